This is an optimization exercise on Yosys and OpenROAD, whose aim is small area, not a production implementation.
Only simulation tests tie the RTL to the original design; equivalence was not proved.
Runs are listed by start time; runs that overlapped did not see each other's results, and the first one shown may already differ from the original design.
The series may have gaps, and a smaller design here may also do less where the tests do not look.
Power and IR drop assume default switching activity.

## design/flow/config.mk

```make
export PLATFORM = sky130hd
export DESIGN_NAME = adas_top
export DESIGN_NICKNAME = adas_top
export VERILOG_FILES = /design/flow/design.v
export SDC_FILE = /design/flow/constraint.sdc
export NUM_CORES = 4
export LEC_CHECK = 0
export CAP_MARGIN = 20
export CORE_MARGIN = 2
export CORE_UTILIZATION = 40
export SLEW_MARGIN = 20
```

## design/flow/constraint.sdc

```tcl
create_clock -name core_clock -period 15.0 [get_ports {clk}]
set_input_delay 3.0000 -clock core_clock [delete_from_list [all_inputs] [get_ports {clk}]]
set_output_delay 3.0000 -clock core_clock [all_outputs]
set_load 0.01 [all_outputs]
```

## design/flow/design.v

```verilog
module adas_top
(
    input clk,
    input rst_n,
    input timer_trick_i,
    input mode_i,                    
    input [1:0] redlight_i,          
    input [1:0] crosswall_i,
    input [7:0] distance_lidar_i,
    input [7:0] distance_cam_i,
    input [7:0] speed_measured_i,
    input [7:0] following_distance_i,
    input [7:0] speed_i,
    output gas_o,
    output brake_o,
    output redlight_o,
    output crosswall_o,
    output [7:0] following_distance_o
);
localparam assistance = 1'b0;
localparam autonomous = 1'b1;
reg gas_r;
reg brake_r;
reg [7:0] speed_buff;
reg [7:0] following_distance_buff;
reg [7:0] sensor_data_flow [3:0];
reg [1:0] state_fmd;
reg [7:0] sensor_measured_data_r;
wire [7:0] sensor_data_diff;
wire [7:0] sensor_data_avg_w;
wire [7:0] sensor_data_avg;
assign gas_o = gas_r;
assign brake_o = brake_r;
assign sensor_data_diff = distance_cam_i - distance_lidar_i;
assign sensor_data_avg_w = (distance_cam_i + distance_lidar_i) / 2;
assign sensor_data_avg = (sensor_data_diff>20) ? 
                        distance_lidar_i : sensor_data_avg_w;
assign following_distance_o = sensor_measured_data_r;
assign redlight_o = redlight_i[0] & redlight_i[1];
assign crosswall_o = crosswall_i[0] & crosswall_i[1];
always @(posedge clk) begin
    if(~rst_n) begin
        gas_r <= 1'b0;
        brake_r <= 1'b0;
    end
    else if(timer_trick_i) begin
        case(mode_i)
            autonomous: begin
                if(speed_measured_i > speed_buff) begin
                        gas_r <= 1'b0;
                        brake_r <= 1'b1;
                end
                else if(speed_measured_i < speed_buff) begin
                    if(following_distance_i > sensor_measured_data_r) begin
                        gas_r <= 1'b0;
                        brake_r <= 1'b1;
                    end
                    else if(following_distance_i == sensor_measured_data_r) begin
                        gas_r <= 1'b1;
                        brake_r <= 1'b1;
                    end
                    else begin
                        gas_r <= 1'b1;
                        brake_r <= 1'b0; 
                    end                     
                end
                else if(speed_measured_i == speed_buff) begin
                    if(following_distance_i > sensor_measured_data_r) begin
                        gas_r <= 1'b0;
                        brake_r <= 1'b1;
                    end
                    else begin
                        gas_r <= 1'b1;
                        brake_r <= 1'b1; 
                    end                    
                end
            end
            assistance: begin 
                gas_r <= 1'b0;
                brake_r <= 1'b0;
            end
        endcase
    end
end
always @(posedge clk) begin
    if(~rst_n) begin
        speed_buff <= 'd100; 
        following_distance_buff <= 'd50;
    end
    else if(timer_trick_i && mode_i) begin
        case({redlight_i, crosswall_i})
            4'b1100: begin
                speed_buff <= 8'b0;
            end
            4'b1111: begin
                speed_buff <= 8'b0;
            end
            4'b0011: begin
                speed_buff <= 'd20;
            end
            default: begin 
                if(speed_i == 8'b0) begin
                    speed_buff <= 'd100; 
                end
                else begin
                    speed_buff <= speed_i; 
                end
            end
        endcase
        if(following_distance_i == 8'b0) begin
            following_distance_buff <= 'd50; 
        end
        else begin
            following_distance_buff <= following_distance_i; 
        end
    end
    else begin
        speed_buff <= speed_buff; 
        following_distance_buff <= following_distance_buff;
    end
end
always @(posedge clk) begin
    if(~rst_n) begin
        sensor_data_flow[0] <= 8'b0;
        sensor_data_flow[1] <= 8'b0;
        sensor_data_flow[2] <= 8'b0;
        sensor_data_flow[3] <= 8'b0;
        state_fmd <= 2'b00;
        sensor_measured_data_r <= 8'b0;
    end
    else if(timer_trick_i) begin
        case(state_fmd)
            2'b00: begin
                sensor_data_flow[0] <= sensor_data_avg;
                sensor_measured_data_r <=  (sensor_data_flow[1] + sensor_data_flow[2] + 
                    sensor_data_flow[3] + sensor_data_avg) / 3;
                state_fmd <= 2'b01;
            end
            2'b01: begin
                sensor_data_flow[1] <= sensor_data_avg;
                sensor_measured_data_r <=  (sensor_data_flow[0] + sensor_data_flow[2] + 
                    sensor_data_flow[3] + sensor_data_avg) / 3;
                state_fmd <= 2'b10;
            end
            2'b10: begin
                sensor_data_flow[2] <= sensor_data_avg;
                sensor_measured_data_r <=  (sensor_data_flow[0] + sensor_data_flow[1] + 
                    sensor_data_flow[3] + sensor_data_avg) / 3;
                state_fmd <= 2'b11;
            end
            2'b11: begin
                sensor_data_flow[2] <= sensor_data_avg;
                sensor_measured_data_r <=  (sensor_data_flow[0] + sensor_data_flow[1] + 
                    sensor_data_flow[2] + sensor_data_avg) / 3;
                state_fmd <= 2'b00;
            end
            default: begin
                sensor_data_flow[0] <= 8'b0;
                sensor_data_flow[1] <= 8'b0;
                sensor_data_flow[2] <= 8'b0;
                sensor_data_flow[3] <= 8'b0;
                state_fmd <= 2'b00;
                sensor_measured_data_r <= 8'b0;
            end
        endcase
    end
    else begin
            sensor_data_flow[0] <= sensor_data_flow[0];
            sensor_data_flow[1] <= sensor_data_flow[1];
            sensor_data_flow[2] <= sensor_data_flow[2];
            sensor_data_flow[3] <= sensor_data_flow[3];
            state_fmd <= state_fmd;
            sensor_measured_data_r <= sensor_measured_data_r;
    end
end
endmodule
```

## design/flow/run.sh

```bash
#!/bin/bash
# synth_recipe.tcl (not shown) runs the flow's synth.tcl, then flattens the netlist and writes it again
# the make line also repeats each setting of config.mk as NAME=value (left out here)
make -C /OpenROAD-flow-scripts/flow DESIGN_CONFIG=/design/flow/config.mk WORK_HOME=/design/flow/orfs CLKGATE_MAP_FILE= SYNTH_SCRIPT=/design/flow/synth_recipe.tcl finish
```

==> reports/qor.csv, run 1 <==
metric;value;unit
io_pins;60;
run_status;complete, no violations;
viasPerCell;5.751;
rows;47;
drv_cap;0;
setup_tns;0;ns
cts.sink_count;44;
synth.area.top_cells;ha_1 (15%), dfxtp_1 (13%), fa_1 (7.3%);
reg2reg_from;sensor_data_flow[0][1]$_SDFFE_PN0P_;
holdWs;0.4588;ns
r2r-end;sensor_measured_data_r[0]$_SDFFE_PN0P_;
netlist.area_leader.share;14.55;%
layout_setup_ws;2.098;ns
synth.distinct_cells;89;
port_buffers;59;
dieArea;18270;sq um
cp_slowest_cell;clkdlybuf4s50_1;
synth_edf_count;0;
synth_area_leader_cell;ha_1;
drc;0;
grt_pass1_vias;6157;
htreeDepth;2;
synth_warnings;2;
diodes;0;
ctsResizeCount;0;
antenna_left;0;
seq_area_frac_synth;12.80;%
maxSlewViolCount;0;
die_x;135.2;um
vias;6746;
synthCells;917;
dr.pass1.iters;5;
crit_start;distance_lidar_i[3];
rsz0062_at_grt;no;
timing.reg2reg.setup_slack;5.85;ns
crit_path_end;sensor_measured_data_r[0]$_SDFFE_PN0P_;
slew_headroom;36.78;%
core-area;16700;sq um
wl;18780;um
syn_avg_cell_area;7.504;sq um
layout_common_cells;inv_1 (115), ha_1 (80), a21oi_1 (75);
postSynth.asyncResetShare;0;%
fin_crit;12.90;ns
netlist_area;6882;sq um
fin_crit_sh;86.02;%
setup.worst_path.start_class;primary input;
setup_viol;0;
setup.worst_path.end_class;flop;
max_freq;77.50;MHz
yosys_register_bits;44;
gp_congestion;0.9100;
area_delta_synth_final;12.53;%
root_buffer;clkbuf_16;
dp.cells;1166;
die_h;135.2;um
numCtsBuffers;5;
multi_input_area;5401;sq um
critPathMaxStageDelay;0.57;ns
mostFrequentLayoutCell;inv_1;
syn_nets;1070;
leakage;3.423;nW
register_area;880.8;sq um
clock_skew;0.007582;ns
track_usage;20.91;%
grt_max_degree;38;
finalHoldViolations;0;
nets;1106;
reg2reg_depth;36;
dpl.hpwl;15080;um
drt-wirelength-per-cell;16.01;um
cts_tree;built;
synth_flop_cell;dfxtp_1;
fin_cells;1173;
pre_cts_slack;1.942;ns
cts_setup_buffers;0;
ir_worst_vdd;0.00006056;V
worst_slew_pin_slew;0.9384;ns
cp.required;15.16;ns
clock_latency;0.30;ns
gr-total-overflow;0;
clk_pin_slew;0.06;ns
layout-drive-gt1-share;4.197;%
cp_max_fo;12;
grt_pass1_wl;31060;um
initialDrtViolationCount;449;
fin_util;46.37;%
cts_buffer_depth;2;
p_per_area;121.4;nW/um^2
postCtsHoldBufs;0;
criticalPathCategory;in -> reg;
antenna_found_initial;0;
start_util;41.20;%
hold_class;reg -> reg;
fillers;1695;
arrival;13.07;ns
## power by group
group / switching, W / total [W] / internal, W
sequential: 0.0000109 / 0.000141 / 0.000130
combinational: 0.000413 / 0.000691 / 0.000278
clock: 0.0000479 / 0.000108 / 0.0000605
## per-stage QoR
step | instance area [sq um] | total power, W
after floorplan | 6882 | 0.0006630
after global placement | 7606 | 0.0008262
after detailed placement | 7606 | 0.0008219
after CTS | 7744 | 0.0009364
after global routing | 7744 | 0.001027
final | 7744 | 0.0009397
## synthesized netlist by cell type (4+ instances only)
| master | count |
|---|---|
| xnor2_1 | 38 |
| mux2i_1 | 8 |
| fa_1 | 25 |
| nor4_1 | 6 |
| or3_1 | 6 |
| ha_1 | 80 |
| and3_1 | 5 |
| o22ai_1 | 10 |
| nor2b_1 | 8 |
| nand3_1 | 18 |
| mux2_2 | 5 |
| a21oi_1 | 75 |
| a31oi_1 | 14 |
| o21bai_1 | 7 |
| a221oi_1 | 9 |
| xor2_1 | 4 |
| o31a_1 | 5 |
| inv_1 | 115 |
| nor2_1 | 73 |
| nand2b_1 | 11 |
| or4_1 | 4 |
| nor3_1 | 12 |
| a2111o_1 | 5 |
| a22oi_1 | 5 |
| buf_2 | 5 |
| a211oi_1 | 16 |
| o21ai_0 | 50 |
| a21o_1 | 24 |
| o21a_1 | 11 |
| nand2_1 | 73 |
| o211ai_1 | 7 |
| nand4_1 | 11 |
| o21ai_1 | 6 |
| a211o_1 | 6 |
| buf_6 | 4 |
| and2_1 | 11 |
| clkbuf_1 | 21 |
| dfxtp_1 | 44 |
## cells by family after synthesis
kind of cell,share of synthesized area (%)
buffers and inverters,8.709
muxes,2.836
adders and majority gates,21.96
AOI/OAI and AO/OA,30.33
DFF,12.80
and+or+nand+nor,18.02
xor gates and xnor gates,5.345
## worst min-delay path by stage
stage | from | endpoint | slack (ns) | depth (start not counted)
2_1_floorplan | sensor_data_flow[2][4]$_SDFFE_PN0P_ | sensor_data_flow[2][4]$_SDFFE_PN0P_ | 0.44 | 2
3_3_place_gp | sensor_data_flow[2][4]$_SDFFE_PN0P_ | sensor_data_flow[2][4]$_SDFFE_PN0P_ | 0.44 | 2
3_5_place_dp | sensor_data_flow[2][5]$_SDFFE_PN0P_ | sensor_data_flow[2][5]$_SDFFE_PN0P_ | 0.45 | 2
4_1_cts | sensor_data_flow[2][5]$_SDFFE_PN0P_ | sensor_data_flow[2][5]$_SDFFE_PN0P_ | 0.46 | 2
5_1_grt | sensor_data_flow[2][4]$_SDFFE_PN0P_ | sensor_data_flow[2][4]$_SDFFE_PN0P_ | 0.48 | 2
6_report | sensor_data_flow[2][5]$_SDFFE_PN0P_ | sensor_data_flow[2][5]$_SDFFE_PN0P_ | 0.46 | 2
## sequential cells by signal, summed over array words and instances (netlist names)
register / flops
brake_r: 1
sensor_measured_data_r: 8
sensor_data_flow: 24
gas_r: 1
state_fmd: 2
speed_buff: 8
## worst max-delay path, delay by kind of cell
family	cells	cell delay (ns)
simple gates	10	2.67
fa+ha+maj	5	1.94
buf+inv	6	1.18
compound gates	15	4.00
xor+xnor	2	0.24
## cell type report
cell class | instances | area share, %
clock inverter | 2 | 0.1616
multi-input combinational | 723 | 69.75
sequential | 44 | 11.38
clock buffer | 5 | 1.616
tap | 220 | 3.555
inverter | 118 | 5.720
timing repair buffer | 61 | 7.820
## metal layers
| metal | vias to the layer above | global-route usage (%) | share of wire, % |
|---|---|---|---|
| li1 | 3363 | - | - |
| met5 | - | 0 | 0 |
| met4 | 0 | 4.919 | 1.8 |
| met3 | 24 | 2.843 | 6.3 |
| met2 | 227 | 33.93 | 44 |
| met1 | 3132 | 29.53 | 48 |
==> run 2, diff against run 1 <==
==> design/flow/design.v (replaced) <==
module adas_top
(
    input clk,
    input rst_n,
    input timer_trick_i,
    input mode_i,
    input [1:0] redlight_i,
    input [1:0] crosswall_i,
    input [7:0] distance_lidar_i,
    input [7:0] distance_cam_i,
    input [7:0] speed_measured_i,
    input [7:0] following_distance_i,
    input [7:0] speed_i,
    output gas_o,
    output brake_o,
    output redlight_o,
    output crosswall_o,
    output [7:0] following_distance_o
);
reg        gas_r, brake_r;
reg [7:0]  t_r;
reg [8:0]  x_r;
reg [7:0]  y_r;
reg [1:0]  p_r;
reg [7:0]  f_r;
assign gas_o = gas_r;
assign brake_o = brake_r;
assign following_distance_o = f_r;
assign redlight_o = redlight_i[0] & redlight_i[1];
assign crosswall_o = crosswall_i[0] & crosswall_i[1];
wire [8:0] bc;
wire [7:0] d;
assign bc[0] = 1'b1;
genvar k;
generate for (k = 0; k < 8; k = k + 1) begin : g_sub
    assign d[k] = distance_cam_i[k] ^ ~distance_lidar_i[k] ^ bc[k];
    assign bc[k+1] = (distance_cam_i[k] & ~distance_lidar_i[k]) |
                     (distance_cam_i[k] & bc[k]) | (~distance_lidar_i[k] & bc[k]);
end endgenerate
wire       bo = ~bc[8];
wire       far = (d[7:5] != 3'b000) | (d[4] & (d[3] | (d[2] & (d[1] | d[0]))));
wire [3:0] e = far ? 4'd0 : d[4:1];
wire [8:0] ac;
wire [7:0] as;
assign ac[0] = 1'b0;
generate for (k = 0; k < 8; k = k + 1) begin : g_fus
    if (k < 4) begin : g_fa
        assign as[k] = distance_lidar_i[k] ^ e[k] ^ ac[k];
        assign ac[k+1] = (distance_lidar_i[k] & e[k]) | (distance_lidar_i[k] & ac[k]) | (e[k] & ac[k]);
    end else begin : g_ha
        assign as[k] = distance_lidar_i[k] ^ ac[k];
        assign ac[k+1] = distance_lidar_i[k] & ac[k];
    end
end endgenerate
wire [7:0] a = {as[7] ^ (bo & ~far), as[6:0]};
wire [9:0] ps, s;
wire [9:0] pc, sc;
assign pc[0] = 1'b0;
assign sc[0] = 1'b0;
generate for (k = 0; k < 9; k = k + 1) begin : g_sum
    wire ak = (k < 8) ? a[k] : 1'b0;
    wire yk = (k < 8) ? y_r[k] : 1'b0;
    assign ps[k] = x_r[k] ^ ak ^ pc[k];
    assign pc[k+1] = (x_r[k] & ak) | (x_r[k] & pc[k]) | (ak & pc[k]);
    assign s[k] = ps[k] ^ yk ^ sc[k];
    assign sc[k+1] = (ps[k] & yk) | (ps[k] & sc[k]) | (yk & sc[k]);
end endgenerate
assign ps[9] = pc[9];
assign s[9] = ps[9] ^ sc[9];
wire [10:0] r1, r0;
wire [9:0]  qb;
assign r1[10] = 1'b0;
assign r0[10] = 1'b0;
generate for (k = 9; k >= 0; k = k - 1) begin : g_div
    assign qb[k] = r1[k+1] | (r0[k+1] & s[k]);
    assign r1[k] = (r0[k+1] & ~s[k]) | (r1[k+1] & s[k]);
    assign r0[k] = (~r1[k+1] & ~r0[k+1] & s[k]) | (r1[k+1] & ~s[k]);
end endgenerate
wire [7:0] q = qb[7:0];
function automatic lt8(input [7:0] x, input [7:0] y);
    integer j;
    reg l;
    begin
        l = 1'b0;
        for (j = 0; j < 8; j = j + 1)
            l = (~x[j] & y[j]) | (~x[j] & l) | (y[j] & l);
        lt8 = l;
    end
endfunction
wire v_gt_t = lt8(t_r, speed_measured_i);
wire v_lt_t = lt8(speed_measured_i, t_r);
wire u_gt_f = lt8(f_r, following_distance_i);
wire u_lt_f = lt8(following_distance_i, f_r);
always @(posedge clk) begin
    if (~rst_n) begin
        gas_r <= 1'b0;
        brake_r <= 1'b0;
    end else if (timer_trick_i) begin
        gas_r <= mode_i & ~v_gt_t & ~u_gt_f;
        brake_r <= mode_i & ~(v_lt_t & u_lt_f);
    end
end
always @(posedge clk) begin
    if (~rst_n)
        t_r <= 8'd100;
    else if (timer_trick_i && mode_i) begin
        case ({redlight_i, crosswall_i})
            4'b1100, 4'b1111: t_r <= 8'd0;
            4'b0011: t_r <= 8'd20;
            default: t_r <= (speed_i == 8'd0) ? 8'd100 : speed_i;
        endcase
    end
end
always @(posedge clk) begin
    if (~rst_n) begin
        x_r <= 9'd0;
        y_r <= 8'd0;
        p_r <= 2'd0;
        f_r <= 8'd0;
    end else if (timer_trick_i) begin
        p_r <= p_r + 2'd1;
        f_r <= q;
        case (p_r)
            2'd0: x_r <= {1'b0, a};
            2'd1: y_r <= a;
            2'd2: x_r <= ps[8:0];
            2'd3: begin x_r <= {1'b0, y_r}; y_r <= a; end
        endcase
    end
end
endmodule
==> reports/qor.csv, run 2 <==
metric;value;unit;change
run_status;complete, no violations;;unchanged
core-area;7687;sq um;was 16,700 sq um
synth_flop_cell;dfxtp_1;;unchanged
leakage;1.628;nW;was 3.423 nW
drt-wirelength-per-cell;13.49;um;was 16.01 um
fin_crit_sh;84.56;%;was 86.02%
synthCells;380;;was 917
syn_nets;466;;was 1,070
port_buffers;59;;unchanged
viasPerCell;5.259;;was 5.751
drc;0;;unchanged
dr.pass1.iters;4;;was 5
p_per_area;127.6;nW/um^2;was 121.4 nW/um^2
grt_pass1_vias;2670;;was 6,157
syn_avg_cell_area;8.334;sq um;was 7.504 sq um
clock_skew;0.008465;ns;was 0.007582 ns
arrival;12.88;ns;was 13.07 ns
area_delta_synth_final;22.88;%;was 12.53%
yosys_register_bits;37;;was 44
grt_pass1_wl;11850;um;was 31,060 um
gr-total-overflow;0;;unchanged
setup_viol;0;;unchanged
maxSlewViolCount;0;;unchanged
rows;32;;was 47
dieArea;8644;sq um;was 18,270 sq um
diodes;0;;unchanged
ir_worst_vdd;0.00009364;V;was 0.00006056 V
die_h;92.98;um;was 135.2 um
layout_common_cells;clkdlybuf4s50_1 (59), inv_1 (55), dfxtp_1 (37);;was inv_1 (115), ha_1 (80), a21oi_1 (75)
dpl.hpwl;5698;um;was 15,080 um
nets;516;;was 1,106
postCtsHoldBufs;0;;unchanged
reg2reg_depth;20;;was 36
mostFrequentLayoutCell;clkdlybuf4s50_1;;was inv_1
antenna_found_initial;0;;unchanged
criticalPathCategory;in -> reg;;unchanged
regMostFlops;x_r;;was sensor_data_flow
numCtsBuffers;5;;unchanged
rsz0062_at_grt;no;;unchanged
synth_warnings;1;;was 2
seq_area_frac_synth;23.39;%;was 12.80%
synth.distinct_cells;61;;was 89
largest_register_ffs;9;;was 24
grt_max_degree;24;;was 38
initialDrtViolationCount;99;;was 449
wl;7191;um;was 18,780 um
cts_setup_buffers;0;;unchanged
ctsResizeCount;0;;unchanged
cp_slowest_cell;fa_1;;was clkdlybuf4s50_1
worst_slew_pin_slew;0.9539;ns;was 0.9384 ns
fin_crit;12.68;ns;was 12.90 ns
setup.worst_path.start_class;primary input;;unchanged
worstHoldPathCells;2;;unchanged
place_area;3805;sq um;was 7606 sq um
slew_headroom;36.17;%;was 36.78%
finalHoldViolations;0;;unchanged
netlist_area;3167;sq um;was 6882 sq um
root_buffer;clkbuf_8;;was clkbuf_16
finish.instance_area;3891;sq um;was 7744 sq um
cts_buffer_depth;2;;unchanged
track_usage;16.90;%;was 20.91%
start_util;41.19;%;was 41.20%
io_pins;60;;unchanged
setup.worst_path.end_class;flop;;unchanged
synth.area.top_cells;dfxtp_1 (23%), fa_1 (16%), inv_1 (6.5%);;was ha_1 (15%), dfxtp_1 (13%), fa_1 (7.3%)
clock_latency;0.29;ns;was 0.30 ns
critPathMaxStageDelay;0.52;ns;was 0.57 ns
setup_tns;0;ns;unchanged
antenna_left;0;;unchanged
synth_area_leader_cell;dfxtp_1;;was ha_1
max_freq;78.84;MHz;was 77.50 MHz
postSynth.asyncResetShare;0;%;unchanged
clk_pin_slew;0.08;ns;was 0.06 ns
htreeDepth;2;;unchanged
yosysMostFrequentCell;inv_1;;unchanged
synth_edf_count;0;;unchanged
die_x;92.98;um;was 135.2 um
layout-drive-gt1-share;3.712;%;was 4.197%
cp.required;15.20;ns;was 15.16 ns
drv_cap;0;;unchanged
synth_common_cells;inv_1 (55), dfxtp_1 (37), nor2_1 (33);;was inv_1 (115), ha_1 (80), a21oi_1 (75)
hold_class;reg -> reg;;unchanged
crit_top_cell;fa_1;;
netlist.area_leader.share;23.39;%;was 14.55%
cts_tree;built;;unchanged
gp_congestion;0.8637;;was 0.9100
cts.sink_count;37;;was 44
timing.reg2reg.setup_slack;8.59;ns;was 5.85 ns
vias;2803;;was 6,746
cp_max_fo;7;;was 12
[run 2: cell types whose count changed in the layout (fill, tap and decap cells not counted), moves of 13 or more]
| cell | previous run | this run |
|---|---|---|
| inv_1 | 115 | 55 |
| o21ai_0 | 50 | 27 |
| a21oi_1 | 75 | 20 |
| xnor2_1 | 38 | 5 |
| a211oi_1 | 16 | 3 |
| nor2_1 | 73 | 33 |
| nand2_1 | 73 | 26 |
| a21o_1 | 24 | 1 |
| nand3_1 | 18 | 3 |
| ha_1 | 80 | 13 |
[run 2: stage by stage]
step                      setup WS [ns]  std cells  util, %  hold WS, ns  power (W)
after global routing              1.765        533    50.62       0.4859  0.0005374
after detailed placement          2.002        525    49.50       0.4672  0.0004304
after floorplan                   3.070        380        -       0.4621  0.0003627
after CTS                         2.297        533    50.57       0.4781  0.0005007
after global placement            2.234        525    49.50       0.4685  0.0004277
final                             2.317        533    50.62       0.4870  0.0004964
[run 2: report_power, final]
group          switching (W)  internal [W]
sequential         0.0000129      0.000111
combinational       0.000163      0.000141
clock              0.0000363     0.0000322
total               0.000212      0.000284
[run 2: cell type report]
class | count | area, sq um
clock inverter | 2 | 10.01
inverter | 55 | 206.4
sequential | 37 | 740.7
timing repair buffer | 59 | 590.6
fill | 743 | 3796
multi-input combinational | 272 | 2143
clock buffer | 6 | 72.57
tap | 102 | 127.6
[run 2: critical path: cells and delay by family]
kind	cells	cell delay, ns
simple gates	3	0.71
xor+xnor	1	0.20
buf+inv	10	0.98
fa+ha+maj	20	6.86
compound gates	5	1.11
[run 2: logic make-up after synthesis]
logic type,share of synthesized area [%]
compound gates,26.55
xor+xnor,2.213
simple gates,14.93
flops,23.39
buf+inv,9.048
mux,2.924
fa+ha+maj,20.94
[run 2: metal layers]
layer	routed length, um	track usage (%)	vias up
met5	0	0	-
met4	72	3.799	0
met3	337	3.546	9
met2	3309	29.05	55
met1	3472	21.90	1327
li1	-	-	1412
[run 2: worst paths after layout]
check                        endpoint           startpoint
hold reg to reg    gas_r$_SDFFE_PN0P_   gas_r$_SDFFE_PN0P_
hold / removal     gas_r$_SDFFE_PN0P_   gas_r$_SDFFE_PN0P_
setup / recovery  f_r[0]$_SDFFE_PN0P_    distance_cam_i[0]
setup reg to reg  f_r[0]$_SDFFE_PN0P_  x_r[0]$_SDFFE_PN0P_
==> run 3, diff against run 2 <==
==> design/flow/flow/run.sh (new file) <==
#!/bin/bash
# Standard synthesis, then an area re-mapping of its combinational logic
# (flip-flops untouched), then the standard layout with buf_1 port buffers.
set -euo pipefail
R=orfs/results/sky130hd/adas_top/base
bash standard.sh synth > 1_standard_synth.log 2>&1
cp $R/1_2_yosys.v 1_2_yosys.standard.v
bash flow/resynth.sh 1_2_yosys.standard.v 1_2_yosys.resynth.v resynth > 2_resynth.log 2>&1
python3 flow/checkregs.py 1_2_yosys.standard.v 1_2_yosys.resynth.v > 3_checkregs.log 2>&1
cp 1_2_yosys.resynth.v $R/1_2_yosys.v
rm -f $R/1_synth.odb $R/1_synth.sdc
export BUFFER_PORTS_ARGS="-buffer_cell sky130_fd_sc_hd__buf_1"
bash standard.sh > 4_standard_layout.log 2>&1
==> design/flow/flow/area.abc (new file) <==
&get -n
&deepsyn -T 60
&put
dch
amap
==> design/flow/flow/checkregs.py (new file) <==
# Check that both netlists hold the same flip-flop instances (name and cell type).
import re, sys
def regs(path):
    t = open(path).read()
    return sorted(re.findall(r'^\s*(sky130_fd_sc_hd__(?:df|sdf|edf|dl)\w*)\s+(\S+)\s*\(', t, re.M))
a, b = regs(sys.argv[1]), regs(sys.argv[2])
print(len(a), 'registers in standard,', len(b), 'after re-mapping')
if a != b:
    print('MISMATCH', set(a) ^ set(b))
    sys.exit(1)
print('registers match')
==> design/flow/flow/mkcomb.py (new file) <==
# Write a copy of the liberty file holding only its combinational cells.
import re, sys
t = open(sys.argv[1]).read()
i = t.index('cell (')
head = t[:i]
out = [head]
pat = re.compile(r'\n\s*cell\s*\(')
while True:
    m = pat.search(t, i - 1)
    if not m:
        break
    s = m.start()
    b = t.index('{', s)
    d = 1
    j = b + 1
    while d:
        c = t[j]
        if c == '{':
            d += 1
        elif c == '}':
            d -= 1
        j += 1
    cell = t[s:j]
    if not re.search(r'\b(ff|latch|statetable)\s*\(', cell):
        out.append(cell)
    i = j
out.append('\n}\n')
open(sys.argv[2], 'w').write(''.join(out))
==> design/flow/flow/resynth.sh (new file) <==
#!/bin/bash
# Re-map the combinational logic of the standard synthesis netlist for area.
# The flip-flops stay the same instances (names, cell types, connections).
# usage: resynth.sh in.v out.v workdir
set -euo pipefail
IN=$1; OUT=$2; W=$3
LIB=$FLOW_HOME/platforms/sky130hd/lib/sky130_fd_sc_hd__tt_025C_1v80.lib
HERE=$(cd "$(dirname "$0")" && pwd)
mkdir -p $W
python3 $HERE/mkcomb.py $LIB $W/comb.lib
cp $HERE/area.abc $W/area.abc
cat > $W/resynth.ys <<Y
read_liberty -lib $LIB
read_liberty -overwrite $W/comb.lib
read_verilog $IN
hierarchy -top $FLOW_TOP
flatten
opt_clean -purge
opt -fast
abc -liberty $LIB -dont_use *lpflow* -dont_use *probe* -dont_use *clkdly* -dont_use *dlygate* -script $W/area.abc
read_liberty -lib -overwrite $LIB
opt_clean -purge
hilomap -singleton -hicell sky130_fd_sc_hd__conb_1 HI -locell sky130_fd_sc_hd__conb_1 LO
insbuf -buf sky130_fd_sc_hd__buf_4 A X
splitnets
opt_clean -purge
check -assert -mapped
tee -o $W/resynth_stat.txt stat -liberty $LIB
write_verilog -noattr -nohex -nodec $OUT
Y
yosys -s $W/resynth.ys
==> design/flow/standard.sh (new file) <==
#!/bin/bash
# synth_recipe.tcl (not shown) runs the flow's synth.tcl, then flattens the netlist and writes it again
# the make line also repeats each setting of config.mk as NAME=value (left out here)
make -C /OpenROAD-flow-scripts/flow DESIGN_CONFIG=/design/flow/config.mk WORK_HOME=/design/flow/orfs CLKGATE_MAP_FILE= SYNTH_SCRIPT=/design/flow/synth_recipe.tcl "${@:-finish}"
--- a/design/flow/config.mk
+++ b/design/flow/config.mk
@@ -7,5 +7,5 @@
 export LEC_CHECK = 0
 export CAP_MARGIN = 20
 export CORE_MARGIN = 2
-export CORE_UTILIZATION = 40
+export CORE_UTILIZATION = 60
 export SLEW_MARGIN = 20
removed: design/flow/run.sh
==> reports/qor.csv, run 3 <==
metric;value;unit;change
drt-wirelength-per-cell;12.37;um;was 13.49 um
numCtsBuffers;5;;unchanged
initialDrtViolationCount;176;;was 99
gr-total-overflow;0;;unchanged
regMostFlops;x_r;;unchanged
io_pins;60;;unchanged
slew_headroom;55.36;%;was 36.17%
mostFrequentLayoutCell;nor2_1;;was clkdlybuf4s50_1
cp_max_fo;5;;was 7
setup_tns;0;ns;unchanged
arrival;11.45;ns;was 12.88 ns
cp.required;15.17;ns;was 15.20 ns
finalHoldViolations;0;;unchanged
cp_slowest_cell;o31ai_1;;was fa_1
p_per_area;127.1;nW/um^2;was 127.6 nW/um^2
clock_latency;0.29;ns;about the same
ir_worst_vdd;0.00006279;V;was 0.00009364 V
drv_cap;0;;unchanged
drc;0;;unchanged
wl;6568;um;was 7191 um
critPathMaxStageDelay;0.59;ns;was 0.52 ns
dr.pass1.iters;5;;was 4
die_x;70.79;um;was 92.98 um
hold_class;reg -> reg;;unchanged
syn_avg_cell_area;6.387;sq um;was 8.334 sq um
grt_pass1_vias;2627;;was 2,670
layout-drive-gt1-share;1.670;%;was 3.712%
gp_congestion;0.8821;;was 0.8637
rows;24;;was 32
htreeDepth;2;;unchanged
cts_tree;built;;unchanged
die_h;70.79;um;was 92.98 um
max_freq;88.63;MHz;was 78.84 MHz
area_delta_synth_final;11.83;%;was 22.88%
clk_pin_slew;0.07;ns;was 0.08 ns
layout_common_cells;nor2_1 (81), buf_1 (59), clkinv_1 (55), o21ai_0 (55), nand2_1 (47);;was clkdlybuf4s50_1 (59), inv_1 (55), dfxtp_1 (37)
antenna_found_initial;0;;unchanged
dp.cells;523;;was 525
netlist_area;2676;sq um;was 3167 sq um
fin_crit_sh;75.22;%;was 84.56%
syn_nets;467;;was 466
leakage;1.069;nW;was 1.628 nW
criticalPathCategory;in -> reg;;unchanged
fillers;413;;was 743
setup_viol;0;;unchanged
antenna_left;0;;unchanged
diodes;0;;unchanged
start_util;61.89;%;was 41.19%
largest_register_ffs;9;;unchanged
clock_skew;0.007955;ns;was 0.008465 ns
rsz0062_at_grt;no;;unchanged
synth_warnings;1;;unchanged
nets;526;;was 516
track_usage;27.08;%;was 16.90%
synthCells;419;;was 380
fin_cells;531;;was 533
root_buffer;clkbuf_8;;unchanged
maxSlewViolCount;0;;unchanged
dpl.hpwl;5248;um;was 5698 um
postCtsHoldBufs;0;;unchanged
dieArea;5011;sq um;was 8644 sq um
viasPerCell;5.810;;was 5.259
cts_setup_buffers;0;;unchanged
register_area;740.7;sq um;unchanged
worst_slew_pin_slew;0.6672;ns;was 0.9539 ns
grt_pass1_wl;11010;um;was 11,850 um
pre_cts_slack;3.582;ns;was 2.002 ns
multi_input_area;1669;sq um;was 2143 sq um
vias;3085;;was 2,803
layout_setup_ws;3.718;ns;was 2.317 ns
cts.sink_count;37;;unchanged
grt_max_degree;23;;was 24
crit_top_cell;nor2_1;;was fa_1
port_buffers;59;;unchanged
fin_crit;11.28;ns;was 12.68 ns
cts_buffer_depth;2;;unchanged
setup.worst_path.end_class;flop;;unchanged
ctsResizeCount;0;;unchanged
core-area;4324;sq um;was 7687 sq um
run_status;complete, no violations;;unchanged
setup.worst_path.start_class;primary input;;unchanged
## run 3: final timing paths
check / slack (ns) / endpoint / startpoint / depth (start not counted)
max: 3.72 / f_r[1]$_SDFFE_PN0P_ / distance_lidar_i[2] / 58
max reg2reg: 8.36 / f_r[1]$_SDFFE_PN0P_ / x_r[1]$_SDFFE_PN0P_ / 41
min reg2reg: 0.47 / brake_r$_SDFFE_PN0P_ / brake_r$_SDFFE_PN0P_ / 2
min: 0.47 / brake_r$_SDFFE_PN0P_ / brake_r$_SDFFE_PN0P_ / 2
## run 3: area by class of cell
cell class	count	area share (%)
clock buffers	6	2.425
clock inverters	2	0.3344
inverters	55	6.898
multi-input cells	319	55.77
flip-flops and latches	37	24.75
well taps	52	2.174
repair buffers	60	7.651
## run 3: where the power goes
group / switching (W) / internal, W
logic: 0.000125 / 0.0000678
clock network: 0.0000345 / 0.0000322
registers: 0.00000962 / 0.000112
## run 3: stage by stage
stage / util [%] / cell area [sq um] / hold WS, ns / total power [W]
5_1_grt: 69.21 / 2993 / 0.5030 / 0.0004112
4_1_cts: 69.21 / 2993 / 0.4717 / 0.0003773
2_1_floorplan: - / 2676 / 0.4473 / 0.0002770
3_3_place_gp: 67.30 / 2910 / 0.4603 / 0.0003041
6_report: 69.21 / 2993 / 0.4720 / 0.0003803
3_5_place_dp: 67.30 / 2910 / 0.4613 / 0.0003112
## run 3: per-layer routing
| metal | track usage [%] | vias up | wire [um] |
|---|---|---|---|
| li1 | - | 1616 | - |
| met1 | 35.14 | 1346 | 3014 |
| met2 | 44.65 | 105 | 3034 |
| met3 | 5.128 | 18 | 389 |
| met4 | 10.48 | 0 | 129 |
| met5 | 0 | - | 0 |
## run 3: worst max-delay path, delay by kind of cell
kind	cells	cell delay, ns
buf+inv	6	0.81
compound gates	29	5.33
simple gates	23	2.30
==> run 4, diff against run 3 <==
==> design/flow/flow/area.abc (replaced) <==
strash
&get -n
&deepsyn -T 60
&put
dch
amap -F 4 -A 10 -x
--- a/design/flow/flow/mkcomb.py
+++ b/design/flow/flow/mkcomb.py
@@ -21,7 +21,11 @@
             d -= 1
         j += 1
     cell = t[s:j]
-    if not re.search(r'\b(ff|latch|statetable)\s*\(', cell):
+    name = re.search(r'cell\s*\(\s*"?(\w+)', cell).group(1)
+    # full adders stay cells of their own (the mapper cannot use two-output cells)
+    if re.match(r'sky130_fd_sc_hd__fah?_', name):
+        pass
+    elif not re.search(r'\b(ff|latch|statetable)\s*\(', cell):
         out.append(cell)
     i = j
 out.append('\n}\n')
--- a/design/flow/config.mk
+++ b/design/flow/config.mk
@@ -8,4 +8,5 @@
 export CAP_MARGIN = 20
 export CORE_MARGIN = 2
 export CORE_UTILIZATION = 60
+export CTS_BUF_LIST = sky130_fd_sc_hd__clkbuf_4
 export SLEW_MARGIN = 20
==> reports/qor.csv, run 4 <==
metric;value;unit;change
layout_common_cells;clkinv_1 (81), buf_1 (59), nor2_1 (40);;was nor2_1 (81), buf_1 (59), clkinv_1 (55), o21ai_0 (55), nand2_1 (47)
finish.instance_area;2924;sq um;was 2993 sq um
fin_crit_sh;87.13;%;was 75.22%
dr.pass1.iters;7;;was 5
place_area;2874;sq um;was 2910 sq um
postCtsHoldBufs;0;;unchanged
setup_tns;0;ns;unchanged
initialDrtViolationCount;173;;was 176
drt-wirelength-per-cell;13.38;um;was 12.37 um
setup_viol;0;;unchanged
largest_register_ffs;9;;unchanged
gp_congestion;0.8960;;was 0.8821
gr-total-overflow;0;;unchanged
setup.worst_path.end_class;flop;;unchanged
antenna_found_initial;0;;unchanged
synth_warnings;1;;unchanged
wl;5952;um;was 6568 um
leakage;1.036;nW;was 1.069 nW
worst_slew_pin_slew;0.7337;ns;was 0.6672 ns
hold_class;reg -> reg;;unchanged
ir_worst_vdd;0.0001173;V;was 0.00006279 V
power;0.0003567;W;was 0.0003803 W
syn_avg_cell_area;7.928;sq um;was 6.387 sq um
vias;2476;;was 3,085
antenna_left;0;;unchanged
area_delta_synth_final;10.76;%;was 11.83%
grt_pass1_wl;10380;um;was 11,010 um
cts_buffer_depth;2;;unchanged
start_util;61.48;%;was 61.89%
port_buffers;59;;unchanged
critPathMaxStageDelay;0.52;ns;was 0.59 ns
ctsResizeCount;0;;unchanged
root_buffer;clkbuf_4;;was clkbuf_8
p_per_area;122.0;nW/um^2;was 127.1 nW/um^2
numCtsBuffers;5;;unchanged
die_x;70.33;um;was 70.79 um
fin_crit;13.07;ns;was 11.28 ns
maxSlewViolCount;0;;unchanged
run_status;complete, no violations;;unchanged
nets;465;;was 526
clock_skew;0.009603;ns;was 0.007955 ns
cp.required;15.25;ns;was 15.17 ns
arrival;13.32;ns;was 11.45 ns
netlist_area;2640;sq um;was 2676 sq um
viasPerCell;5.564;;was 5.810
finalHoldViolations;0;;unchanged
criticalPathCategory;in -> reg;;unchanged
rsz0062_at_grt;no;;unchanged
core-area;4294;sq um;was 4324 sq um
cts.sink_count;37;;unchanged
crit_top_cell;fa_1;;was nor2_1
grt_util_met3;6.205;%;was 5.128%
cp_max_fo;3;;was 5
dieArea;4946;sq um;was 5011 sq um
slew_headroom;50.57;%;was 55.36%
drv_cap;0;;unchanged
use_met1;36.25;%;was 35.14%
track_usage;26.12;%;was 27.08%
timing.reg2reg.setup_slack;7.97;ns;was 8.36 ns
regMostFlops;x_r;;unchanged
clk_pin_slew;0.11;ns;was 0.07 ns
setup.worst_path.start_class;primary input;;unchanged
io_pins;60;;unchanged
met2_usage;41.19;%;was 44.65%
grt_max_degree;21;;was 23
cp_slowest_cell;fa_1;;was o31ai_1
layout-drive-gt1-share;1.781;%;was 1.670%
die_h;70.33;um;was 70.79 um
syn_nets;406;;was 467
mostFrequentLayoutCell;clkinv_1;;was nor2_1
drc;0;;unchanged
rows;24;;unchanged
clock_latency;0.35;ns;was 0.29 ns
max_freq;76.51;MHz;was 88.63 MHz
grt_busiest_layer;met2;;unchanged
dpl.hpwl;4829;um;was 5248 um
synthCells;333;;was 419
fin_util;68.09;%;was 69.21%
cts_tree;built;;unchanged
htreeDepth;2;;unchanged
diodes;0;;unchanged
cts_setup_buffers;0;;unchanged
grt_pass1_vias;2393;;was 2,627
-- run 4: area by class of cell --
type                            count  area, sq um
Multi-Input combinational cell    209         1543
Fill cell                         406         1370
Sequential cell                    37        740.7
Inverter                           79        296.5
Timing Repair Buffer               60        229.0
Tap cell                           52        65.06
Clock buffer                        5        37.54
Clock inverter                      3        12.51
-- run 4: critical path, delay by kind of cell --
family,cells,cell delay (ns)
buffers and inverters,9,0.68
adder cells (fa/ha/maj),17,6.29
AND/OR/NAND/NOR,9,1.27
AO/OA/AOI/OAI,12,2.04
-- run 4: metal layers --
metal / share of wire, % / vias to the layer above
met3: 6.2 / 6
met5: 0 / -
li1: - / 1261
met1: 47 / 1138
met4: 0.71 / 0
met2: 46 / 71
-- run 4: path summary, 6_finish.rpt --
check	startpoint	end	cells past startpoint
worst min-delay path	t_r[1]$_SDFFE_PN0P_	t_r[1]$_SDFFE_PN0P_	2
worst min register to register	t_r[1]$_SDFFE_PN0P_	t_r[1]$_SDFFE_PN0P_	2
worst max-delay path	distance_cam_i[0]	f_r[0]$_SDFFE_PN0P_	47
worst max register to register	x_r[1]$_SDFFE_PN0P_	f_r[0]$_SDFFE_PN0P_	26
-- run 4: stage by stage --
step | hold slack, ns | instances | setup WS [ns]
after global placement | 0.4547 | 437 | 1.876
after global routing | 0.5079 | 445 | 1.095
final | 0.4810 | 445 | 1.931
after floorplan | 0.4350 | 333 | 2.440
after CTS | 0.4852 | 445 | 1.937
after detailed placement | 0.4660 | 437 | 1.525
-- run 4: power by group --
part,internal [W],switching (W),total (W)
sequential,0.000111,0.0000102,0.000121
clock,0.0000170,0.0000340,0.0000510
combinational,0.0000724,0.000112,0.000184
==> run 5, diff against run 4 <==
--- a/design/flow/design.v
+++ b/design/flow/design.v
@@ -18,7 +18,7 @@
     output [7:0] following_distance_o
 );
 reg        gas_r, brake_r;
-reg [7:0]  t_r;
+reg [7:0]  tn_r;    
 reg [8:0]  x_r;
 reg [7:0]  y_r;
 reg [1:0]  p_r;
@@ -77,37 +77,38 @@
     assign r0[k] = (~r1[k+1] & ~r0[k+1] & s[k]) | (r1[k+1] & ~s[k]);
 end endgenerate
 wire [7:0] q = qb[7:0];
-function automatic lt8(input [7:0] x, input [7:0] y);
+function automatic cy8(input [7:0] x, input [7:0] y, input c0);
     integer j;
-    reg l;
+    reg c;
     begin
-        l = 1'b0;
+        c = c0;
         for (j = 0; j < 8; j = j + 1)
-            l = (~x[j] & y[j]) | (~x[j] & l) | (y[j] & l);
-        lt8 = l;
+            c = (x[j] & y[j]) | (x[j] & c) | (y[j] & c);
+        cy8 = c;
     end
 endfunction
-wire v_gt_t = lt8(t_r, speed_measured_i);
-wire v_lt_t = lt8(speed_measured_i, t_r);
-wire u_gt_f = lt8(f_r, following_distance_i);
-wire u_lt_f = lt8(following_distance_i, f_r);
+wire [7:0] fn = ~f_r;
+wire v_gt_t = cy8(speed_measured_i, tn_r, 1'b0);
+wire v_ge_t = cy8(speed_measured_i, tn_r, 1'b1);
+wire u_gt_f = cy8(following_distance_i, fn, 1'b0);
+wire u_ge_f = cy8(following_distance_i, fn, 1'b1);
 always @(posedge clk) begin
     if (~rst_n) begin
         gas_r <= 1'b0;
         brake_r <= 1'b0;
     end else if (timer_trick_i) begin
         gas_r <= mode_i & ~v_gt_t & ~u_gt_f;
-        brake_r <= mode_i & ~(v_lt_t & u_lt_f);
+        brake_r <= mode_i & (v_ge_t | u_ge_f);
     end
 end
 always @(posedge clk) begin
     if (~rst_n)
-        t_r <= 8'd100;
+        tn_r <= ~8'd100;
     else if (timer_trick_i && mode_i) begin
         case ({redlight_i, crosswall_i})
-            4'b1100, 4'b1111: t_r <= 8'd0;
-            4'b0011: t_r <= 8'd20;
-            default: t_r <= (speed_i == 8'd0) ? 8'd100 : speed_i;
+            4'b1100, 4'b1111: tn_r <= ~8'd0;
+            4'b0011: tn_r <= ~8'd20;
+            default: tn_r <= (speed_i == 8'd0) ? ~8'd100 : ~speed_i;
         endcase
     end
 end
==> design/flow/flow/area0.abc (new file) <==
strash
&get -n
&deepsyn -T 15
&put
dch
amap -F 4 -A 10 -x
==> design/flow/flow/area1.abc (new file) <==
strash
&get -n
&deepsyn -T 30
&put
dc2
dch
amap -F 4 -A 10 -x
==> design/flow/flow/area2.abc (new file) <==
strash
&get -n
&deepsyn -T 20 -S 3
&put
dch
amap -F 4 -A 10 -x
==> design/flow/flow/area3.abc (new file) <==
strash
&get -n
&deepsyn -T 45 -S 1
&put
dc2
dch
amap -F 4 -A 10 -x
==> design/flow/flow/resynth.sh (replaced) <==
#!/bin/bash
# Re-map the combinational logic of the standard synthesis netlist for area.
# The flip-flops and full adders stay the same instances (names, cell types,
# connections). Several ABC runs (different scripts) go in parallel and
# the smallest result is kept.
# usage: resynth.sh in.v out.v workdir
set -euo pipefail
IN=$(readlink -f $1); OUT=$(readlink -f $2); W=$3
LIB=$FLOW_HOME/platforms/sky130hd/lib/sky130_fd_sc_hd__tt_025C_1v80.lib
HERE=$(cd "$(dirname "$0")" && pwd)
mkdir -p $W
W=$(readlink -f $W)
python3 $HERE/mkcomb.py $LIB $W/comb.lib
for i in 0 1 2 3; do
  mkdir -p $W/r$i
  cp $HERE/area$i.abc $W/r$i/area.abc
  cat > $W/r$i/resynth.ys <<Y
read_liberty -lib $LIB
read_liberty -overwrite $W/comb.lib
read_verilog $IN
hierarchy -top $FLOW_TOP
flatten
opt_clean -purge
opt -fast
abc -liberty $LIB -dont_use *lpflow* -dont_use *probe* -dont_use *clkdly* -dont_use *dlygate* -script $W/r$i/area.abc
read_liberty -lib -overwrite $LIB
opt_clean -purge
hilomap -singleton -hicell sky130_fd_sc_hd__conb_1 HI -locell sky130_fd_sc_hd__conb_1 LO
insbuf -buf sky130_fd_sc_hd__buf_4 A X
splitnets
opt_clean -purge
check -assert -mapped
tee -o $W/r$i/stat.txt stat -liberty $LIB
write_verilog -noattr -nohex -nodec $W/r$i/out.v
Y
  (cd $W/r$i && yosys -s resynth.ys > yosys.log 2>&1) &
done
wait
best=""
bestarea=""
for i in 0 1 2 3; do
  a=$(grep "Chip area" $W/r$i/stat.txt | awk '{print $NF}')
  echo "run $i: area $a"
  if [[ -z "$best" ]] || python3 -c "import sys; sys.exit(0 if $a < $bestarea else 1)"; then
    best=$i; bestarea=$a
  fi
done
echo "kept run $best: area $bestarea"
cp $W/r$best/out.v $OUT
removed: design/flow/flow/area.abc
==> reports/qor.csv, run 5 <==
metric;value;unit;change
reg2reg_depth;30;;was 26
setup_viol;0;;unchanged
antenna_found_initial;0;;unchanged
start_util;63.61;%;was 61.48%
viasPerCell;5.515;;was 5.564
synth_warnings;1;;unchanged
use_met1;32.83;%;was 36.25%
setup.worst_path.start_class;primary input;;unchanged
worstHoldPathCells;2;;unchanged
reg2reg_from;x_r[1]$_SDFFE_PN0P_;;unchanged
dpl.hpwl;4475;um;was 4829 um
pre_cts_slack;0.7653;ns;was 1.525 ns
die_h;69.59;um;was 70.33 um
cp_slowest_cell;fa_1;;unchanged
regMostFlops;x_r;;unchanged
leakage;0.9961;nW;was 1.036 nW
clk_pin_slew;0.11;ns;about the same
gp_congestion;0.8631;;was 0.8960
met2_usage;40.92;%;was 41.19%
port_buffers;59;;unchanged
rows;23;;was 24
track_usage;24.49;%;was 26.12%
wl;5516;um;was 5952 um
dieArea;4843;sq um;was 4946 sq um
die_x;69.59;um;was 70.33 um
grt_pass1_wl;9666;um;was 10,380 um
cts_setup_buffers;0;;unchanged
cts_tree;built;;unchanged
slew_headroom;56.11;%;was 50.57%
clock_skew;0.01192;ns;was 0.009603 ns
cts_buffer_depth;2;;unchanged
grt_max_degree;13;;was 21
layout_setup_ws;1.129;ns;was 1.931 ns
root_buffer;clkbuf_4;;unchanged
grt_pass1_vias;2313;;was 2,393
setup_tns;0;ns;unchanged
critPathMaxStageDelay;0.56;ns;was 0.52 ns
fin_crit;13.87;ns;was 13.07 ns
criticalPathCategory;in -> reg;;unchanged
cp_max_fo;4;;was 3
finalHoldViolations;0;;unchanged
cts.sink_count;37;;unchanged
ctsResizeCount;0;;unchanged
drv_cap;0;;unchanged
dr.pass1.iters;5;;was 7
multi_input_area;1510;sq um;was 1543 sq um
crit_top_cell;fa_1;;unchanged
gr-total-overflow;0;;unchanged
drc;0;;unchanged
diodes;0;;unchanged
syn_nets;398;;was 406
postCtsHoldBufs;0;;unchanged
syn_avg_cell_area;7.942;sq um;was 7.928 sq um
synthCells;325;;was 333
maxSlewViolCount;0;;unchanged
area_delta_synth_final;10.57;%;was 10.76%
vias;2388;;was 2,476
arrival;14.10;ns;was 13.32 ns
grt_busiest_layer;met2;;unchanged
ir_worst_vdd;0.00007843;V;was 0.0001173 V
worst_slew_pin_slew;0.6417;ns;was 0.7337 ns
setup.worst_path.end_class;flop;;unchanged
grt_util_met3;3.924;%;was 6.205%
numCtsBuffers;5;;unchanged
initialDrtViolationCount;176;;was 173
nets;456;;was 465
timing.reg2reg.setup_slack;7.60;ns;was 7.97 ns
hold_class;reg -> reg;;unchanged
clock_latency;0.35;ns;about the same
largest_register_ffs;9;;unchanged
antenna_left;0;;unchanged
min_to;gas_r$_SDFFE_PN0P_;;was t_r[1]$_SDFFE_PN0P_
fin_crit_sh;92.47;%;was 87.13%
register_area;740.7;sq um;unchanged
rsz0062_at_grt;no;;unchanged
layout-drive-gt1-share;1.567;%;was 1.781%
fillers;385;;was 406
min_from;gas_r$_SDFFE_PN0P_;;was t_r[1]$_SDFFE_PN0P_
layout_common_cells;clkinv_1 (73), buf_1 (59), nor2_1 (40);;was clkinv_1 (81), buf_1 (59), nor2_1 (40)
htreeDepth;2;;unchanged
run_status;complete, no violations;;unchanged
p_per_area;122.3;nW/um^2;was 122.0 nW/um^2
io_pins;60;;unchanged
core-area;4058;sq um;was 4294 sq um
max_freq;72.09;MHz;was 76.51 MHz
r2r-end;f_r[0]$_SDFFE_PN0P_;;unchanged
netlist_area;2581;sq um;was 2640 sq um
mostFrequentLayoutCell;clkinv_1;;unchanged
drt-wirelength-per-cell;12.74;um;was 13.38 um
fin_util;70.34;%;was 68.09%
cp.required;15.23;ns;was 15.25 ns
==> run 5: area by class of cell <==
cell class	instances	area share (%)
Timing Repair Buffer	59	7.760
Clock inverter	1	0.1315
Inverter	72	9.470
Sequential cell	37	25.95
Multi-Input combinational cell	208	52.92
Clock buffer	6	1.578
Tap cell	50	2.192
==> run 5: critical path, delay by kind of cell <==
kind,cells,cell delay (ns)
compound gates,11,2.04
fa+ha+maj,17,6.28
buf+inv,12,1.08
simple gates,12,1.67
==> run 5: layer usage <==
metal  routed length, um  up-vias  part of all wire (%)
li1                    -     1227                     -
met5                   0        -                     0
met1                2489     1091                    45
met2                2649       63                    48
met4                  72        0                   1.3
met3                 306        7                   5.5
==> run 5: power by group <==
part	switching, W	internal, W	leakage, nW
clock	0.0000325	0.0000188	0.0292
sequential	0.00000880	0.000110	0.304
combinational	0.000109	0.0000700	0.663
total	0.000150	0.000199	0.996
==> run 5: worst max-delay path by stage <==
stage	startpoint	end	slack, ns
3_3_place_gp	distance_lidar_i[0]	f_r[0]$_SDFFE_PN0P_	1.10
6_report	distance_lidar_i[0]	f_r[0]$_SDFFE_PN0P_	1.13
5_1_grt	distance_lidar_i[0]	f_r[0]$_SDFFE_PN0P_	0.05
2_1_floorplan	distance_lidar_i[0]	f_r[0]$_SDFFE_PN0P_	1.85
4_1_cts	distance_lidar_i[0]	f_r[0]$_SDFFE_PN0P_	1.10
3_5_place_dp	distance_lidar_i[0]	f_r[0]$_SDFFE_PN0P_	0.77
==> run 5: metrics by stage <==
step	hold slack (ns)	total power [W]	cell area, sq um	std cells
6_report	0.4770	0.0003490	2854	433
5_1_grt	0.5063	0.0003833	2854	433
3_3_place_gp	0.4558	0.0002951	2805	426
4_1_cts	0.4807	0.0003505	2854	433
3_5_place_dp	0.4636	0.0003000	2805	426
2_1_floorplan	0.4577	0.0002680	2581	325
==> run 6, diff against run 5 <==
--- a/design/flow/design.v
+++ b/design/flow/design.v
@@ -21,24 +21,28 @@
 reg [7:0]  tn_r;    
 reg [8:0]  x_r;
 reg [7:0]  y_r;
-reg [1:0]  p_r;
+reg [1:0]  p_r;     
 reg [7:0]  f_r;
 assign gas_o = gas_r;
 assign brake_o = brake_r;
 assign following_distance_o = f_r;
 assign redlight_o = redlight_i[0] & redlight_i[1];
 assign crosswall_o = crosswall_i[0] & crosswall_i[1];
-wire [8:0] bc;
-wire [7:0] d;
+wire [5:0] bc;
+wire [4:0] d;
 assign bc[0] = 1'b1;
 genvar k;
-generate for (k = 0; k < 8; k = k + 1) begin : g_sub
+generate for (k = 0; k < 5; k = k + 1) begin : g_sub
     assign d[k] = distance_cam_i[k] ^ ~distance_lidar_i[k] ^ bc[k];
     assign bc[k+1] = (distance_cam_i[k] & ~distance_lidar_i[k]) |
                      (distance_cam_i[k] & bc[k]) | (~distance_lidar_i[k] & bc[k]);
 end endgenerate
-wire       bo = ~bc[8];
-wire       far = (d[7:5] != 3'b000) | (d[4] & (d[3] | (d[2] & (d[1] | d[0]))));
+wire [2:0] ch = distance_cam_i[7:5];
+wire [2:0] lh = distance_lidar_i[7:5];
+wire [2:0] lh1 = {lh[2] ^ (lh[1] & lh[0]), lh[1] ^ lh[0], ~lh[0]};
+wire       hi_zero = bc[5] ? (ch == lh) : (ch == lh1);
+wire       far = ~hi_zero | (d[4] & (d[3] | (d[2] & (d[1] | d[0]))));
+wire       bo = ~bc[5] & (lh == 3'b111);
 wire [3:0] e = far ? 4'd0 : d[4:1];
 wire [8:0] ac;
 wire [7:0] as;
@@ -119,13 +123,13 @@
         p_r <= 2'd0;
         f_r <= 8'd0;
     end else if (timer_trick_i) begin
-        p_r <= p_r + 2'd1;
+        p_r <= {p_r[0], ~p_r[1]};
         f_r <= q;
         case (p_r)
-            2'd0: x_r <= {1'b0, a};
-            2'd1: y_r <= a;
-            2'd2: x_r <= ps[8:0];
-            2'd3: begin x_r <= {1'b0, y_r}; y_r <= a; end
+            2'b00: x_r <= {1'b0, a};
+            2'b01: y_r <= a;
+            2'b11: x_r <= ps[8:0];
+            2'b10: begin x_r <= {1'b0, y_r}; y_r <= a; end
         endcase
     end
 end
--- a/design/flow/config.mk
+++ b/design/flow/config.mk
@@ -8,5 +8,7 @@
 export CAP_MARGIN = 20
 export CORE_MARGIN = 2
 export CORE_UTILIZATION = 60
-export CTS_BUF_LIST = sky130_fd_sc_hd__clkbuf_4
+export CTS_BUF_LIST = sky130_fd_sc_hd__clkbuf_8
+export CTS_CLUSTER_DIAMETER = 200
+export CTS_CLUSTER_SIZE = 40
 export SLEW_MARGIN = 20
==> reports/qor.csv, run 6 <==
metric;value;unit;change
run_status;complete, no violations;;unchanged
gr-total-overflow;0;;unchanged
rsz0062_at_grt;no;;unchanged
die_x;69.23;um;was 69.59 um
fin_crit_sh;88.78;%;was 92.47%
grt_pass1_wl;9763;um;was 9666 um
cp.required;15.22;ns;was 15.23 ns
crit_top_cell;fa_1;;unchanged
diodes;0;;unchanged
wl_met3;229;um;was 306 um
wl_met2;2633;um;was 2649 um
cts_setup_buffers;0;;unchanged
regMostFlops;x_r;;unchanged
timing.reg2reg.setup_slack;7.76;ns;was 7.60 ns
synthCells;323;;was 325
syn_nets;393;;was 398
criticalPathCategory;in -> reg;;unchanged
numCtsBuffers;5;;unchanged
antenna_found_initial;0;;unchanged
maxSlewViolCount;0;;unchanged
setup.worst_path.start_class;primary input;;unchanged
syn_avg_cell_area;7.902;sq um;was 7.942 sq um
clock_latency;0.28;ns;was 0.35 ns
r2r-end;f_r[0]$_SDFFE_PN0P_;;unchanged
setup_viol;0;;unchanged
gp_congestion;0.8370;;was 0.8631
cp_slowest_cell;fa_1;;unchanged
htreeDepth;2;;unchanged
netlist_area;2552;sq um;was 2581 sq um
start_util;62.90;%;was 63.61%
port_buffers;59;;unchanged
drc;0;;unchanged
crit_start;distance_lidar_i[1];;was distance_lidar_i[0]
fin_cells;432;;was 433
largest_register_ffs;9;;unchanged
clock_skew;0.006227;ns;was 0.01192 ns
leakage;1.001;nW;was 0.9961 nW
dpl.hpwl;4624;um;was 4475 um
io_pins;60;;unchanged
track_usage;24.71;%;was 24.49%
setup_tns;0;ns;unchanged
vias;2455;;was 2,388
ir_worst_vdd;0.00009692;V;was 0.00007843 V
dieArea;4792;sq um;was 4843 sq um
reg2reg_from;x_r[1]$_SDFFE_PN0P_;;unchanged
arrival;13.54;ns;was 14.10 ns
setup.worst_path.end_class;flop;;unchanged
finalHoldViolations;0;;unchanged
p_per_area;151.6;nW/um^2;was 122.3 nW/um^2
antenna_left;0;;unchanged
cts_tree;built;;unchanged
cts.sink_count;37;;unchanged
core-area;4058;sq um;unchanged
dp.cells;424;;was 426
area_delta_synth_final;11.91;%;was 10.57%
postCtsHoldBufs;0;;unchanged
nets;451;;was 456
wl;5607;um;was 5516 um
critPathMaxStageDelay;0.56;ns;about the same
hold_class;reg -> reg;;unchanged
dr.pass1.iters;5;;unchanged
slew_headroom;32.27;%;was 56.11%
dr.max_layer_used;met4;;unchanged
layout-drive-gt1-share;1.309;%;was 1.567%
power;0.0004329;W;was 0.0003490 W
reg2reg_depth;27;;was 30
wl_met1;2696;um;was 2489 um
initialDrtViolationCount;121;;was 176
mostFrequentLayoutCell;clkinv_1;;unchanged
drv_cap;0;;unchanged
crit_path_end;f_r[0]$_SDFFE_PN0P_;;unchanged
fin_crit;13.32;ns;was 13.87 ns
worst_slew_pin_slew;1.005;ns;was 0.6417 ns
drt-wirelength-per-cell;12.98;um;was 12.74 um
holdWs;0.4754;ns;was 0.4770 ns
die_h;69.23;um;was 69.59 um
ctsResizeCount;0;;unchanged
layout_common_cells;clkinv_1 (68), buf_1 (59), nor2_1 (41);;was clkinv_1 (73), buf_1 (59), nor2_1 (40)
grt_max_degree;18;;was 13
cts_buffer_depth;2;;unchanged
viasPerCell;5.683;;was 5.515
max_freq;75.09;MHz;was 72.09 MHz
clk_pin_slew;0.07;ns;was 0.11 ns
grt_pass1_vias;2317;;was 2,313
cp_max_fo;4;;unchanged
root_buffer;clkbuf_8;;was clkbuf_4
rows;23;;unchanged
synth_warnings;1;;unchanged
[run 6: power breakdown]
group          switching (W)  total [W]  internal, W
registers          0.0000100   0.000123     0.000113
clock network      0.0000340  0.0000650    0.0000310
logic               0.000152   0.000245    0.0000928
[run 6: area by class of cell]
| class | count | area, sq um |
|---|---|---|
| clock buffer | 5 | 68.82 |
| clock inverter | 3 | 11.26 |
| fill | 365 | 1201 |
| inverter | 68 | 255.2 |
| multi-input combinational | 210 | 1496 |
| sequential | 37 | 740.7 |
| tap | 50 | 62.56 |
| timing repair buffer | 59 | 221.5 |
[run 6: worst min-delay path by stage]
stage                     cells past startpoint                    to                 start
after detailed placement                      2  brake_r$_SDFFE_PN0P_  brake_r$_SDFFE_PN0P_
after global placement                        2   p_r[1]$_SDFFE_PN0P_   p_r[1]$_SDFFE_PN0P_
final                                         2   p_r[1]$_SDFFE_PN0P_   p_r[1]$_SDFFE_PN0P_
after CTS                                     2   p_r[1]$_SDFFE_PN0P_   p_r[1]$_SDFFE_PN0P_
after floorplan                               2   p_r[1]$_SDFFE_PN0P_   p_r[1]$_SDFFE_PN0P_
after global routing                          2   p_r[1]$_SDFFE_PN0P_   p_r[1]$_SDFFE_PN0P_
[run 6: critical path, delay by kind of cell]
family / cells / cell delay, ns
adder cells (fa/ha/maj): 14 / 5.84
AO/OA/AOI/OAI: 11 / 2.68
buffers and inverters: 10 / 0.99
AND/OR/NAND/NOR: 10 / 1.02
[run 6: metal layers]
layer / up-vias / global-route usage, %
li1: 1251 / -
met1: 1150 / 33.90
met2: 48 / 40.92
met3: 6 / 4.215
met4: 0 / 6.100
met5: - / 0
[run 6: stage by stage]
stage | setup slack (ns) | area (sq um) | util [%]
after global routing | 0.7275 | 2856 | 70.40
after floorplan | 2.653 | 2552 | -
after detailed placement | 1.428 | 2776 | 68.42
after CTS | 1.714 | 2856 | 70.40
after global placement | 1.828 | 2776 | 68.42
final | 1.683 | 2856 | 70.40
==> run 7, diff against run 6 <==
--- a/design/flow/config.mk
+++ b/design/flow/config.mk
@@ -8,7 +8,5 @@
 export CAP_MARGIN = 20
 export CORE_MARGIN = 2
 export CORE_UTILIZATION = 60
-export CTS_BUF_LIST = sky130_fd_sc_hd__clkbuf_8
-export CTS_CLUSTER_DIAMETER = 200
-export CTS_CLUSTER_SIZE = 40
+export CTS_BUF_LIST = sky130_fd_sc_hd__clkbuf_4
 export SLEW_MARGIN = 20
==> reports/qor.csv, run 7 <==
metric;value;unit;change
run_status;complete, no violations;;unchanged
ctsResizeCount;0;;unchanged
grt_pass1_vias;2316;;was 2,317
drv_cap;0;;unchanged
grt_pass1_wl;9784;um;was 9763 um
clk_pin_slew;0.11;ns;was 0.07 ns
layout-drive-gt1-share;2.094;%;was 1.309%
htreeDepth;2;;unchanged
port_buffers;59;;unchanged
timing.reg2reg.setup_slack;7.75;ns;was 7.76 ns
switchingPower;0.0001943;W;was 0.0001962 W
numCtsBuffers;5;;unchanged
setup.worst_path.start_class;primary input;;unchanged
synth_warnings;1;;unchanged
core-area;4058;sq um;unchanged
criticalPathCategory;in -> reg;;unchanged
vias;2442;;was 2,455
fin_crit;13.27;ns;was 13.32 ns
drc;0;;unchanged
diodes;0;;unchanged
track_usage;24.59;%;was 24.71%
holdWs;0.4812;ns;was 0.4754 ns
power;0.0004241;W;was 0.0004329 W
seqPwrFrac;29.0;%;was 28.4%
maxSlewViolCount;0;;unchanged
dpl.hpwl;4624;um;unchanged
largest_register_ffs;9;;unchanged
antenna_left;0;;unchanged
cts_buffer_depth;2;;unchanged
cp_slowest_cell;fa_1;;unchanged
grt_max_degree;18;;unchanged
rsz0062_at_grt;no;;unchanged
clockPowerShare;13.2;%;was 15.0%
antenna_found_initial;0;;unchanged
setup_viol;0;;unchanged
root_buffer;clkbuf_4;;was clkbuf_8
cts_setup_buffers;0;;unchanged
cts_tree;built;;unchanged
die_x;69.23;um;unchanged
leakage;0.9856;nW;was 1.001 nW
regMostFlops;x_r;;unchanged
layout_common_cells;clkinv_1 (68), buf_1 (59), nor2_1 (41);;unchanged
fin_crit_sh;88.44;%;was 88.78%
gr-total-overflow;0;;unchanged
synthCells;323;;unchanged
netlist_area;2552;sq um;unchanged
max_freq;75.38;MHz;was 75.09 MHz
p_sw_share;45.82;%;was 45.32%
finalHoldViolations;0;;unchanged
cp_max_fo;4;;unchanged
pwr-share-comb;57.8;%;was 56.6%
intPower;0.0002298;W;was 0.0002367 W
wl;5623;um;was 5607 um
syn_avg_cell_area;7.902;sq um;unchanged
gp_congestion;0.8370;;unchanged
setup.worst_path.end_class;flop;;unchanged
nets;451;;unchanged
viasPerCell;5.653;;was 5.683
p_per_area;149.5;nW/um^2;was 151.6 nW/um^2
cts.sink_count;37;;unchanged
slew_headroom;32.99;%;was 32.27%
rows;23;;unchanged
hold_class;reg -> reg;;unchanged
area_delta_synth_final;11.13;%;was 11.91%
arrival;13.54;ns;about the same
clock_skew;0.009778;ns;was 0.006227 ns
path_delay_family;adder cells;;unchanged
io_pins;60;;unchanged
worst-path-buf-inv;9;;was 10
die_h;69.23;um;unchanged
ir_worst_vdd;0.00009368;V;was 0.00009692 V
clock_latency;0.33;ns;was 0.28 ns
drt-wirelength-per-cell;13.02;um;was 12.98 um
syn_nets;393;;unchanged
start_util;62.90;%;unchanged
initialDrtViolationCount;183;;was 121
dr.pass1.iters;4;;was 5
worst_slew_pin_slew;0.9946;ns;was 1.005 ns
cp.required;15.27;ns;was 15.22 ns
critPathMaxStageDelay;0.56;ns;about the same
postCtsHoldBufs;0;;unchanged
setup_tns;0;ns;unchanged
dieArea;4792;sq um;unchanged
mostFrequentLayoutCell;clkinv_1;;unchanged
crit_top_cell;fa_1;;unchanged
==> run 7: layer usage <==
metal / vias to the layer above / track usage [%] / part of all wire (%)
met4: 0 / 5.011 / 0.82
met1: 1138 / 34.19 / 49
met2: 47 / 40.92 / 47
met3: 7 / 3.924 / 3.6
li1: 1250 / - / -
met5: - / 0 / 0
==> run 7: layout make-up <==
class / instances / area [sq um]
clock buffer: 8 / 60.06
fill: 365 / 1221
inverter: 68 / 255.2
multi-input combinational: 210 / 1496
sequential: 37 / 740.7
tap: 50 / 62.56
timing repair buffer: 59 / 221.5
==> run 7: power groups by stage <==
stage	Clock, W	Sequential (W)	Combinational (W)
3_5_place_dp	0	0.000125	0.000243
4_1_cts	0.0000576	0.000123	0.000244
3_3_place_gp	0	0.000125	0.000235
5_1_grt	0.0000616	0.000125	0.000283
6_report	0.0000561	0.000123	0.000245
2_1_floorplan	0	0.000123	0.000202
==> run 7: through the flow <==
step	worst slack (ns)	cells	util [%]	cell area [sq um]
detailed placement	1.428	424	68.42	2776
global route	0.7880	432	69.90	2836
CTS	1.767	432	69.90	2836
finish	1.734	432	69.90	2836
global placement	1.828	424	68.42	2776
floorplan	2.653	323	-	2552
==> run 7: path summary, 6_finish.rpt <==
path,from,endpoint,cells after the start
worst max register to register,x_r[1]$_SDFFE_PN0P_,f_r[0]$_SDFFE_PN0P_,27
worst max-delay path,distance_lidar_i[1],f_r[0]$_SDFFE_PN0P_,45
worst min register to register,p_r[1]$_SDFFE_PN0P_,p_r[1]$_SDFFE_PN0P_,2
worst min-delay path,p_r[1]$_SDFFE_PN0P_,p_r[1]$_SDFFE_PN0P_,2
==> run 7: tightest hold or removal path, cell delays in order (launching register included) <==
cell and delay (ns):
dfxtp_1 0.33, clkinv_1 0.05, a21oi_1 0.06
==> run 8, diff against run 7 <==
--- a/design/flow/flow/run.sh
+++ b/design/flow/flow/run.sh
@@ -10,4 +10,5 @@
 cp 1_2_yosys.resynth.v $R/1_2_yosys.v
 rm -f $R/1_synth.odb $R/1_synth.sdc
 export BUFFER_PORTS_ARGS="-buffer_cell sky130_fd_sc_hd__buf_1"
+export CTS_ARGS="-sink_clustering_enable -repair_clock_nets -buf_list sky130_fd_sc_hd__clkbuf_4 -dont_use_dummy_load"
 bash standard.sh > 4_standard_layout.log 2>&1
--- a/design/flow/flow/resynth.sh
+++ b/design/flow/flow/resynth.sh
@@ -20,6 +20,7 @@
 read_verilog $IN
 hierarchy -top $FLOW_TOP
 flatten
+rename -hide w:*.*
 opt_clean -purge
 opt -fast
 abc -liberty $LIB -dont_use *lpflow* -dont_use *probe* -dont_use *clkdly* -dont_use *dlygate* -script $W/r$i/area.abc
==> reports/qor.csv, run 8 <==
metric;value;unit;change
run_status;complete, no violations;;unchanged
dpl.hpwl;4527;um;was 4624 um
syn_avg_cell_area;7.912;sq um;was 7.902 sq um
area_delta_synth_final;12.90;%;was 11.13%
antenna_found_initial;0;;unchanged
finalHoldViolations;0;;unchanged
setup_tns;0;ns;unchanged
cp_max_fo;4;;unchanged
power;0.0004074;W;was 0.0004241 W
dp.cells;424;;unchanged
root_buffer;clkbuf_4;;unchanged
rsz0062_at_grt;no;;unchanged
hold_class;reg -> reg;;unchanged
arrival;13.27;ns;was 13.54 ns
drt-wirelength-per-cell;12.83;um;was 13.02 um
slew_headroom;29.09;%;was 32.99%
mostFrequentLayoutCell;clkinv_1;;unchanged
viasPerCell;5.494;;was 5.653
critPathMaxStageDelay;0.56;ns;about the same
fin_crit_sh;86.60;%;was 88.44%
netlist_area;2492;sq um;was 2552 sq um
worst_slew_pin_slew;1.056;ns;was 0.9946 ns
maxSlewViolCount;0;;unchanged
leakage;0.9718;nW;was 0.9856 nW
grt_pass1_vias;2071;;was 2,316
die_h;68.45;um;was 69.23 um
layout_common_cells;clkinv_1 (68), buf_1 (59), nor2_1 (41);;unchanged
synthCells;315;;was 323
initialDrtViolationCount;75;;was 183
cts_setup_buffers;0;;unchanged
ctsResizeCount;0;;unchanged
drv_cap;0;;unchanged
gr-total-overflow;0;;unchanged
gp_congestion;0.8377;;was 0.8370
track_usage;25.73;%;was 24.59%
port_buffers;59;;unchanged
setup.worst_path.end_class;flop;;unchanged
p_per_area;144.8;nW/um^2;was 149.5 nW/um^2
pre_cts_slack;1.629;ns;was 1.428 ns
rows;23;;unchanged
layout_setup_ws;2.010;ns;was 1.734 ns
cp_slowest_cell;fa_1;;unchanged
grt_pass1_wl;8907;um;was 9784 um
clk_pin_slew;0.10;ns;was 0.11 ns
cts.sink_count;37;;unchanged
start_util;62.31;%;was 62.90%
io_pins;60;;unchanged
numCtsBuffers;5;;unchanged
setup_viol;0;;unchanged
max_freq;76.98;MHz;was 75.38 MHz
fin_util;70.35;%;was 69.90%
htreeDepth;2;;unchanged
core-area;4000;sq um;was 4058 sq um
setup.worst_path.start_class;primary input;;unchanged
regMostFlops;x_r;;unchanged
vias;2357;;was 2,442
clock_skew;0.01109;ns;was 0.009778 ns
criticalPathCategory;in -> reg;;unchanged
cp.required;15.28;ns;was 15.27 ns
cts_buffer_depth;2;;unchanged
fin_cells;429;;was 432
fin_crit;12.99;ns;was 13.27 ns
layout-drive-gt1-share;1.319;%;was 2.094%
largest_register_ffs;9;;unchanged
ir_worst_vdd;0.00007682;V;was 0.00009368 V
dieArea;4685;sq um;was 4792 sq um
crit_top_cell;fa_1;;unchanged
clock_latency;0.34;ns;was 0.33 ns
drc;0;;unchanged
nets;451;;unchanged
timing.reg2reg.setup_slack;7.93;ns;was 7.75 ns
postCtsHoldBufs;0;;unchanged
syn_nets;385;;was 393
die_x;68.45;um;was 69.23 um
grt_max_degree;18;;unchanged
diodes;0;;unchanged
antenna_left;0;;unchanged
dr.pass1.iters;4;;unchanged
cts_tree;built;;unchanged
synth_warnings;1;;unchanged
wl;5503;um;was 5623 um
## run 8: worst max-delay path: cells and delay by family
kind	cells	cell delay [ns]
and+or+nand+nor	10	0.98
adders and majority gates	14	5.84
buffers and inverters	10	0.99
AOI/OAI and AO/OA	11	2.49
## run 8: metal layers
| metal | global-route usage, % | wire [um] | vias up | part of all wire, % |
|---|---|---|---|---|
| met5 | 0 | 0 | - | 0 |
| met1 | 35.88 | 2711 | 1069 | 49 |
| met3 | 6.414 | 239 | 2 | 4.3 |
| met2 | 40.14 | 2521 | 46 | 46 |
| li1 | - | - | 1240 | - |
| met4 | 6.000 | 30 | 0 | 0.55 |
## run 8: final timing paths
| kind | to | startpoint | depth (start not counted) |
|---|---|---|---|
| setup / recovery | f_r[0]$_SDFFE_PN0P_ | distance_lidar_i[1] | 45 |
| hold / removal | p_r[1]$_SDFFE_PN0P_ | p_r[1]$_SDFFE_PN0P_ | 2 |
| hold reg to reg | p_r[1]$_SDFFE_PN0P_ | p_r[1]$_SDFFE_PN0P_ | 2 |
| setup reg to reg | f_r[0]$_SDFFE_PN0P_ | x_r[1]$_SDFFE_PN0P_ | 27 |
## run 8: stage by stage
stage	instance area, sq um	hold slack (ns)
2_1_floorplan	2492	0.4388
3_3_place_gp	2776	0.4603
3_5_place_dp	2776	0.4602
4_1_cts	2814	0.4744
5_1_grt	2814	0.4883
6_report	2814	0.4731
## run 8: final cells by class
class / instances / area (sq um)
Sequential cell: 37 / 740.7
Fill cell: 355 / 1186
Timing Repair Buffer: 59 / 221.5
Inverter: 68 / 255.2
Clock buffer: 5 / 37.54
Tap cell: 50 / 62.56
Multi-Input combinational cell: 210 / 1496
## run 8: power breakdown
| group | total, W | switching (W) | internal, W |
|---|---|---|---|
| clock | 0.0000453 | 0.0000296 | 0.0000157 |
| sequential | 0.000123 | 0.0000104 | 0.000113 |
| combinational | 0.000239 | 0.000147 | 0.0000922 |
| total | 0.000407 | 0.000187 | 0.000221 |
==> run 9, diff against run 8 <==
==> design/flow/flow/area0.abc (replaced) <==
strash
&get -n
&deepsyn -T 8 -S 0
&put
dch
amap -F 4 -A 10 -x
strash
&get -n
&deepsyn -T 8 -S 0
&put
dch
amap -F 4 -A 10 -x
strash
&get -n
&deepsyn -T 8 -S 0
&put
dch
amap -F 4 -A 10 -x
strash
&get -n
&deepsyn -T 8 -S 0
&put
dch
amap -F 4 -A 10 -x
strash
&get -n
&deepsyn -T 8 -S 0
&put
dch
amap -F 4 -A 10 -x
strash
&get -n
&deepsyn -T 8 -S 0
&put
dch
amap -F 4 -A 10 -x
==> design/flow/flow/area1.abc (replaced) <==
strash
&get -n
&deepsyn -T 8 -S 1
&put
dc2
dch
amap -F 4 -A 10 -x
strash
&get -n
&deepsyn -T 8 -S 1
&put
dc2
dch
amap -F 4 -A 10 -x
strash
&get -n
&deepsyn -T 8 -S 1
&put
dc2
dch
amap -F 4 -A 10 -x
strash
&get -n
&deepsyn -T 8 -S 1
&put
dc2
dch
amap -F 4 -A 10 -x
strash
&get -n
&deepsyn -T 8 -S 1
&put
dc2
dch
amap -F 4 -A 10 -x
strash
&get -n
&deepsyn -T 8 -S 1
&put
dc2
dch
amap -F 4 -A 10 -x
==> design/flow/flow/area2.abc (replaced) <==
strash
&get -n
&deepsyn -T 12 -S 2
&put
dch
amap -F 4 -A 10 -x
strash
&get -n
&deepsyn -T 12 -S 2
&put
dch
amap -F 4 -A 10 -x
strash
&get -n
&deepsyn -T 12 -S 2
&put
dch
amap -F 4 -A 10 -x
strash
&get -n
&deepsyn -T 12 -S 2
&put
dch
amap -F 4 -A 10 -x
==> design/flow/flow/area3.abc (replaced) <==
strash
&get -n
&deepsyn -T 6 -S 3
&put
dch
amap -F 4 -A 10 -x
strash
&get -n
&deepsyn -T 6 -S 3
&put
dch
amap -F 4 -A 10 -x
strash
&get -n
&deepsyn -T 6 -S 3
&put
dch
amap -F 4 -A 10 -x
strash
&get -n
&deepsyn -T 6 -S 3
&put
dch
amap -F 4 -A 10 -x
strash
&get -n
&deepsyn -T 6 -S 3
&put
dch
amap -F 4 -A 10 -x
strash
&get -n
&deepsyn -T 6 -S 3
&put
dch
amap -F 4 -A 10 -x
strash
&get -n
&deepsyn -T 6 -S 3
&put
dch
amap -F 4 -A 10 -x
strash
&get -n
&deepsyn -T 6 -S 3
&put
dch
amap -F 4 -A 10 -x
==> reports/qor.csv, run 9 <==
metric;value;unit;change
run_status;complete, no violations;;unchanged
worst_slew_pin_slew;0.8547;ns;was 1.056 ns
drc;0;;unchanged
dieArea;4626;sq um;was 4685 sq um
drt-wirelength-per-cell;12.75;um;was 12.83 um
drv_cap;0;;unchanged
postCtsHoldBufs;0;;unchanged
finalHoldViolations;0;;unchanged
antenna_left;0;;unchanged
cp.required;15.24;ns;was 15.28 ns
setup.worst_path.start_class;primary input;;unchanged
setup_viol;0;;unchanged
grt_pass1_vias;2191;;was 2,071
rows;23;;unchanged
layout_common_cells;clkinv_1 (68), buf_1 (59), dfxtp_1 (37);;was clkinv_1 (68), buf_1 (59), nor2_1 (41)
mostFrequentLayoutCell;clkinv_1;;unchanged
cts.sink_count;37;;unchanged
root_buffer;clkbuf_4;;unchanged
htreeDepth;2;;unchanged
numCtsBuffers;5;;unchanged
timing.reg2reg.setup_slack;7.93;ns;about the same
reg2reg_from;x_r[0]$_SDFFE_PN0P_;;was x_r[1]$_SDFFE_PN0P_
synthCells;306;;was 315
rsz0062_at_grt;no;;unchanged
critPathMaxStageDelay;0.55;ns;was 0.56 ns
arrival;13.23;ns;was 13.27 ns
port_buffers;59;;unchanged
area_delta_synth_final;13.54;%;was 12.90%
die_x;68.02;um;was 68.45 um
layout-drive-gt1-share;1.892;%;was 1.319%
fin_crit_sh;86.62;%;was 86.60%
nets;442;;was 451
regMostFlops;x_r;;unchanged
clock_latency;0.35;ns;was 0.34 ns
grt_pass1_wl;8901;um;was 8907 um
ctsResizeCount;0;;unchanged
max_freq;76.96;MHz;was 76.98 MHz
clk_pin_slew;0.12;ns;was 0.10 ns
track_usage;25.46;%;was 25.73%
io_pins;60;;unchanged
largest_register_ffs;9;;unchanged
diodes;0;;unchanged
maxSlewViolCount;0;;unchanged
grt_max_degree;16;;was 18
cts_tree;built;;unchanged
wl;5354;um;was 5503 um
dpl.hpwl;4425;um;was 4527 um
ir_worst_vdd;0.00007464;V;was 0.00007682 V
viasPerCell;5.631;;was 5.494
netlist_area;2459;sq um;was 2492 sq um
dr.pass1.iters;4;;unchanged
multi_input_area;1474;sq um;was 1496 sq um
syn_nets;376;;was 385
fillers;385;;was 355
crit_start;distance_lidar_i[0];;was distance_lidar_i[1]
clock_skew;0.02740;ns;was 0.01109 ns
initialDrtViolationCount;137;;was 75
setup.worst_path.end_class;flop;;unchanged
fin_crit;12.99;ns;about the same
min_from;brake_r$_SDFFE_PN0P_;;was p_r[1]$_SDFFE_PN0P_
vias;2365;;was 2,357
cts_buffer_depth;2;;unchanged
leakage;0.9571;nW;was 0.9718 nW
criticalPathCategory;in -> reg;;unchanged
die_h;68.02;um;was 68.45 um
gp_congestion;0.8294;;was 0.8377
synth_warnings;1;;unchanged
setup_tns;0;ns;unchanged
core-area;3971;sq um;was 4000 sq um
pre_cts_slack;1.666;ns;was 1.629 ns
gr-total-overflow;0;;unchanged
slew_headroom;42.42;%;was 29.09%
cp_slowest_cell;fa_1;;unchanged
start_util;61.91;%;was 62.31%
layout_setup_ws;2.007;ns;was 2.010 ns
cp_max_fo;4;;unchanged
antenna_found_initial;0;;unchanged
syn_avg_cell_area;8.035;sq um;was 7.912 sq um
register_area;740.7;sq um;unchanged
p_per_area;121.6;nW/um^2;was 144.8 nW/um^2
hold_class;reg -> reg;;unchanged
cts_setup_buffers;0;;unchanged
crit_top_cell;fa_1;;unchanged
## run 9: final timing paths
path / end / cells past startpoint
max: f_r[0]$_SDFFE_PN0P_ / 43
min reg2reg: brake_r$_SDFFE_PN0P_ / 2
max reg2reg: f_r[0]$_SDFFE_PN0P_ / 26
min: brake_r$_SDFFE_PN0P_ / 2
## run 9: per-stage QoR
stage               utilization, %  hold slack, ns  instances  power (W)  area (sq um)
floorplan                        -          0.4498        306  0.0002535          2459
global placement             69.06          0.4537        415  0.0002890          2743
detailed placement           69.06          0.4640        415  0.0002939          2743
CTS                          70.01          0.4777        420  0.0003392          2780
global route                 70.29          0.5066        420  0.0003703          2791
finish                       70.29          0.4797        420  0.0003394          2791
## run 9: cell type report
class	count	area share, %
tap	50	2.241
multi-input combinational	201	52.80
sequential	37	26.54
inverter	68	9.144
clock buffer	5	1.345
timing repair buffer	59	7.934
## run 9: report_power, final
part           switching, W   total, W  internal (W)  leakage [nW]
logic              0.000108   0.000174     0.0000664         0.631
clock network     0.0000304  0.0000461     0.0000157        0.0230
registers        0.00000831   0.000119      0.000111         0.304
## run 9: layer usage
layer / wire (um) / GRT usage [%]
met1: 2278 / 30.52
met2: 2644 / 45.51
met3: 378 / 5.428
met4: 51 / 7.750
met5: 0 / 0
## run 9: critical path: cells and delay by family
family | cells | cell delay [ns]
adder cells (fa/ha/maj) | 14 | 5.77
AO/OA/AOI/OAI | 13 | 2.53
buffers and inverters | 10 | 1.06
AND/OR/NAND/NOR | 6 | 0.88
==> run 10, diff against run 9 <==
--- a/design/flow/design.v
+++ b/design/flow/design.v
@@ -21,7 +21,7 @@
 reg [7:0]  tn_r;    
 reg [8:0]  x_r;
 reg [7:0]  y_r;
-reg [1:0]  p_r;     
+reg [1:0]  p_r;
 reg [7:0]  f_r;
 assign gas_o = gas_r;
 assign brake_o = brake_r;
@@ -123,13 +123,13 @@
         p_r <= 2'd0;
         f_r <= 8'd0;
     end else if (timer_trick_i) begin
-        p_r <= {p_r[0], ~p_r[1]};
+        p_r <= {p_r[1] ^ p_r[0], ~p_r[0]};
         f_r <= q;
         case (p_r)
             2'b00: x_r <= {1'b0, a};
             2'b01: y_r <= a;
-            2'b11: x_r <= ps[8:0];
-            2'b10: begin x_r <= {1'b0, y_r}; y_r <= a; end
+            2'b10: x_r <= ps[8:0];
+            2'b11: begin x_r <= {1'b0, y_r}; y_r <= a; end
         endcase
     end
 end
--- a/design/flow/flow/run.sh
+++ b/design/flow/flow/run.sh
@@ -1,6 +1,7 @@
 #!/bin/bash
 # Standard synthesis, then an area re-mapping of its combinational logic
-# (flip-flops untouched), then the standard layout with buf_1 port buffers.
+# (flip-flops and full adders untouched), then the standard layout with buf_1
+# port buffers and a clock tree of clkbuf_4 without dummy loads.
 set -euo pipefail
 R=orfs/results/sky130hd/adas_top/base
 bash standard.sh synth > 1_standard_synth.log 2>&1
==> design/flow/flow/area4.abc (new file) <==
strash
&get -n
&deepsyn -T 8 -S 4
&put
dch
amap -F 4 -A 10 -x
strash
&get -n
&deepsyn -T 8 -S 4
&put
dch
amap -F 4 -A 10 -x
strash
&get -n
&deepsyn -T 8 -S 4
&put
dch
amap -F 4 -A 10 -x
strash
&get -n
&deepsyn -T 8 -S 4
&put
dch
amap -F 4 -A 10 -x
strash
&get -n
&deepsyn -T 8 -S 4
&put
dch
amap -F 4 -A 10 -x
strash
&get -n
&deepsyn -T 8 -S 4
&put
dch
amap -F 4 -A 10 -x
==> design/flow/flow/area5.abc (new file) <==
strash
&get -n
&deepsyn -T 8 -S 5
&put
dc2
dch
amap -F 4 -A 10 -x
strash
&get -n
&deepsyn -T 8 -S 5
&put
dc2
dch
amap -F 4 -A 10 -x
strash
&get -n
&deepsyn -T 8 -S 5
&put
dc2
dch
amap -F 4 -A 10 -x
strash
&get -n
&deepsyn -T 8 -S 5
&put
dc2
dch
amap -F 4 -A 10 -x
strash
&get -n
&deepsyn -T 8 -S 5
&put
dc2
dch
amap -F 4 -A 10 -x
strash
&get -n
&deepsyn -T 8 -S 5
&put
dc2
dch
amap -F 4 -A 10 -x
==> design/flow/flow/area6.abc (new file) <==
strash
&get -n
&deepsyn -T 10 -S 6
&put
dch
amap -F 4 -A 10 -x
strash
&get -n
&deepsyn -T 10 -S 6
&put
dch
amap -F 4 -A 10 -x
strash
&get -n
&deepsyn -T 10 -S 6
&put
dch
amap -F 4 -A 10 -x
strash
&get -n
&deepsyn -T 10 -S 6
&put
dch
amap -F 4 -A 10 -x
strash
&get -n
&deepsyn -T 10 -S 6
&put
dch
amap -F 4 -A 10 -x
==> design/flow/flow/area7.abc (new file) <==
strash
&get -n
&deepsyn -T 6 -S 7
&put
dc2
dch
amap -F 4 -A 10 -x
strash
&get -n
&deepsyn -T 6 -S 7
&put
dc2
dch
amap -F 4 -A 10 -x
strash
&get -n
&deepsyn -T 6 -S 7
&put
dc2
dch
amap -F 4 -A 10 -x
strash
&get -n
&deepsyn -T 6 -S 7
&put
dc2
dch
amap -F 4 -A 10 -x
strash
&get -n
&deepsyn -T 6 -S 7
&put
dc2
dch
amap -F 4 -A 10 -x
strash
&get -n
&deepsyn -T 6 -S 7
&put
dc2
dch
amap -F 4 -A 10 -x
strash
&get -n
&deepsyn -T 6 -S 7
&put
dc2
dch
amap -F 4 -A 10 -x
strash
&get -n
&deepsyn -T 6 -S 7
&put
dc2
dch
amap -F 4 -A 10 -x
--- a/design/flow/flow/resynth.sh
+++ b/design/flow/flow/resynth.sh
@@ -1,8 +1,8 @@
 #!/bin/bash
 # Re-map the combinational logic of the standard synthesis netlist for area.
 # The flip-flops and full adders stay the same instances (names, cell types,
-# connections). Several ABC runs (different scripts) go in parallel and
-# the smallest result is kept.
+# connections). Eight ABC runs (different scripts and seeds, four at a time)
+# are made and the smallest result is kept.
 # usage: resynth.sh in.v out.v workdir
 set -euo pipefail
 IN=$(readlink -f $1); OUT=$(readlink -f $2); W=$3
@@ -11,7 +11,8 @@
 mkdir -p $W
 W=$(readlink -f $W)
 python3 $HERE/mkcomb.py $LIB $W/comb.lib
-for i in 0 1 2 3; do
+for i in 0 1 2 3 4 5 6 7; do
+  [[ $i == 4 ]] && wait
   mkdir -p $W/r$i
   cp $HERE/area$i.abc $W/r$i/area.abc
   cat > $W/r$i/resynth.ys <<Y
@@ -39,7 +40,7 @@
 wait
 best=""
 bestarea=""
-for i in 0 1 2 3; do
+for i in 0 1 2 3 4 5 6 7; do
   a=$(grep "Chip area" $W/r$i/stat.txt | awk '{print $NF}')
   echo "run $i: area $a"
   if [[ -z "$best" ]] || python3 -c "import sys; sys.exit(0 if $a < $bestarea else 1)"; then
==> reports/qor.csv, run 10 <==
metric;value;unit;change
run_status;complete, no violations;;unchanged
grt_max_degree;12;;was 16
netlist_area;2455;sq um;was 2459 sq um
maxSlewViolCount;0;;unchanged
fin_crit_sh;85.15;%;was 86.62%
area_delta_synth_final;13.10;%;was 13.54%
fin_crit;12.77;ns;was 12.99 ns
max_freq;78.30;MHz;was 76.96 MHz
largest_register_ffs;9;;unchanged
holdWs;0.4703;ns;was 0.4797 ns
vias;2345;;was 2,365
antenna_found_initial;0;;unchanged
layout-drive-gt1-share;1.340;%;was 1.892%
criticalPathCategory;in -> reg;;unchanged
postCtsHoldBufs;0;;unchanged
cp_max_fo;4;;unchanged
path_delay_family;adder cells;;unchanged
port_buffers;59;;unchanged
setup_tns;0;ns;unchanged
drt-wirelength-per-cell;12.31;um;was 12.75 um
rsz0062_at_grt;no;;unchanged
ctsResizeCount;0;;unchanged
rows;23;;unchanged
worst-path-buf-inv;9;;was 10
worst_slew_pin_slew;1.100;ns;was 0.8547 ns
syn_avg_cell_area;7.945;sq um;was 8.035 sq um
clock_skew;0.02381;ns;was 0.02740 ns
cts_tree;built;;unchanged
ir_worst_vdd;0.0001015;V;was 0.00007464 V
grt_pass1_wl;8721;um;was 8901 um
syn_nets;379;;was 376
gr-total-overflow;0;;unchanged
numCtsBuffers;5;;unchanged
fin_cells;423;;was 420
layout_setup_ws;2.228;ns;was 2.007 ns
cts.sink_count;37;;unchanged
cp_slowest_cell;fa_1;;unchanged
regMostFlops;x_r;;unchanged
cp.required;15.28;ns;was 15.24 ns
critPathMaxStageDelay;0.55;ns;about the same
root_buffer;clkbuf_4;;unchanged
dieArea;4619;sq um;was 4626 sq um
cts_setup_buffers;0;;unchanged
wl;5207;um;was 5354 um
fillers;357;;was 385
pre_cts_slack;1.846;ns;was 1.666 ns
cts_buffer_depth;2;;unchanged
setup.worst_path.end_class;flop;;unchanged
min_from;gas_r$_SDFFE_PN0P_;;was brake_r$_SDFFE_PN0P_
leakage;0.9639;nW;was 0.9571 nW
crit_start;distance_lidar_i[1];;was distance_lidar_i[0]
viasPerCell;5.544;;was 5.631
start_util;61.81;%;was 61.91%
diodes;0;;unchanged
dp.cells;418;;was 415
htreeDepth;2;;unchanged
clk_pin_slew;0.11;ns;was 0.12 ns
drc;0;;unchanged
arrival;13.05;ns;was 13.23 ns
hold_class;reg -> reg;;unchanged
io_pins;60;;unchanged
synthCells;309;;was 306
grt_pass1_vias;2112;;was 2,191
die_x;67.97;um;was 68.02 um
track_usage;25.15;%;was 25.46%
reg2reg_from;x_r[1]$_SDFFE_PN0P_;;was x_r[0]$_SDFFE_PN0P_
initialDrtViolationCount;131;;was 137
nets;445;;was 442
core-area;3971;sq um;unchanged
p_per_area;130.6;nW/um^2;was 121.6 nW/um^2
setup.worst_path.start_class;primary input;;unchanged
layout_common_cells;clkinv_1 (59), buf_1 (59), nor2_1 (41);;was clkinv_1 (68), buf_1 (59), dfxtp_1 (37)
clock_latency;0.36;ns;was 0.35 ns
synth_warnings;1;;unchanged
antenna_left;0;;unchanged
dpl.hpwl;4230;um;was 4425 um
die_h;67.97;um;was 68.02 um
drv_cap;0;;unchanged
crit_top_cell;fa_1;;unchanged
setup_viol;0;;unchanged
finalHoldViolations;0;;unchanged
gp_congestion;0.8455;;was 0.8294
slew_headroom;25.91;%;was 42.42%
dr.pass1.iters;5;;was 4
## run 10: area by class of cell
type	count	area (sq um)	share of cell area, %
clock buffer	5	37.54	1.352
timing repair buffer	59	221.5	7.977
sequential	37	740.7	26.68
multi-input combinational	213	1493	53.76
tap	50	62.56	2.253
inverter	59	221.5	7.977
## run 10: layer usage
metal  wire, um  global-route usage [%]  share of wire [%]  up-vias
met5          0                       0                  0        -
met4         96                   10.25                1.8        0
met3        239                   3.947                4.6       10
met2       2481                   43.57                 48       53
met1       2389                   31.18                 46     1067
li1           -                       -                  -     1215
## run 10: where the power goes
group,internal [W],switching [W],total [W]
registers,0.000112,0.00000912,0.000121
clock network,0.0000156,0.0000315,0.0000471
logic,0.0000760,0.000119,0.000195
total,0.000203,0.000159,0.000363
## run 10: through the flow
step | util, % | area [sq um] | total power [W]
2_1_floorplan | - | 2455 | 0.0002739
3_5_place_dp | 68.97 | 2739 | 0.0003150
3_3_place_gp | 68.97 | 2739 | 0.0003118
4_1_cts | 69.91 | 2776 | 0.0003624
5_1_grt | 69.91 | 2776 | 0.0003984
6_report | 69.91 | 2776 | 0.0003627
## run 10: worst paths after layout
| check | to | slack (ns) | cells after the start |
|---|---|---|---|
| setup / recovery | f_r[0]$_SDFFE_PN0P_ | 2.23 | 46 |
| hold / removal | gas_r$_SDFFE_PN0P_ | 0.47 | 2 |
| setup reg to reg | f_r[0]$_SDFFE_PN0P_ | 8.02 | 28 |
| hold reg to reg | gas_r$_SDFFE_PN0P_ | 0.47 | 2 |
## run 10: worst register-to-register path, delay by kind of cell, from the launching register on
family | cells | cell delay (ns)
AO/OA/AOI/OAI | 7 | 1.34
adder cells (fa/ha/maj) | 9 | 3.82
buffers and inverters | 3 | 0.29
flip-flops | 1 | 0.33
AND/OR/NAND/NOR | 9 | 1.13
==> run 11, diff against run 10 <==
==> design/flow/flow/area0.abc (replaced) <==
strash
&get -n
&deepsyn -T 8 -S 0
&dc2
&put
dch
amap -F 4 -A 10 -x
mfs3 -ae
strash
&get -n
&deepsyn -T 8 -S 0
&dc2
&put
dch
amap -F 4 -A 10 -x
mfs3 -ae
strash
&get -n
&deepsyn -T 8 -S 0
&dc2
&put
dch
amap -F 4 -A 10 -x
mfs3 -ae
strash
&get -n
&deepsyn -T 8 -S 0
&dc2
&put
dch
amap -F 4 -A 10 -x
mfs3 -ae
strash
&get -n
&deepsyn -T 8 -S 0
&dc2
&put
dch
amap -F 4 -A 10 -x
mfs3 -ae
strash
&get -n
&deepsyn -T 8 -S 0
&dc2
&put
dch
amap -F 4 -A 10 -x
mfs3 -ae
==> design/flow/flow/area1.abc (replaced) <==
strash
&get -n
&deepsyn -T 8 -S 1
&dc2
&put
dch
amap -F 4 -A 10 -x
strash
&get -n
&deepsyn -T 8 -S 1
&dc2
&put
dch
amap -F 4 -A 10 -x
strash
&get -n
&deepsyn -T 8 -S 1
&dc2
&put
dch
amap -F 4 -A 10 -x
strash
&get -n
&deepsyn -T 8 -S 1
&dc2
&put
dch
amap -F 4 -A 10 -x
strash
&get -n
&deepsyn -T 8 -S 1
&dc2
&put
dch
amap -F 4 -A 10 -x
strash
&get -n
&deepsyn -T 8 -S 1
&dc2
&put
dch
amap -F 4 -A 10 -x
==> design/flow/flow/area2.abc (replaced) <==
strash
&get -n
&deepsyn -T 12 -S 2
&dc2
&put
dch
amap -F 4 -A 10 -x
mfs3 -ae
strash
&get -n
&deepsyn -T 12 -S 2
&dc2
&put
dch
amap -F 4 -A 10 -x
mfs3 -ae
strash
&get -n
&deepsyn -T 12 -S 2
&dc2
&put
dch
amap -F 4 -A 10 -x
mfs3 -ae
strash
&get -n
&deepsyn -T 12 -S 2
&dc2
&put
dch
amap -F 4 -A 10 -x
mfs3 -ae
==> design/flow/flow/area3.abc (replaced) <==
strash
&get -n
&deepsyn -T 6 -S 3
&dc2
&put
dch
amap -F 4 -A 10 -x
strash
&get -n
&deepsyn -T 6 -S 3
&dc2
&put
dch
amap -F 4 -A 10 -x
strash
&get -n
&deepsyn -T 6 -S 3
&dc2
&put
dch
amap -F 4 -A 10 -x
strash
&get -n
&deepsyn -T 6 -S 3
&dc2
&put
dch
amap -F 4 -A 10 -x
strash
&get -n
&deepsyn -T 6 -S 3
&dc2
&put
dch
amap -F 4 -A 10 -x
strash
&get -n
&deepsyn -T 6 -S 3
&dc2
&put
dch
amap -F 4 -A 10 -x
strash
&get -n
&deepsyn -T 6 -S 3
&dc2
&put
dch
amap -F 4 -A 10 -x
strash
&get -n
&deepsyn -T 6 -S 3
&dc2
&put
dch
amap -F 4 -A 10 -x
==> design/flow/flow/area4.abc (replaced) <==
strash
&get -n
&deepsyn -T 8 -S 4
&dc2
&put
dch
amap -F 4 -A 10 -x
mfs3 -ae
strash
&get -n
&deepsyn -T 8 -S 4
&dc2
&put
dch
amap -F 4 -A 10 -x
mfs3 -ae
strash
&get -n
&deepsyn -T 8 -S 4
&dc2
&put
dch
amap -F 4 -A 10 -x
mfs3 -ae
strash
&get -n
&deepsyn -T 8 -S 4
&dc2
&put
dch
amap -F 4 -A 10 -x
mfs3 -ae
strash
&get -n
&deepsyn -T 8 -S 4
&dc2
&put
dch
amap -F 4 -A 10 -x
mfs3 -ae
strash
&get -n
&deepsyn -T 8 -S 4
&dc2
&put
dch
amap -F 4 -A 10 -x
mfs3 -ae
==> design/flow/flow/area5.abc (replaced) <==
strash
&get -n
&deepsyn -T 8 -S 5
&dc2
&put
dch
amap -F 4 -A 10 -x
strash
&get -n
&deepsyn -T 8 -S 5
&dc2
&put
dch
amap -F 4 -A 10 -x
strash
&get -n
&deepsyn -T 8 -S 5
&dc2
&put
dch
amap -F 4 -A 10 -x
strash
&get -n
&deepsyn -T 8 -S 5
&dc2
&put
dch
amap -F 4 -A 10 -x
strash
&get -n
&deepsyn -T 8 -S 5
&dc2
&put
dch
amap -F 4 -A 10 -x
strash
&get -n
&deepsyn -T 8 -S 5
&dc2
&put
dch
amap -F 4 -A 10 -x
==> design/flow/flow/area6.abc (replaced) <==
strash
&get -n
&deepsyn -T 10 -S 6
&dc2
&put
dch
amap -F 4 -A 10 -x
mfs3 -ae
strash
&get -n
&deepsyn -T 10 -S 6
&dc2
&put
dch
amap -F 4 -A 10 -x
mfs3 -ae
strash
&get -n
&deepsyn -T 10 -S 6
&dc2
&put
dch
amap -F 4 -A 10 -x
mfs3 -ae
strash
&get -n
&deepsyn -T 10 -S 6
&dc2
&put
dch
amap -F 4 -A 10 -x
mfs3 -ae
strash
&get -n
&deepsyn -T 10 -S 6
&dc2
&put
dch
amap -F 4 -A 10 -x
mfs3 -ae
==> design/flow/flow/area7.abc (replaced) <==
strash
&get -n
&deepsyn -T 6 -S 7
&dc2
&put
dch
amap -F 4 -A 10 -x
mfs3 -ae
strash
&get -n
&deepsyn -T 6 -S 7
&dc2
&put
dch
amap -F 4 -A 10 -x
mfs3 -ae
strash
&get -n
&deepsyn -T 6 -S 7
&dc2
&put
dch
amap -F 4 -A 10 -x
mfs3 -ae
strash
&get -n
&deepsyn -T 6 -S 7
&dc2
&put
dch
amap -F 4 -A 10 -x
mfs3 -ae
strash
&get -n
&deepsyn -T 6 -S 7
&dc2
&put
dch
amap -F 4 -A 10 -x
mfs3 -ae
strash
&get -n
&deepsyn -T 6 -S 7
&dc2
&put
dch
amap -F 4 -A 10 -x
mfs3 -ae
strash
&get -n
&deepsyn -T 6 -S 7
&dc2
&put
dch
amap -F 4 -A 10 -x
mfs3 -ae
strash
&get -n
&deepsyn -T 6 -S 7
&dc2
&put
dch
amap -F 4 -A 10 -x
mfs3 -ae
--- a/design/flow/flow/resynth.sh
+++ b/design/flow/flow/resynth.sh
@@ -2,7 +2,7 @@
 # Re-map the combinational logic of the standard synthesis netlist for area.
 # The flip-flops and full adders stay the same instances (names, cell types,
 # connections). Eight ABC runs (different scripts and seeds, four at a time)
-# are made and the smallest result is kept.
+# are made and the smallest result is kept; a run that fails is skipped.
 # usage: resynth.sh in.v out.v workdir
 set -euo pipefail
 IN=$(readlink -f $1); OUT=$(readlink -f $2); W=$3
@@ -35,12 +35,16 @@
 tee -o $W/r$i/stat.txt stat -liberty $LIB
 write_verilog -noattr -nohex -nodec $W/r$i/out.v
 Y
-  (cd $W/r$i && yosys -s resynth.ys > yosys.log 2>&1) &
+  (cd $W/r$i && yosys -s resynth.ys > yosys.log 2>&1 || echo "run $i failed") &
 done
 wait
 best=""
 bestarea=""
 for i in 0 1 2 3 4 5 6 7; do
+  if [[ ! -s $W/r$i/out.v ]]; then
+    echo "run $i: no result"
+    continue
+  fi
   a=$(grep "Chip area" $W/r$i/stat.txt | awk '{print $NF}')
   echo "run $i: area $a"
   if [[ -z "$best" ]] || python3 -c "import sys; sys.exit(0 if $a < $bestarea else 1)"; then
==> reports/qor.csv, run 11 <==
metric;value;unit;change
run_status;complete, no violations;;unchanged
clk_pin_slew;0.10;ns;was 0.11 ns
die_h;67.84;um;was 67.97 um
rows;23;;unchanged
setup_tns;0;ns;unchanged
clock_skew;0.01778;ns;was 0.02381 ns
dr.pass1.iters;5;;unchanged
holdWs;0.4801;ns;was 0.4703 ns
io_pins;60;;unchanged
regMostFlops;x_r;;unchanged
fin_crit_sh;90.45;%;was 85.15%
gp_congestion;0.7671;;was 0.8455
crit_top_cell;fa_1;;unchanged
setup.worst_path.end_class;flop;;unchanged
cp_max_fo;4;;unchanged
register_area;740.7;sq um;unchanged
cp.required;15.26;ns;was 15.28 ns
maxSlewViolCount;0;;unchanged
port_buffers;59;;unchanged
cts.sink_count;37;;unchanged
cts_setup_buffers;0;;unchanged
drt-wirelength-per-cell;13.04;um;was 12.31 um
leakage;0.9621;nW;was 0.9639 nW
clock_latency;0.35;ns;was 0.36 ns
drc;0;;unchanged
critPathMaxStageDelay;0.55;ns;about the same
ctsResizeCount;0;;unchanged
fillers;345;;was 357
max_freq;73.70;MHz;was 78.30 MHz
root_buffer;clkbuf_4;;unchanged
nets;440;;was 445
synthCells;304;;was 309
start_util;61.56;%;was 61.81%
reg2reg_depth;28;;unchanged
syn_nets;374;;was 379
htreeDepth;2;;unchanged
area_delta_synth_final;13.15;%;was 13.10%
ir_worst_vdd;0.00006657;V;was 0.0001015 V
arrival;13.83;ns;was 13.05 ns
finalHoldViolations;0;;unchanged
vias;2406;;was 2,345
dieArea;4602;sq um;was 4619 sq um
syn_avg_cell_area;8.042;sq um;was 7.945 sq um
setup_viol;0;;unchanged
wl;5451;um;was 5207 um
cp_slowest_cell;fa_1;;unchanged
cts_buffer_depth;2;;unchanged
criticalPathCategory;in -> reg;;unchanged
grt_max_degree;18;;was 12
numCtsBuffers;5;;unchanged
cts_tree;built;;unchanged
dpl.hpwl;4480;um;was 4230 um
layout-drive-gt1-share;1.359;%;was 1.340%
slew_headroom;46.94;%;was 25.91%
synth_warnings;1;;unchanged
gr-total-overflow;0;;unchanged
p_per_area;143.8;nW/um^2;was 130.6 nW/um^2
drv_cap;0;;unchanged
grt_pass1_wl;8728;um;was 8721 um
worstHoldPathCells;2;;unchanged
grt_pass1_vias;2161;;was 2,112
antenna_left;0;;unchanged
multi_input_area;1483;sq um;was 1493 sq um
track_usage;25.55;%;was 25.15%
viasPerCell;5.756;;was 5.544
setup.worst_path.start_class;primary input;;unchanged
antenna_found_initial;0;;unchanged
fin_crit;13.57;ns;was 12.77 ns
postCtsHoldBufs;0;;unchanged
hold_class;reg -> reg;;unchanged
netlist_area;2445;sq um;was 2455 sq um
core-area;3971;sq um;unchanged
largest_register_ffs;9;;unchanged
power;0.0003979;W;was 0.0003627 W
rsz0062_at_grt;no;;unchanged
worst_slew_pin_slew;0.7959;ns;was 1.100 ns
initialDrtViolationCount;145;;was 131
die_x;67.84;um;was 67.97 um
layout_common_cells;clkinv_1 (59), buf_1 (59), dfxtp_1 (37);;was clkinv_1 (59), buf_1 (59), nor2_1 (41)
diodes;0;;unchanged
-- run 11: layer usage --
| metal | GRT usage, % | share of wire [%] | wire [um] |
|---|---|---|---|
| met1 | 28.16 | 44 | 2378 |
| met2 | 47.79 | 50 | 2702 |
| met3 | 5.099 | 4.9 | 265 |
| met4 | 10.25 | 1.9 | 104 |
| met5 | 0 | 0 | 0 |
-- run 11: area by class of cell --
class                   count  share of cell area [%]
multi-input cells         208                   53.60
flip-flops and latches     37                   26.78
repair buffers             59                   8.005
inverters                  59                   8.005
well taps                  50                   2.261
clock buffers               5                   1.357
-- run 11: path summary, 6_finish.rpt --
check | slack, ns | startpoint | to
hold / removal | 0.48 | gas_r$_SDFFE_PN0P_ | gas_r$_SDFFE_PN0P_
setup reg to reg | 7.40 | x_r[0]$_SDFFE_PN0P_ | f_r[0]$_SDFFE_PN0P_
setup / recovery | 1.43 | distance_lidar_i[0] | f_r[0]$_SDFFE_PN0P_
hold reg to reg | 0.48 | gas_r$_SDFFE_PN0P_ | gas_r$_SDFFE_PN0P_
-- run 11: metrics by stage --
| step | setup WS, ns | cells | area, sq um | util (%) |
|---|---|---|---|---|
| 2_1_floorplan | 2.382 | 304 | 2445 | - |
| 3_3_place_gp | 1.408 | 413 | 2729 | 68.71 |
| 3_5_place_dp | 1.080 | 413 | 2729 | 68.71 |
| 4_1_cts | 1.408 | 418 | 2766 | 69.66 |
| 5_1_grt | 0.4967 | 418 | 2766 | 69.66 |
| 6_report | 1.432 | 418 | 2766 | 69.66 |
-- run 11: power breakdown --
part           switching, W  internal [W]  leakage, nW
Sequential       0.00000890      0.000112        0.304
Combinational      0.000140     0.0000908        0.636
Clock             0.0000303     0.0000157       0.0230
-- run 11: worst max-delay path, delay by kind of cell --
kind | cells | cell delay, ns
buf+inv | 8 | 0.77
xor+xnor | 1 | 0.18
compound gates | 17 | 2.99
fa+ha+maj | 14 | 5.79
simple gates | 7 | 1.08

static timing again, ports no longer ideal:
In the flow no input, the clock included, has a driving cell. The finished layouts below were timed again as built, in two steps. Step 1 assumes that a clkbuf_16 drives the clock port and a buf_2 every other input. Step 2 moves the port delays by t, midway between the first and last clock arrival at a register: inputs arrive t later, outputs are due t later. That takes back most of the time a late clock gives input paths. a / b / c = ideal / step 1 / step 2; a / b = the first two.
| run | t, ns | slack for setup (ns) | hold WS [ns] | worst setup path after step 2 | pins driven straight from the clock port |
|---|---|---|---|---|---|
| run 1 | 0.332 | 2.098 / 2.110 / 1.778 | 0.459 / 0.459 / 0.459 | input to register | 1 |
| run 2 | 0.312 | 2.317 / 2.313 / 2.001 | 0.487 / 0.487 / 0.487 | input to register | 1 |
| run 3 | 0.312 | 3.717 / 3.725 / 3.413 | 0.472 / 0.472 / 0.472 | input to register | 1 |
| run 4 | 0.373 | 1.931 / 1.937 / 1.564 | 0.481 / 0.481 / 0.481 | input to register | 1 |
| run 5 | 0.369 | 1.129 / 1.129 / 0.760 | 0.477 / 0.477 / 0.477 | input to register | 1 |
| run 6 | 0.308 | 1.683 / 1.686 / 1.377 | 0.475 / 0.475 / 0.475 | input to register | 1 |
| run 7 | 0.354 | 1.734 / 1.735 / 1.381 | 0.481 / 0.481 / 0.481 | input to register | 1 |
| run 8 | 0.362 | 2.010 / 2.011 / 1.648 | 0.473 / 0.473 / 0.473 | input to register | 1 |
| run 9 | 0.356 | 2.007 / 2.009 / 1.653 | 0.480 / 0.480 / 0.480 | input to register | 1 |
| run 10 | 0.371 | 2.228 / 2.223 / 1.852 | 0.470 / 0.470 / 0.470 | input to register | 1 |
| run 11 | 0.367 | 1.432 / 1.438 / 1.071 | 0.480 / 0.480 / 0.480 | input to register | 1 |
After both steps setup and hold are still met in every run listed. For run 10, which loses most, drivers alone change the setup slack by -0.005 ns; drivers and shift together by -0.376 ns.
